Source: an optimization exercise on an open RTL-to-GDS flow (aim: small area). Production flows keep margins and buffers that such runs may drop.
In this exercise RTL edits were held to simulation tests only and were not proved equivalent to the original.
The runs stand in the order in which they began. Some may have run side by side, so a run need not build on the results above it, and the first need not be the original design.
Not every run is shown, and edits may drop behaviour that the tests do not exercise.
The flow treats the clock pin as an ideal source. Dropping or thinning the clock tree relies on that and would not hold on a real chip.
No activity file was given, so power comes from the tool's default toggle rates.

<file path="design.v">
module pxconv(
    input clk,
    input rst,
	input [15:0] axi_to_pxconv_data,
	input axi_to_pxconv_valid,
	input pixel_ack,
	output reg pxconv_to_axi_ready_to_rd,
	output reg [11:0] pxconv_to_axi_mst_length,
	output [3:0] pxconv_to_bram_we,
	output reg [31:0] pxconv_to_bram_data,
	output reg pxconv_to_bram_wr_en,
	output reg [31:0] pxconv_to_bram_addr,
	output busy,
	output reg wnd_in_bram
    );
	wire [15:0] px_low_red, px_low_blue, px_low_green;
	wire [17:0] px_low_grey;
	reg [23:0] px_cnt;
	reg [23:0] row_cnt;
	reg [23:0] px_cnt_d;
	reg [15:0] axi_to_pxconv_data_d;
	reg axi_to_pxconv_valid_d;
	assign px_low_red = (((axi_to_pxconv_data_d & 16'hf800) >> 11) << 3);
	assign px_low_blue = (((axi_to_pxconv_data_d & 16'h07e0) >> 5) << 2);
	assign px_low_green = ((axi_to_pxconv_data_d & 16'h001f) << 3);
	assign px_low_grey = (px_low_red + px_low_blue + px_low_green) / 3;
	assign pxconv_to_bram_we = 4'hf;
	assign busy = pxconv_to_bram_wr_en; 
	always@(posedge clk) begin
		if(rst) begin
			pxconv_to_bram_data <= 'h0;
			pxconv_to_bram_addr <= 'h1400;
			pxconv_to_bram_wr_en <= 1'b0;
			px_cnt <= 24'b0;
			px_cnt_d <= 24'b0;
			row_cnt <= 24'b0;
			axi_to_pxconv_valid_d <= 1'b0;
		end
		else begin
			axi_to_pxconv_data_d <= axi_to_pxconv_data;
			axi_to_pxconv_valid_d <= axi_to_pxconv_valid;
			px_cnt_d <= px_cnt;
			pxconv_to_bram_data <= {16'b0, px_low_grey[15:0]};
			if(axi_to_pxconv_valid) begin
				if(px_cnt == 24'h4B000) begin   
					px_cnt <= 24'h0;
				end
				else begin
					px_cnt <= px_cnt + 1;
				end
			end
			if(axi_to_pxconv_valid_d) begin
				pxconv_to_bram_wr_en <= 1'b1;
				if(px_cnt_d == 32'h4B000) begin
					px_cnt_d <= 24'b0;
				end
				else begin
					px_cnt_d <= px_cnt_d + 1;
				end
				if(pxconv_to_bram_addr == 'h1400) begin
					pxconv_to_bram_addr <= 'h0;
				end 
				else begin
					pxconv_to_bram_addr <= pxconv_to_bram_addr + 1;
				end
			end
			else begin
				pxconv_to_bram_wr_en <= 1'b0;
			end
		end
	end
	always@(posedge clk) begin
		if(rst) begin
			pxconv_to_axi_mst_length <= 11'h80;  
		end
		else begin
			if(px_cnt < 24'h1400) begin
				pxconv_to_axi_mst_length <= 11'h80;  
			end
			else begin
				pxconv_to_axi_mst_length <= 11'h80;  
			end
		end
	end
	always@(posedge clk) begin
		if(rst) begin
			pxconv_to_axi_ready_to_rd <= 1'b0;
			row_cnt <= 24'h0;
		end
		else begin
			if(px_cnt < 24'h13FF) begin  
				pxconv_to_axi_ready_to_rd <= 1'b1;
			end
			else begin
				if(pixel_ack) begin
					row_cnt <= row_cnt + 1;
					pxconv_to_axi_ready_to_rd <= 1'b1;
				end
				else begin
					pxconv_to_axi_ready_to_rd <= 1'b0;
				end
			end
		end
	end
	always@(posedge clk) begin
		if(rst) begin
			wnd_in_bram <= 1'b0;
		end
		else begin
			if(px_cnt_d >= 24'h1400) wnd_in_bram <= 1'b1;
			else wnd_in_bram <= 1'b0;
		end
	end
endmodule
</file>
<file path="run.sh">
#!/bin/bash
# synth_recipe.tcl (not shown) runs the flow's synth.tcl, then flattens the netlist and writes it again
# the make line also repeats each setting of config.mk as NAME=value (left out here)
make -C /OpenROAD-flow-scripts/flow DESIGN_CONFIG=/design/flow/config.mk WORK_HOME=/design/flow/orfs CLKGATE_MAP_FILE= SYNTH_SCRIPT=/design/flow/synth_recipe.tcl finish
</file>
<file path="config.mk">
export PLATFORM = sky130hd
export DESIGN_NAME = pxconv
export DESIGN_NICKNAME = pxconv
export VERILOG_FILES = /design/flow/design.v
export SDC_FILE = /design/flow/constraint.sdc
export NUM_CORES = 4
export LEC_CHECK = 0
export CAP_MARGIN = 20
export CORE_MARGIN = 2
export CORE_UTILIZATION = 40
export SLEW_MARGIN = 20
</file>
<file path="constraint.sdc">
create_clock -name core_clock -period 10.0 [get_ports {clk}]
set_input_delay 2.0000 -clock core_clock [delete_from_list [all_inputs] [get_ports {clk}]]
set_output_delay 2.0000 -clock core_clock [all_outputs]
set_load 0.01 [all_outputs]
</file>
==> results of run 1 <==
cell usage in the layout (no fill, tap or decap), drive strengths merged, types with 6 or more instances in the layout:
master / netlist / routed
xnor2: 29 / 29
inv: 25 / 28
nor2: 118 / 118
or3: 7 / 7
nor2b: 26 / 26
and3: 13 / 13
dfxtp: 93 / 93
nand2: 51 / 51
fa: 6 / 6
o31ai: 6 / 6
ha: 13 / 13
clkdlybuf4s50: 0 / 64
clkbuf: 26 / 10
buf: 47 / 6
nor4b: 6 / 6
a21oi: 46 / 46
nand3: 35 / 35
nor3: 14 / 14
o21ai: 25 / 25
nor4: 19 / 19
conb: 2 / 39
nand4: 25 / 25
xor2: 49 / 49
edfxtp: 16 / 16
final cells by class:
class / count / share of cell area (%)
well taps: 220 / 3.62
flip-flops and latches: 109 / 30.8
inverters: 27 / 1.33
clock inverters: 6 / 1.07
repair buffers: 70 / 9.01
multi-input cells: 613 / 51.2
clock buffers: 10 / 3.01
power groups by stage:
stage,Clock (mW),Combinational (mW),Sequential (mW)
finish,0.382,0.741,0.479
global route,0.412,0.809,0.481
CTS,0.394,0.728,0.479
detailed placement,0,0.723,0.489
global placement,0,0.730,0.490
floorplan,0,0.567,0.496
worst max-delay path by stage:
stage,endpoint,slack [ps],depth (start not counted)
after floorplan,pxconv_to_bram_data[0],4430,29
final,pxconv_to_bram_data[0],3520,27
after detailed placement,pxconv_to_bram_data[0],3630,27
after global routing,pxconv_to_bram_data[0],3020,27
after global placement,pxconv_to_bram_data[0],3860,27
after CTS,pxconv_to_bram_data[0],3600,27
stage by stage:
| stage | util, % | std cells |
|---|---|---|
| floorplan | - | 822 |
| global placement | 44.5 | 1039 |
| detailed placement | 44.5 | 1039 |
| CTS | 46.4 | 1055 |
| global route | 46.4 | 1055 |
| finish | 46.4 | 1055 |
sequential cells by signal (all words and copies together), names as in the netlist:
name / flops
pxconv_to_bram_addr: 32
px_cnt: 24
px_cnt_d: 24
axi_to_pxconv_data_d: 16
pxconv_to_bram_data: 9
axi_to_pxconv_valid_d: 1
pxconv_to_axi_ready_to_rd: 1
pxconv_to_bram_wr_en: 1
wnd_in_bram: 1
cells by family (layout without fill, tap and decap cells):
group                      after synthesis  count (layout)  synth area share [%]
adders and majority gates               19              19                  4.26
xor gates and xnor gates                78              78                  10.6
buffers and inverters                  100             113                  8.35
other                                    2              39                 0.113
muxes                                    4               4                 0.603
DFF                                    109             109                  35.3
AOI/OAI and AO/OA                      141             141                  15.7
and+or+nand+nor                        332             332                  25.2
per-layer routing:
metal	GRT usage, %	part of all wire [%]	vias to the layer above
met3	3.30	4.1	31
li1	-	-	2787
met2	28.2	46	143
met1	24.0	48	2556
met5	0	0	-
met4	6.63	2.1	0
worst max-delay path: stages, from the launching register on:
cell and delay (ps):
edfxtp_1 320, inv_1 50, fa_1 530, inv_1 50
ha_1 750, clkinv_1 430, nor3_1 380, nor2_1 80
nor2_1 110, ha_1 270, nand4b_1 170, nand3_1 120
o2111a_1 250, o211ai_1 220, nand2_2 270, o311ai_0 160
o211ai_1 150, nand3_1 130, ha_1 270, nor2_1 240
o41ai_2 140, nor3_2 280, nor2_1 90, xor2_1 220
ha_1 190, inv_1 70, a2111oi_2 330, a22oi_1 100
==> results.cfg, run 1 <==
[clock_tree]
htree_levels = 3
cts_sinks = 109
insertion_delay_ps = 360
cts-buffers-inserted = 9
cts_resized = 0
cts_hold_buffers = 0
clk_pin_slew_ps = 80
cts-root-buf = clkbuf_16
cts_tree = done
cts.path.max_buffers = 2
cts_setup_buffers = 0

[floorplan]
core_area_um2 = 16400
die-area_um2 = 17600
initial_core_util_pct = 40.5
rows = 47
die_w_um = 133
die_h_um = 133
num_io_pins = 104

[grt]
grt_pass1_vias = 5199
antenna_found_initial = 0
grt_pass1_wl_um = 25600
grtUsageTotal_pct = 17.7
grt_max_degree = 39
grt-ovfl-total = 0

[sta]
fmax_ghz = 0.154
relSlewSlack_pct = 34.1
whs_ps = 529
setup_viol = 0
tns_ps = 0
slew_violations = 0
min_period_over_period_pct = 64.8
fin_crit_ps = 6480
fin_worst_skew_ps = 11.9
final_hold_viol_count = 0
rsz0062_at_grt = no
worst_pin_slew_ps = 982
setup_slack_ps = 3520

[drt]
dr.pass1.iters = 5
routedWlPerCell_um = 14.6
viasPerCell = 5.23
num_vias = 5517
postRouteAntennaNets = 0
drtIter0Drc = 586
drcViolationCount = 0
wl_um = 15400

[layout]
area_growth_pct = 14.6
layout.nets = 869
final_cell_area_um2 = 7610
nFillCells = 1595
multiInputGateArea_um2 = 3900
drive_above_1_share_pct = 6.23
diodes = 0
regArea_um2 = 2340

[setup_path]
cp-start-kind = flip-flop
reg2reg_to = pxconv_to_bram_data[0]
arrival_ps = 6720
rr_worst_depth = 27
r2r-start = axi_to_pxconv_data_d[4]
cp_max_fo = 17
r2r_slack_ps = 3520
cp-end-kind = flip-flop
cp.required_ps = 10240
cp-startpoint = axi_to_pxconv_data_d[4]
crit_type = reg2reg

[placed_design]
pre_cts_slack_ps = 3630
postPlaceCellArea_um2 = 7300
io_buffers = 64
gp_routability_congestion = 0.904
dpl.hpwl_um = 10900

[synthesis]
ys_top_cells_by_count = nor2_1 (118), dfxtp_1 (93), nand2_1 (49), xor2_1 (48), a21oi_1 (46)
yosysMostFrequentCell = nor2_1
synth_top_area_share_pct = 28.0
synthArstFlopShare_pct = 0
synthTopCellsByArea = dfxtp_1 (28%), edfxtp_1 (7.2%), nor2_1 (6.7%), xor2_1 (6.3%), buf_4 (4.6%)
synth_seq_area_share_pct = 35.3
syn_area_um2 = 6640
yosysTopAreaCell = dfxtp_1
ys_ff_latch = 109
syn_inst = 785
synth.avg_cell_area_um2 = 8.46
synthFlopType = dfxtp_1
synth_edf_count = 16
synth_warnings = 1
synth_cell_type_count = 86

[min_path]
hold_path_end = pxconv_to_bram_addr[9]
whs_path_depth = 2
hp-class = reg2reg
hp-start = pxconv_to_bram_addr[9]

[power_and_ir_drop]
intPower_mw = 0.954
combPwrFrac_pct = 46.3
switchingPower_mw = 0.647
clockPowerShare_pct = 23.9
power.total_mw = 1.60
power_density_nw_per_um2 = 210
leakage_nw = 2.81
peakVddDrop_uv = 99.7
pwr-share-seq_pct = 29.9
switching_share_pct = 40.4

[flow_run]
cap_violations = 0

[run_status]
status = complete, no violations
==> run 2: changes to the inputs <==
==> design.v (replaced) <==
module pxconv(
    input clk,
    input rst,
	input [15:0] axi_to_pxconv_data,
	input axi_to_pxconv_valid,
	input pixel_ack,
	output reg pxconv_to_axi_ready_to_rd,
	output [11:0] pxconv_to_axi_mst_length,
	output [3:0] pxconv_to_bram_we,
	output [31:0] pxconv_to_bram_data,
	output reg pxconv_to_bram_wr_en,
	output [31:0] pxconv_to_bram_addr,
	output busy,
	output reg wnd_in_bram
    );
	wire [4:0] r = axi_to_pxconv_data[15:11];
	wire [5:0] g = axi_to_pxconv_data[10:5];
	wire [4:0] b = axi_to_pxconv_data[4:0];
	wire [5:0] rb = r + b;
	wire [7:0] s = {1'b0, rb, 1'b0} + {2'b0, g};
	wire [7:0] grey = {s / 3'd3, 2'b0} | (s % 3'd3);
	reg [7:0] grey_d;    
	reg [7:0] data_q;    
	reg [18:0] px_cnt;   
	reg [12:0] addr_q;   
	reg wnd_d;           
	reg valid_d;         
	assign pxconv_to_axi_mst_length = 12'h080;
	assign pxconv_to_bram_we = 4'hf;
	assign pxconv_to_bram_data = {24'b0, data_q};
	assign pxconv_to_bram_addr = {19'b0, addr_q};
	assign busy = pxconv_to_bram_wr_en;
	wire px_last = px_cnt[18] & px_cnt[15] & px_cnt[13] & px_cnt[12];
	wire addr_last = addr_q[12] & addr_q[10];
	always @(posedge clk) begin
		grey_d <= grey;
		data_q <= grey_d;
	end
	always @(posedge clk) begin
		if (rst) begin
			px_cnt <= 19'h0;
			addr_q <= 13'h1400;
			valid_d <= 1'b0;
			pxconv_to_bram_wr_en <= 1'b0;
			pxconv_to_axi_ready_to_rd <= 1'b0;
			wnd_d <= 1'b0;
			wnd_in_bram <= 1'b0;
		end else begin
			if (axi_to_pxconv_valid)
				px_cnt <= px_last ? 19'h0 : px_cnt + 1'b1;
			if (valid_d)
				addr_q <= addr_last ? 13'h0 : addr_q + 1'b1;
			valid_d <= axi_to_pxconv_valid;
			pxconv_to_bram_wr_en <= valid_d;
			pxconv_to_axi_ready_to_rd <= (px_cnt < 19'h13FF) | pixel_ack;
			wnd_d <= px_cnt >= 19'h1400;
			wnd_in_bram <= wnd_d;
		end
	end
endmodule
==> flow/run.sh (new file) <==
#!/bin/bash
# The standard layout, with two changes to how it is built:
#  - the constant outputs share the synthesis's single tie-high and tie-low cells instead of
#    getting one tie cell each;
#  - the port buffers are the smallest buffer, buf_1.
set -euo pipefail
export SKIP_REPAIR_TIE_FANOUT=1
export BUFFER_PORTS_ARGS="-buffer_cell sky130_fd_sc_hd__buf_1"
bash standard.sh > standard.log 2>&1
==> standard.sh (new file) <==
#!/bin/bash
# synth_recipe.tcl (not shown) runs the flow's synth.tcl, then flattens the netlist and writes it again
# the make line also repeats each setting of config.mk as NAME=value (left out here)
make -C /OpenROAD-flow-scripts/flow DESIGN_CONFIG=/design/flow/config.mk WORK_HOME=/design/flow/orfs CLKGATE_MAP_FILE= SYNTH_SCRIPT=/design/flow/synth_recipe.tcl "${@:-finish}"
--- a/config.mk
+++ b/config.mk
@@ -5,6 +5,7 @@
 export SDC_FILE = /design/flow/constraint.sdc
 export NUM_CORES = 4
 export LEC_CHECK = 0
+export ABC_AREA = 1
 export CAP_MARGIN = 20
 export CORE_MARGIN = 2
 export CORE_UTILIZATION = 40
removed: run.sh
==> results.cfg, run 2 <==
[power_and_ir_drop]
power.total_mw = 0.812
pwr-share-seq_pct = 31.9
switchingPower_mw = 0.363
power_density_nw_per_um2 = 250
clockPowerShare_pct = 15.2
switching_share_pct = 44.7
peakVddDrop_uv = 105
intPower_mw = 0.449
combPwrFrac_pct = 52.9
leakage_nw = 1.39

[clock_tree]
cts_setup_buffers = 0
htree_levels = 2
cts_sinks = 53
cts_resized = 0
cts-root-buf = clkbuf_8
cts_tree = done
insertion_delay_ps = 310
cts_hold_buffers = 0
cts-buffers-inserted = 5
cts.path.max_buffers = 2
clk_pin_slew_ps = 90

[layout]
drive_above_1_share_pct = 6.82
diodes = 0
area_growth_pct = -1.93
largest_reg_flops = 19
nFillCells = 860
reg.largest.list = px_cnt: 19 flops, addr_q: 13 flops
layout_common_cells = nand2_1 (77), inv_1 (63), dfxtp_1 (53), buf_1 (44), nor2_1 (33)
layout.nets = 478
final_common_cell = nand2_1
final_cell_area_um2 = 3240
post-route-util_pct = 40.1
largest-register = px_cnt

[synthesis]
syn_inst = 449
synth_top_area_share_pct = 32.1
ys_top_cells_by_count = nand2_1 (77), inv_1 (63), buf_4 (60), dfxtp_1 (53), nor2_1 (33)
synthFlopType = dfxtp_1
ys_ff_latch = 53
synthXorXnorAreaFrac_pct = 1.85
yosysTopAreaCell = dfxtp_1
synth_cell_type_count = 40
synth.avg_cell_area_um2 = 7.36
synth_seq_area_share_pct = 32.1
syn_area_um2 = 3310
synthAdderAreaFrac_pct = 7.65
synthArstFlopShare_pct = 0
yosysMostFrequentCell = nand2_1
synthTopCellsByArea = dfxtp_1 (32%), buf_4 (14%), nand2_1 (8.7%), inv_1 (7.2%), ha_1 (6.4%)
synth-simple-area-share_pct = 26.6
synth_warnings = 1
synthMuxAreaShare_pct = 0
synth_edf_count = 0
synth_top_family_by_area = simple AND/OR/NAND/NOR gates
synth_compound_area_share_pct = 10.3

[min_path]
hp-class = reg2reg

[grt]
grtUsageTotal_pct = 12.6
grt-ovfl-total = 0
grt_pass1_wl_um = 9250
grt_pass1_vias = 2358
antenna_found_initial = 0
grt_max_degree = 55

[floorplan]
die_h_um = 94.9
core_area_um2 = 8090
rows = 33
initial_core_util_pct = 40.8
num_io_pins = 104
die_w_um = 94.9
die-area_um2 = 9010

[setup_path]
cp_max_fo = 4
crit_type = in2reg
cp.required_ps = 10210
arrival_ps = 6160
cp-end-kind = flip-flop
cp-start-kind = input port

[run_status]
status = complete, no violations

[drt]
viasPerCell = 4.60
wl_um = 5540
postRouteAntennaNets = 0
drtIter0Drc = 47
drcViolationCount = 0
num_vias = 2506
routedWlPerCell_um = 10.2
dr.pass1.iters = 6

[sta]
relSlewSlack_pct = 56.9
min_period_over_period_pct = 59.5
worst_pin_slew_ps = 647
tns_ps = 0
slew_violations = 0
rsz0062_at_grt = no
fmax_ghz = 0.168
final_hold_viol_count = 0
fin_worst_skew_ps = 8.53
fin_crit_ps = 5950
setup_viol = 0

[placed_design]
io_buffers = 44
dpl.hpwl_um = 4480
postPlaceCellArea_um2 = 3150
gp_routability_congestion = 0.788

[flow_run]
cap_violations = 0
-- run 2: metal layers --
metal / vias up / routed length, um / part of all wire (%) / global-route usage [%]
met5: - / 0 / 0 / 0
met4: 0 / 99 / 1.8 / 4.95
met3: 8 / 205 / 3.7 / 2.47
met2: 44 / 2620 / 47 / 23.1
met1: 1090 / 2610 / 47 / 14.2
li1: 1364 / - / - / -
-- run 2: final cells by class --
class	count	area [um2]	share of cell area, %
Multi-Input combinational cell	269	1540	47.6
Sequential cell	53	1060	32.7
Timing Repair Buffer	44	165	5.09
Inverter	66	248	7.64
Tap cell	105	131	4.05
Clock inverter	3	25.0	0.772
Clock buffer	5	68.8	2.12
-- run 2: per-stage QoR --
stage / instances / hold slack (ps) / worst slack (ps)
after floorplan: 449 / 310 / 4160
after global placement: 537 / 310 / 3870
after detailed placement: 537 / 312 / 3700
after CTS: 545 / 336 / 4040
after global routing: 545 / 346 / 3540
final: 545 / 334 / 4050
-- run 2: kinds of logic after synthesis --
kind of cell | after synthesis
compound gates | 57
xor+xnor | 7
fa+ha+maj | 19
buf+inv | 127
flops | 53
other cells | 2
simple gates | 184
-- run 2: power groups by stage --
| stage | sequential [mW] | clock, mW | combinational (mW) |
|---|---|---|---|
| global route | 0.263 | 0.136 | 0.496 |
| detailed placement | 0.265 | 0 | 0.431 |
| finish | 0.259 | 0.123 | 0.429 |
| floorplan | 0.272 | 0 | 0.359 |
| CTS | 0.260 | 0.129 | 0.433 |
| global placement | 0.264 | 0 | 0.422 |
-- run 2: final timing paths --
path	from	end	slack (ps)	depth (start not counted)
max	axi_to_pxconv_data[0]	grey_d[3]	4050	26
min	grey_d[2]	data_q[2]	330	0
max reg2reg	px_cnt[0]	px_cnt[17]	7670	15
min reg2reg	grey_d[2]	data_q[2]	330	0
-- run 2: critical path, cell delays in order --
cell	delay, ps
buf_1	70
ha_1	240
fa_1	530
inv_1	60
fa_1	410
nand3b_1	180
nand2_2	110
xor2_1	230
nand3_2	150
nand2_1	100
inv_2	40
o21ai_1	100
nand2_1	110
o21ai_2	170
nand2_1	100
nand3_2	130
nand2_1	70
ha_1	240
a21oi_4	200
nand3_1	120
and2_1	190
ha_1	230
inv_1	110
nand3_1	120
nand3_1	90
nand2_1	50
==> run 3: changes to the inputs <==
==> design.v (replaced) <==
module pxconv(
    input clk,
    input rst,
	input [15:0] axi_to_pxconv_data,
	input axi_to_pxconv_valid,
	input pixel_ack,
	output reg pxconv_to_axi_ready_to_rd,
	output [11:0] pxconv_to_axi_mst_length,
	output [3:0] pxconv_to_bram_we,
	output [31:0] pxconv_to_bram_data,
	output reg pxconv_to_bram_wr_en,
	output [31:0] pxconv_to_bram_addr,
	output busy,
	output reg wnd_in_bram
    );
	genvar i;
	wire [4:0] r = axi_to_pxconv_data[15:11];
	wire [5:0] g = axi_to_pxconv_data[10:5];
	wire [4:0] b = axi_to_pxconv_data[4:0];
	wire [5:0] rb;
	wire [5:0] c1;
	assign c1[0] = 1'b0;
	generate for (i = 0; i < 5; i = i + 1) begin : add_rb
		assign rb[i] = r[i] ^ b[i] ^ c1[i];
		assign c1[i+1] = (r[i] & b[i]) | (c1[i] & (r[i] ^ b[i]));
	end endgenerate
	assign rb[5] = c1[5];
	wire [7:0] s;
	wire [6:0] c2;
	assign s[0] = g[0];
	assign c2[1] = 1'b0;
	generate for (i = 1; i < 6; i = i + 1) begin : add_s
		assign s[i] = rb[i-1] ^ g[i] ^ c2[i];
		assign c2[i+1] = (rb[i-1] & g[i]) | (c2[i] & (rb[i-1] ^ g[i]));
	end endgenerate
	assign s[6] = rb[5] ^ c2[6];
	assign s[7] = rb[5] & c2[6];
	wire [1:0] rem [0:8];
	wire [7:0] quo;
	assign rem[8] = 2'd0;
	generate for (i = 7; i >= 0; i = i - 1) begin : div3
		assign quo[i] = rem[i+1][1] | (rem[i+1][0] & s[i]);
		assign rem[i][1] = rem[i+1][1] ? s[i] : (rem[i+1][0] & ~s[i]);
		assign rem[i][0] = rem[i+1][1] ? ~s[i] : (~rem[i+1][0] & s[i]);
	end endgenerate
	wire [7:0] grey = {quo[5:0], rem[0]};
	reg [7:0] grey_d;    
	reg [7:0] data_q;    
	reg [18:0] px_cnt;   
	reg [12:0] addr_q;   
	reg valid_d;         
	reg wnd_d;           
	assign pxconv_to_axi_mst_length = 12'h080;
	assign pxconv_to_bram_we = 4'hf;
	assign pxconv_to_bram_data = {24'b0, data_q};
	assign pxconv_to_bram_addr = {19'b0, addr_q};
	assign busy = pxconv_to_bram_wr_en;
	always @(posedge clk) begin
		grey_d <= grey;
		data_q <= grey_d;
	end
	wire px_last = px_cnt[18] & px_cnt[15] & px_cnt[13] & px_cnt[12];
	wire px_wrap = axi_to_pxconv_valid & px_last;
	wire [19:0] px_t;
	wire [18:0] px_inc;
	assign px_t[0] = axi_to_pxconv_valid;
	generate for (i = 0; i < 19; i = i + 1) begin : px_ha
		assign px_inc[i] = px_cnt[i] ^ px_t[i];
		assign px_t[i+1] = px_cnt[i] & px_t[i];
	end endgenerate
	localparam [18:0] PX_LAST_BITS = 19'h4B001;
	wire addr_last = addr_q[12] & addr_q[10];
	wire addr_wrap = valid_d & addr_last;
	wire [13:0] addr_t;
	wire [12:0] addr_inc;
	assign addr_t[0] = valid_d;
	generate for (i = 0; i < 13; i = i + 1) begin : addr_ha
		assign addr_inc[i] = addr_q[i] ^ addr_t[i];
		assign addr_t[i+1] = addr_q[i] & addr_t[i];
	end endgenerate
	localparam [12:0] ADDR_LAST_BITS = 13'h1401;
	generate for (i = 0; i < 19; i = i + 1) begin : px_bit
		always @(posedge clk)
			px_cnt[i] <= ~rst & px_inc[i] & ~(PX_LAST_BITS[i] & px_wrap);
	end endgenerate
	generate for (i = 0; i < 13; i = i + 1) begin : addr_bit
		always @(posedge clk)
			if (i == 12 || i == 10)
				addr_q[i] <= rst | (addr_inc[i] & ~addr_wrap);
			else
				addr_q[i] <= ~rst & addr_inc[i] & ~(ADDR_LAST_BITS[i] & addr_wrap);
	end endgenerate
	wire px_hi = |px_cnt[18:13];
	wire px_ge_1400 = px_hi | (px_cnt[12] & (px_cnt[11] | px_cnt[10]));
	wire px_ge_13ff = px_ge_1400 | (px_cnt[12] & (&px_cnt[9:0]));
	always @(posedge clk) begin
		valid_d <= ~rst & axi_to_pxconv_valid;
		pxconv_to_bram_wr_en <= ~rst & valid_d;
		pxconv_to_axi_ready_to_rd <= ~rst & (~px_ge_13ff | pixel_ack);
		wnd_d <= ~rst & px_ge_1400;
		wnd_in_bram <= ~rst & wnd_d;
	end
endmodule
==> flow/run.sh (replaced) <==
#!/bin/bash
# The standard layout, with three changes to how it is built:
#  - after the standard synthesis, the combinational logic between the registers is mapped
#    again by ABC with a stronger area script (the registers, ports, tie cells and port
#    buffers of the standard synthesis are kept as they are, with their names);
#  - the constant outputs share the synthesis's single tie-high and tie-low cells instead of
#    getting one tie cell each;
#  - the port buffers are the smallest buffer, buf_1.
# Each tool's output goes to a log of its own in this folder.
set -euo pipefail
export SKIP_REPAIR_TIE_FANOUT=1
export BUFFER_PORTS_ARGS="-buffer_cell sky130_fd_sc_hd__buf_1"
DEEPSYN_T=${DEEPSYN_T:-60}

bash standard.sh synth > standard_synth.log 2>&1

RES=orfs/results/${FLOW_PLATFORM}/pxconv/base
LIB=${FLOW_HOME}/platforms/${FLOW_PLATFORM}/lib/sky130_fd_sc_hd__tt_025C_1v80.lib
cp $RES/1_2_yosys.v standard_1_2_yosys.v

# cells kept as they are: registers, tie cells and the buffers synthesis put on the ports
keep=$(grep -oE 'sky130_fd_sc_hd__(df|conb|buf_4)[a-z0-9_]*' standard_1_2_yosys.v | sort -u)
dont_use=$(grep -oE 'cell \("sky130_fd_sc_hd__(lpflow_|probe)[a-z0-9_]*' $LIB | sed 's/cell ("//' | sort -u)
{
  echo "read_liberty -ignore_miss_func $LIB"
  echo "read_verilog standard_1_2_yosys.v"
  echo "hierarchy -top $FLOW_TOP"
  for c in $keep; do echo "setattr -mod -set blackbox 1 $c"; done
  echo "flatten"
  echo "hierarchy -top $FLOW_TOP"
  echo "opt_clean -purge"
  echo "stat -liberty $LIB"
  printf 'abc -liberty %s' "$LIB"
  for c in $dont_use; do printf ' -dont_use %s' "$c"; done
  echo " -script +strash;&get,-n;&deepsyn,-T,${DEEPSYN_T};&put;dch,-f;amap;topo"
  echo "opt_clean -purge"
  echo "rename -enumerate -pattern _r%_"
  echo "stat -liberty $LIB"
  echo "write_verilog -noattr -noexpr -nohex -nodec resynth.v"
} > resynth.ys
yosys -s resynth.ys > resynth.log 2>&1

cp resynth.v $RES/1_2_yosys.v
touch $RES/1_2_yosys.v
bash standard.sh > standard.log 2>&1
==> results.cfg, run 3 <==
[clock_tree]
cts_hold_buffers = 0
clk_pin_slew_ps = 90
cts_sinks = 53
cts_tree = done
cts-root-buf = clkbuf_8
cts-buffers-inserted = 5
cts.path.max_buffers = 2
htree_levels = 2
cts_setup_buffers = 0
cts_resized = 0
insertion_delay_ps = 300

[power_and_ir_drop]
power_density_nw_per_um2 = 189
intPower_mw = 0.322
switching_share_pct = 29.7
clockPowerShare_pct = 25.7
switchingPower_mw = 0.136
pwr-share-seq_pct = 54.2
power.total_mw = 0.458
peakVddDrop_uv = 83.1
combPwrFrac_pct = 20.1
leakage_nw = 0.848

[sta]
fmax_ghz = 0.168
tns_ps = 0
fin_crit_ps = 5960
final_hold_viol_count = 0
slew_violations = 0
fin_worst_skew_ps = 3.75
setup_slack_ps = 4040
min_period_over_period_pct = 59.6
setup_viol = 0
rsz0062_at_grt = no

[floorplan]
rows = 28
die_h_um = 83.2
die_w_um = 83.2
initial_core_util_pct = 41.9
num_io_pins = 104
core_area_um2 = 5990
die-area_um2 = 6920

[drt]
wl_um = 3690
drcViolationCount = 0
viasPerCell = 4.71
dr.pass1.iters = 4
routedWlPerCell_um = 9.62
postRouteAntennaNets = 0
drtIter0Drc = 76
num_vias = 1810

[grt]
use_met1_pct = 13.3
grtUsageTotal_pct = 11.1
grtUsageMet3_pct = 3.28
grt_max_degree = 55
grt-ovfl-total = 0
grt_pass1_vias = 1530
grt_pass1_wl_um = 6400
antenna_found_initial = 0
grt-busiest-layer = met2
grt_util_met2_pct = 18.4

[setup_path]
cp_max_fo = 4
cp-start-kind = input port
arrival_ps = 6170
crit_type = in2reg
cp-end-kind = flip-flop
cp.required_ps = 10200

[layout]
largest-register = px_cnt
layout.nets = 328
final_common_cell = nor2_1
area_growth_pct = -3.69
drive_above_1_share_pct = 2.91
layout_common_cells = nor2_1 (56), dfxtp_1 (53), buf_1 (44), clkinv_1 (27), nor3_1 (17)
nFillCells = 611
reg.largest.list = px_cnt: 19 flops, addr_q: 13 flops
largest_reg_flops = 19
diodes = 0

[placed_design]
dpl.hpwl_um = 2840
io_buffers = 44
gp_routability_congestion = 0.736
pre_cts_slack_ps = 3690

[synthesis]
synth_warnings = 1
syn_area_um2 = 2510
syn_inst = 316
synth.avg_cell_area_um2 = 7.93

[min_path]
hp-class = reg2reg

[run_status]
status = complete, no violations

[flow_run]
cap_violations = 0
run 3: worst max-delay path, cell delays in order:
cell and delay [ps]:
buf_1 110, nor2_1 50, a21oi_1 140, nand2_1 80, o21ai_0 120, a21oi_1 130
nand2_1 80, o21ai_0 120, o21ai_0 230, nand2_1 90, o21ai_0 140, nor3_1 100
a31oi_1 210, clkinv_1 110, a22oi_1 220, o21ai_0 140, o21ai_0 130, nor2b_1 90
or2_0 230, nand2_1 90, o21ai_0 110, o21ai_0 220, o22ai_1 150, nor2b_1 170
or2_0 240, o32ai_1 350, nor2_1 100, a22o_1 200
run 3: cell type report:
type | instances | area [um2] | share of cell area (%)
inverter | 27 | 101 | 4.20
clock buffer | 5 | 68.8 | 2.85
multi-input combinational | 176 | 895 | 37.0
sequential | 53 | 1060 | 43.9
clock inverter | 3 | 22.5 | 0.933
tap | 75 | 93.8 | 3.89
timing repair buffer | 45 | 173 | 7.15
run 3: worst paths after layout:
kind	from	endpoint	slack, ps	cells past startpoint
max	axi_to_pxconv_data[6]	grey_d[0]	4040	28
max reg2reg	px_cnt[0]	px_cnt[17]	6880	18
min reg2reg	grey_d[7]	data_q[7]	330	0
min	grey_d[7]	data_q[7]	330	0
run 3: stage by stage:
stage                     utilization (%)  hold slack [ps]  instances  cell area [um2]
after CTS                            40.3              335        384             2410
final                                40.3              333        384             2410
after global routing                 40.3              338        384             2410
after global placement               38.8              312        376             2320
after detailed placement             38.8              312        376             2320
after floorplan                         -              310        316             2510
run 3: power by group through the flow:
stage | sequential [mW] | combinational, mW | clock, mW
after global placement | 0.254 | 0.0905 | 0
after floorplan | 0.260 | 0.0762 | 0
final | 0.248 | 0.0918 | 0.118
after CTS | 0.249 | 0.0928 | 0.125
after detailed placement | 0.254 | 0.0926 | 0
after global routing | 0.251 | 0.105 | 0.132
run 3: per-layer routing:
metal	part of all wire, %	up-vias
met5	0	-
met4	1.9	0
met3	5.3	6
met2	46	33
met1	47	792
li1	-	979
==> run 4: changes to the inputs <==
--- a/flow/run.sh
+++ b/flow/run.sh
@@ -10,6 +10,7 @@
 set -euo pipefail
 export SKIP_REPAIR_TIE_FANOUT=1
 export BUFFER_PORTS_ARGS="-buffer_cell sky130_fd_sc_hd__buf_1"
+export CTS_ARGS="-sink_clustering_enable -repair_clock_nets -dont_use_dummy_load -buf_list sky130_fd_sc_hd__clkbuf_8 -root_buf sky130_fd_sc_hd__clkbuf_8 -sink_clustering_size 60 -sink_clustering_max_diameter 500"
 DEEPSYN_T=${DEEPSYN_T:-60}
 
 bash standard.sh synth > standard_synth.log 2>&1
==> results.cfg, run 4 <==
[run_status]
status = complete, no violations

[min_path]
hp-class = reg2reg

[floorplan]
rows = 28
die-area_um2 = 6920
die_h_um = 83.2
num_io_pins = 104
initial_core_util_pct = 41.9
core_area_um2 = 5990
die_w_um = 83.2

[drt]
dr.pass1.iters = 4
drtIter0Drc = 62
drcViolationCount = 0
wl_um = 3680
num_vias = 1796
viasPerCell = 4.71
routedWlPerCell_um = 9.67
postRouteAntennaNets = 0

[setup_path]
arrival_ps = 6170
r2r_slack_ps = 6880
cp_max_fo = 4
cp-start-kind = input port
cp.required_ps = 10200
crit_type = in2reg
cp-end-kind = flip-flop

[synthesis]
synth.avg_cell_area_um2 = 7.93
synth_warnings = 1
syn_inst = 316
syn_area_um2 = 2510

[grt]
grt_max_degree = 55
grt-ovfl-total = 0
grt_pass1_wl_um = 6380
grtUsageTotal_pct = 11.1
antenna_found_initial = 0
grt_pass1_vias = 1527

[clock_tree]
cts_tree = done
htree_levels = 2
insertion_delay_ps = 300
cts_hold_buffers = 0
cts.path.max_buffers = 2
cts_sinks = 53
cts-buffers-inserted = 5
cts_setup_buffers = 0
cts_resized = 0
cts-root-buf = clkbuf_8
clk_pin_slew_ps = 90

[layout]
largest-register = px_cnt
reg.largest.list = px_cnt: 19 flops, addr_q: 13 flops
layout.nets = 328
post-route-util_pct = 39.9
drive_above_1_share_pct = 1.96
final_common_cell = nor2_1
finalNonFillerCells = 381
area_growth_pct = -4.59
layout_common_cells = nor2_1 (56), dfxtp_1 (53), buf_1 (44), clkinv_1 (27), nor3_1 (17)
diodes = 0
largest_reg_flops = 19

[sta]
rsz0062_at_grt = no
final_hold_viol_count = 0
setup_viol = 0
fin_worst_skew_ps = 16.2
fin_crit_ps = 5970
min_period_over_period_pct = 59.7
fmax_ghz = 0.168
tns_ps = 0
slew_violations = 0
whs_ps = 329

[placed_design]
dp_cells = 376
io_buffers = 44
gp_routability_congestion = 0.736
dpl.hpwl_um = 2840

[power_and_ir_drop]
power.total_mw = 0.444
power_density_nw_per_um2 = 186
leakage_nw = 0.836
peakVddDrop_uv = 75.5

[flow_run]
cap_violations = 0
==> run 4: worst paths after layout <==
path	startpoint	end	depth (start not counted)
worst max register to register	px_cnt[0]	px_cnt[17]	18
worst max-delay path	axi_to_pxconv_data[6]	grey_d[0]	28
worst min-delay path	grey_d[7]	data_q[7]	0
worst min register to register	grey_d[7]	data_q[7]	0
==> run 4: power by group <==
| part | internal, mW | total, mW | switching, mW | leakage [nW] |
|---|---|---|---|---|
| combinational | 0.0309 | 0.0918 | 0.0609 | 0.365 |
| sequential | 0.241 | 0.248 | 0.00717 | 0.435 |
| clock | 0.0452 | 0.104 | 0.0591 | 0.0359 |
| total | 0.317 | 0.444 | 0.127 | 0.836 |
==> run 4: final cells by class <==
| class | count | area, um2 |
|---|---|---|
| fill | 612 | 3600 |
| sequential | 53 | 1060 |
| multi-input combinational | 176 | 895 |
| timing repair buffer | 45 | 173 |
| inverter | 27 | 101 |
| tap | 75 | 93.8 |
| clock buffer | 5 | 68.8 |
==> run 4: worst max-delay path, stage by stage <==
cell	delay, ps
buf_1	110
nor2_1	50
a21oi_1	140
nand2_1	80
o21ai_0	120
a21oi_1	130
nand2_1	80
o21ai_0	120
o21ai_0	230
nand2_1	90
o21ai_0	140
nor3_1	100
a31oi_1	210
clkinv_1	110
a22oi_1	220
o21ai_0	140
o21ai_0	130
nor2b_1	90
or2_0	230
nand2_1	90
o21ai_0	110
o21ai_0	220
o22ai_1	150
nor2b_1	170
or2_0	240
o32ai_1	350
nor2_1	100
a22o_1	200
==> run 4: metal layers <==
layer	GRT usage (%)	share of wire (%)
met1	13.2	47
met2	18.5	46
met3	2.68	5.3
met4	5.37	1.8
met5	0	0
==> run 4: stage by stage <==
step           setup WS (ps)  area (um2)
2_1_floorplan           4340        2510
3_3_place_gp            3890        2320
3_5_place_dp            3690        2320
4_1_cts                 4010        2390
5_1_grt                 3290        2390
6_report                4030        2390
==> run 5: changes to the inputs <==
--- a/flow/run.sh
+++ b/flow/run.sh
@@ -10,7 +10,7 @@
 set -euo pipefail
 export SKIP_REPAIR_TIE_FANOUT=1
 export BUFFER_PORTS_ARGS="-buffer_cell sky130_fd_sc_hd__buf_1"
-export CTS_ARGS="-sink_clustering_enable -repair_clock_nets -dont_use_dummy_load -buf_list sky130_fd_sc_hd__clkbuf_8 -root_buf sky130_fd_sc_hd__clkbuf_8 -sink_clustering_size 60 -sink_clustering_max_diameter 500"
+export CTS_ARGS="-sink_clustering_enable -repair_clock_nets -dont_use_dummy_load -buf_list sky130_fd_sc_hd__clkbuf_8 -root_buf sky130_fd_sc_hd__clkbuf_8 -sink_clustering_size 60 -sink_clustering_max_diameter 500 -sink_buffer_max_cap_derate 1.0"
 DEEPSYN_T=${DEEPSYN_T:-60}
 
 bash standard.sh synth > standard_synth.log 2>&1
==> results.cfg, run 5 <==
[layout]
regArea_um2 = 1060
area_growth_pct = -4.59
layout_common_cells = nor2_1 (56), dfxtp_1 (53), buf_1 (44), clkinv_1 (27), nor3_1 (17)
final_common_cell = nor2_1
post-route-util_pct = 39.9
largest-register = px_cnt
drive_above_1_share_pct = 1.96
final_cell_area_um2 = 2390
layout.nets = 328
nFillCells = 612
multiInputGateArea_um2 = 895
largest_reg_flops = 19
reg.largest.list = px_cnt: 19 flops, addr_q: 13 flops
diodes = 0

[sta]
min_period_over_period_pct = 59.7
slew_violations = 0
fin_crit_ps = 5970
rsz0062_at_grt = no
setup_viol = 0
tns_ps = 0
fin_worst_skew_ps = 16.2
setup_slack_ps = 4030
fmax_ghz = 0.168
final_hold_viol_count = 0

[drt]
drcViolationCount = 0
dr.pass1.iters = 4
drtIter0Drc = 62
wl_um = 3680
routedWlPerCell_um = 9.67
viasPerCell = 4.71
postRouteAntennaNets = 0
num_vias = 1796

[synthesis]
synth_warnings = 1
synth.avg_cell_area_um2 = 7.93
syn_area_um2 = 2510
syn_inst = 316

[floorplan]
die_h_um = 83.2
initial_core_util_pct = 41.9
die_w_um = 83.2
num_io_pins = 104
rows = 28
core_area_um2 = 5990
die-area_um2 = 6920

[setup_path]
arrival_ps = 6170
cp-end-kind = flip-flop
cp-start-kind = input port
cp_max_fo = 4
crit_type = in2reg
cp.required_ps = 10200

[run_status]
status = complete, no violations

[placed_design]
io_buffers = 44
gp_routability_congestion = 0.736
dpl.hpwl_um = 2840
pre_cts_slack_ps = 3690
postPlaceCellArea_um2 = 2320

[grt]
grt_pass1_wl_um = 6380
grt_max_degree = 55
grt_pass1_vias = 1527
grtUsageTotal_pct = 11.1
antenna_found_initial = 0
grt-ovfl-total = 0

[min_path]
hp-class = reg2reg

[clock_tree]
clk_pin_slew_ps = 90
cts-buffers-inserted = 5
cts_sinks = 53
cts_resized = 0
cts_tree = done
cts-root-buf = clkbuf_8
cts.path.max_buffers = 2
cts_hold_buffers = 0
htree_levels = 2
insertion_delay_ps = 300
cts_setup_buffers = 0

[power_and_ir_drop]
power.total_mw = 0.444
peakVddDrop_uv = 75.5
power_density_nw_per_um2 = 186
leakage_nw = 0.836

[flow_run]
cap_violations = 0
run 5: cell counts in the layout (fill, tap and decap cells not counted):
No cell type changed its count.
run 5: layout make-up:
class | count | share of cell area, %
Sequential cell | 53 | 44.4
Multi-Input combinational cell | 176 | 37.4
Timing Repair Buffer | 45 | 7.22
Inverter | 27 | 4.24
Tap cell | 75 | 3.92
Clock buffer | 5 | 2.88
run 5: path summary, 6_finish.rpt:
path | endpoint | startpoint | slack (ps) | cells past startpoint
worst min-delay path | data_q[7] | grey_d[7] | 330 | 0
worst max-delay path | grey_d[0] | axi_to_pxconv_data[6] | 4030 | 28
worst max register to register | px_cnt[17] | px_cnt[0] | 6880 | 18
worst min register to register | data_q[7] | grey_d[7] | 330 | 0
run 5: worst max-delay path, stage by stage:
cell and delay (ps):
buf_1 110, nor2_1 50, a21oi_1 140, nand2_1 80
o21ai_0 120, a21oi_1 130, nand2_1 80, o21ai_0 120
o21ai_0 230, nand2_1 90, o21ai_0 140, nor3_1 100
a31oi_1 210, clkinv_1 110, a22oi_1 220, o21ai_0 140
o21ai_0 130, nor2b_1 90, or2_0 230, nand2_1 90
o21ai_0 110, o21ai_0 220, o22ai_1 150, nor2b_1 170
or2_0 240, o32ai_1 350, nor2_1 100, a22o_1 200
run 5: stage by stage:
| stage | std cells | hold WS, ps |
|---|---|---|
| final | 381 | 329 |
| after global routing | 381 | 334 |
| after CTS | 381 | 332 |
| after detailed placement | 376 | 312 |
| after global placement | 376 | 312 |
| after floorplan | 316 | 310 |
run 5: report_power, final:
group | total [mW] | switching [mW] | internal, mW
clock | 0.104 | 0.0591 | 0.0452
sequential | 0.248 | 0.00717 | 0.241
combinational | 0.0918 | 0.0609 | 0.0309
run 5: layer usage:
metal  vias up  wire, um  global-route usage (%)
met2        34      1690                    18.5
met5         -         0                       0
met4         0        65                    5.37
met3         5       195                    2.68
li1        974         -                       -
met1       783      1730                    13.2
==> run 6: changes to the inputs <==
--- a/flow/run.sh
+++ b/flow/run.sh
@@ -10,7 +10,7 @@
 set -euo pipefail
 export SKIP_REPAIR_TIE_FANOUT=1
 export BUFFER_PORTS_ARGS="-buffer_cell sky130_fd_sc_hd__buf_1"
-export CTS_ARGS="-sink_clustering_enable -repair_clock_nets -dont_use_dummy_load -buf_list sky130_fd_sc_hd__clkbuf_8 -root_buf sky130_fd_sc_hd__clkbuf_8 -sink_clustering_size 60 -sink_clustering_max_diameter 500 -sink_buffer_max_cap_derate 1.0"
+export CTS_ARGS="-sink_clustering_enable -repair_clock_nets -dont_use_dummy_load -buf_list sky130_fd_sc_hd__clkbuf_16 -root_buf sky130_fd_sc_hd__clkbuf_16 -sink_clustering_size 60 -sink_clustering_max_diameter 500 -sink_buffer_max_cap_derate 1.0"
 DEEPSYN_T=${DEEPSYN_T:-60}
 
 bash standard.sh synth > standard_synth.log 2>&1
==> results.cfg, run 6 <==
[run_status]
status = complete, no violations

[synthesis]
syn_area_um2 = 2510
synth_warnings = 1
syn_inst = 316
synth.avg_cell_area_um2 = 7.93

[power_and_ir_drop]
peakVddDrop_uv = 91.6
power_density_nw_per_um2 = 201
leakage_nw = 0.861

[clock_tree]
htree_levels = 2
cts_tree = done
cts_setup_buffers = 0
cts-root-buf = clkbuf_16
insertion_delay_ps = 290
cts_hold_buffers = 0
cts-buffers-inserted = 5
cts_sinks = 53
cts.path.max_buffers = 2
clk_pin_slew_ps = 60
cts_resized = 0

[placed_design]
io_buffers = 44
dp_cells = 376
dpl.hpwl_um = 2840
gp_routability_congestion = 0.736

[setup_path]
cp.required_ps = 10180
r2r_slack_ps = 6880
reg2reg_to = px_cnt[17]
cp_slowest_cell = o32ai_1
crit_top_cell = o21ai_0
crit_type = in2reg
cp-end-kind = flip-flop
arrival_ps = 6170
cp_max_fo = 4
crit_buf_inv = 2
r2r-start = px_cnt[0]
worst-path-stages = 28
rr_worst_depth = 18
cp-startpoint = axi_to_pxconv_data[6]
cp-start-kind = input port
critical_path.top_delay_family = compound AO/OA/AOI/OAI gates
critPathMaxStageDelay_ps = 350

[drt]
drcViolationCount = 0
drtIter0Drc = 70
dr.pass1.iters = 4
postRouteAntennaNets = 0
routedWlPerCell_um = 9.74
viasPerCell = 4.74
num_vias = 1807
wl_um = 3710

[sta]
setup_viol = 0
fin_crit_ps = 5990
whs_ps = 324
rsz0062_at_grt = no
slew_violations = 0
tns_ps = 0
fmax_ghz = 0.167
final_hold_viol_count = 0
fin_worst_skew_ps = 12.1
min_period_over_period_pct = 59.9

[layout]
final_common_cell = nor2_1
drive_above_1_share_pct = 1.96
multiInputGateArea_um2 = 895
largest-register = px_cnt
post-route-util_pct = 40.9
layout_common_cells = nor2_1 (56), dfxtp_1 (53), buf_1 (44), clkinv_1 (27), nor3_1 (17)
reg.largest.list = px_cnt: 19 flops, addr_q: 13 flops
largest_reg_flops = 19
layout.nets = 328
nFillCells = 606
diodes = 0
finalNonFillerCells = 381
regArea_um2 = 1060
area_growth_pct = -2.35

[floorplan]
num_io_pins = 104
die_h_um = 83.2
initial_core_util_pct = 41.9
die-area_um2 = 6920
rows = 28
die_w_um = 83.2
core_area_um2 = 5990

[grt]
grt-ovfl-total = 0
grt_pass1_vias = 1534
grt_max_degree = 55
grt_pass1_wl_um = 6400
grtUsageTotal_pct = 11.1
antenna_found_initial = 0

[min_path]
whs_path_depth = 0
hold_path_end = data_q[7]
hp-class = reg2reg
hp-start = grey_d[7]

[flow_run]
cap_violations = 0
## run 6: where the power goes
group	internal, mW	switching [mW]
registers	0.241	0.00716
logic	0.0309	0.0610
clock network	0.0884	0.0635
total	0.361	0.132
## run 6: routing by layer
metal | vias to the layer above | track usage, % | wire (um)
met5 | - | 0 | 0
met4 | 0 | 4.47 | 38
met3 | 4 | 3.28 | 202
met2 | 34 | 18.7 | 1730
met1 | 795 | 13.3 | 1740
li1 | 974 | - | -
## run 6: cell type report
class	instances	area share (%)
multi-input cells	176	36.5
clock buffers	5	5.11
inverters	27	4.14
flip-flops and latches	53	43.3
well taps	75	3.83
repair buffers	45	7.05
## run 6: worst max path at each step
stage	end	slack [ps]
4_1_cts	grey_d[0]	3990
3_3_place_gp	grey_d[0]	3890
5_1_grt	grey_d[0]	3260
3_5_place_dp	grey_d[0]	3690
2_1_floorplan	grey_d[0]	4340
6_report	grey_d[0]	4010
## run 6: metrics by stage
step                      cell area (um2)  worst slack, ps  power [mW]
after floorplan                      2510             4340       0.337
after global placement               2320             3890       0.344
after detailed placement             2320             3690       0.347
after CTS                            2450             3990       0.502
after global routing                 2450             3260       0.524
final                                2450             4010       0.492
==> run 7: changes to the inputs <==
--- a/flow/run.sh
+++ b/flow/run.sh
@@ -5,13 +5,17 @@
 #    buffers of the standard synthesis are kept as they are, with their names);
 #  - the constant outputs share the synthesis's single tie-high and tie-low cells instead of
 #    getting one tie cell each;
-#  - the port buffers are the smallest buffer, buf_1.
+#  - the port buffers are the smallest buffer, buf_1;
+#  - the clock tree is a few leaf buffers driven from the clock port (flow/post_cts.tcl).
 # Each tool's output goes to a log of its own in this folder.
 set -euo pipefail
 export SKIP_REPAIR_TIE_FANOUT=1
 export BUFFER_PORTS_ARGS="-buffer_cell sky130_fd_sc_hd__buf_1"
-export CTS_ARGS="-sink_clustering_enable -repair_clock_nets -dont_use_dummy_load -buf_list sky130_fd_sc_hd__clkbuf_16 -root_buf sky130_fd_sc_hd__clkbuf_16 -sink_clustering_size 60 -sink_clustering_max_diameter 500 -sink_buffer_max_cap_derate 1.0"
 DEEPSYN_T=${DEEPSYN_T:-60}
+# CTS without dummy loads; its tree is then replaced by flow/post_cts.tcl
+export CTS_ARGS="-sink_clustering_enable -repair_clock_nets -dont_use_dummy_load"
+export FLOW_FLOW_DIR=$PWD/flow
+export POST_CTS_TCL=$PWD/flow/post_cts.tcl
 
 bash standard.sh synth > standard_synth.log 2>&1
 
==> flow/clock_tree.tcl (new file) <==
# Replaces the clock tree CTS built with K leaf buffers driven straight from the clock port,
# each driving the registers of one cluster (k-means on the register positions).
proc my_clock_tree { k cell } {
  set block [ord::get_db_block]
  set clknet [$block findNet clk]
  set cbs {}
  foreach inst [$block getInsts] {
    if {[string match *clkbuf* [[$inst getMaster] getName]] || [string match *clkinv* [[$inst getMaster] getName]] && [string match clkload* [$inst getName]]} { lappend cbs $inst }
  }
  foreach inst $cbs {
    foreach it [$inst getITerms] {
      if {[$it isOutputSignal]} {
        set on [$it getNet]
        if {$on eq "NULL"} { continue }
        foreach s [$on getITerms] { if {[$s getInst] != $inst} { $s disconnect; $s connect $clknet } }
        $it disconnect
        odb::dbNet_destroy $on
      }
    }
  }
  foreach inst $cbs { foreach it [$inst getITerms] { $it disconnect }; odb::dbInst_destroy $inst }
  # sinks and their positions
  set pts {}
  foreach it [$clknet getITerms] {
    set b [[$it getInst] getBBox]
    lappend pts [list $it [expr {([$b xMin] + [$b xMax]) / 2.0}] [expr {([$b yMin] + [$b yMax]) / 2.0}]]
  }
  set pts [lsort -real -index 1 $pts]
  set n [llength $pts]
  # seed centres spread along x, then k-means
  set cs {}
  for {set i 0} {$i < $k} {incr i} { set p [lindex $pts [expr {int(($i + 0.5) * $n / $k)}]]; lappend cs [list [lindex $p 1] [lindex $p 2]] }
  for {set iter 0} {$iter < 50} {incr iter} {
    set groups {}
    for {set i 0} {$i < $k} {incr i} { lappend groups {} }
    foreach p $pts {
      set best 0; set bd 1e30
      for {set i 0} {$i < $k} {incr i} {
        set c [lindex $cs $i]
        set d [expr {abs([lindex $p 1] - [lindex $c 0]) + abs([lindex $p 2] - [lindex $c 1])}]
        if {$d < $bd} { set bd $d; set best $i }
      }
      lset groups $best [concat [lindex $groups $best] [list $p]]
    }
    set ncs {}
    for {set i 0} {$i < $k} {incr i} {
      set g [lindex $groups $i]
      if {[llength $g] == 0} { lappend ncs [lindex $cs $i]; continue }
      set sx 0; set sy 0
      foreach p $g { set sx [expr {$sx + [lindex $p 1]}]; set sy [expr {$sy + [lindex $p 2]}] }
      lappend ncs [list [expr {$sx / [llength $g]}] [expr {$sy / [llength $g]}]]
    }
    set cs $ncs
  }
  set dbu [$block getDbUnitsPerMicron]
  for {set i 0} {$i < $k} {incr i} {
    set g [lindex $groups $i]
    if {[llength $g] == 0} { continue }
    set pins {}
    foreach p $g { set it [lindex $p 0]; lappend pins [get_pins "[[$it getInst] getName]/[[$it getMTerm] getName]"] }
    set c [lindex $cs $i]
    puts "clock leaf $i: [llength $g] sinks at [expr {[lindex $c 0] / $dbu}] [expr {[lindex $c 1] / $dbu}]"
    insert_buffer -buffer_cell $cell -net clk -load_pins $pins -buffer_name clkleaf_$i -net_name clk_leaf_$i \
      -location [list [expr {[lindex $c 0] / $dbu}] [expr {[lindex $c 1] / $dbu}]]
  }
}
==> flow/post_cts.tcl (new file) <==
# Runs at the end of ORFS's CTS step: swaps CTS's tree (a root buffer and four leaf buffers)
# for 2 leaf buffers that the clock port drives directly.
source $::env(FLOW_FLOW_DIR)/clock_tree.tcl
my_clock_tree 2 sky130_fd_sc_hd__clkbuf_16
set_placement_padding -global -left $::env(CELL_PAD_IN_SITES_DETAIL_PLACEMENT) -right $::env(CELL_PAD_IN_SITES_DETAIL_PLACEMENT)
detailed_placement
check_placement -verbose
estimate_parasitics -placement
report_worst_slack -max
report_worst_slack -min
==> results.cfg, run 7 <==
[run_status]
status = complete, no violations

[layout]
regArea_um2 = 1060
diodes = 0
reg.largest.list = px_cnt: 19 flops, addr_q: 13 flops
nFillCells = 612
largest-register = px_cnt
final_common_cell = nor2_1
layout_common_cells = nor2_1 (56), dfxtp_1 (53), buf_1 (44), clkinv_1 (27), nor3_1 (17)
area_growth_pct = -5.34
drive_above_1_share_pct = 0.990
largest_reg_flops = 19
layout.nets = 325
multiInputGateArea_um2 = 895

[flow_run]
cap_violations = 0

[setup_path]
cp.required_ps = 10060
r2r_slack_ps = 6890
crit_type = in2reg
reg2reg_to = px_cnt[17]
rr_worst_depth = 18
cp_max_fo = 4
arrival_ps = 6160
cp-end-kind = flip-flop
cp-start-kind = input port
r2r-start = px_cnt[0]

[grt]
grt_max_degree = 55
grt_pass1_vias = 1494
grtUsageTotal_pct = 12.5
antenna_found_initial = 0
grt_pass1_wl_um = 6230
grt-ovfl-total = 0

[placed_design]
pre_cts_slack_ps = 3690
dpl.hpwl_um = 2840
io_buffers = 44
gp_routability_congestion = 0.736

[drt]
dr.pass1.iters = 6
wl_um = 3710
viasPerCell = 4.82
num_vias = 1822
drcViolationCount = 0
drtIter0Drc = 140
postRouteAntennaNets = 0
routedWlPerCell_um = 9.81

[sta]
setup_slack_ps = 3900
final_hold_viol_count = 0
rsz0062_at_grt = no
fin_crit_ps = 6100
slew_violations = 0
setup_viol = 0
fin_worst_skew_ps = 8.22
fmax_ghz = 0.164
min_period_over_period_pct = 61.0
tns_ps = 0

[floorplan]
core_area_um2 = 5990
rows = 28
initial_core_util_pct = 41.9
die-area_um2 = 6920
num_io_pins = 104
die_w_um = 83.2
die_h_um = 83.2

[min_path]
hold_path_end = data_q[7]
hp-start = grey_d[7]
whs_path_depth = 0
hp-class = reg2reg

[power_and_ir_drop]
clockPowerShare_pct = 20.1
pwr-share-seq_pct = 58.3
leakage_nw = 0.824
power_density_nw_per_um2 = 179
intPower_mw = 0.309
switchingPower_mw = 0.117
combPwrFrac_pct = 21.6
switching_share_pct = 27.5
peakVddDrop_uv = 132

[synthesis]
synth.avg_cell_area_um2 = 7.93
syn_area_um2 = 2510
syn_inst = 316
synth_warnings = 1

[clock_tree]
clk_pin_slew_ps = 100
insertion_delay_ps = 160
cts_sinks = 53
run 7: power by group through the flow:
stage	registers, mW	clock network [mW]	logic [mW]
after floorplan	0.260	0	0.0762
after global placement	0.254	0	0.0905
after detailed placement	0.254	0	0.0926
after global routing	0.251	0.0968	0.105
final	0.248	0.0857	0.0918
run 7: how the worst max path moves through the flow:
stage	startpoint	end	slack, ps	cells after the start
2_1_floorplan	axi_to_pxconv_data[0]	grey_d[0]	4340	28
3_3_place_gp	axi_to_pxconv_data[0]	grey_d[0]	3890	28
3_5_place_dp	axi_to_pxconv_data[0]	grey_d[0]	3690	28
5_1_grt	axi_to_pxconv_data[0]	grey_d[0]	3130	28
6_report	axi_to_pxconv_data[6]	grey_d[0]	3900	28
run 7: per-layer routing:
metal | wire, um | up-vias | GRT usage (%)
met5 | 0 | - | 0
met4 | 28 | 0 | 2.68
met3 | 260 | 3 | 2.19
met2 | 1780 | 48 | 21.3
met1 | 1640 | 802 | 16.6
li1 | - | 969 | -
run 7: cell type report, without the clock buffers:
class	count	area share (%)
multi-input cells	176	37.7
repair buffers	45	7.27
well taps	75	3.95
flip-flops and latches	53	44.7
inverters	27	4.27
run 7: critical path, cell delays in order:
cell,delay [ps]
buf_1,110
nor2_1,50
a21oi_1,140
nand2_1,80
o21ai_0,120
a21oi_1,130
nand2_1,80
o21ai_0,120
o21ai_0,220
nand2_1,90
o21ai_0,140
nor3_1,100
a31oi_1,210
clkinv_1,110
a22oi_1,220
o21ai_0,140
o21ai_0,130
nor2b_1,90
or2_0,240
nand2_1,90
o21ai_0,110
o21ai_0,230
o22ai_1,160
nor2b_1,170
or2_0,240
o32ai_1,350
nor2_1,90
a22o_1,200
run 7: through the flow:
stage          area [um2]  utilization (%)  hold WS, ps  std cells  total power, mW
5_1_grt              2370             39.6          341        378            0.453
2_1_floorplan        2510                -          310        316            0.337
3_5_place_dp         2320             38.8          312        376            0.347
6_report             2370             39.6          336        378            0.426
3_3_place_gp         2320             38.8          312        376            0.344
==> run 8: changes to the inputs <==
==> flow/post_cts.tcl (replaced) <==
# Runs at the end of ORFS's CTS step: swaps CTS's tree (a root buffer and four leaf buffers)
# for 3 leaf buffers that the clock port drives directly.
source $::env(FLOW_FLOW_DIR)/clock_tree.tcl
my_clock_tree 3 sky130_fd_sc_hd__clkbuf_8
set_placement_padding -global -left $::env(CELL_PAD_IN_SITES_DETAIL_PLACEMENT) -right $::env(CELL_PAD_IN_SITES_DETAIL_PLACEMENT)
detailed_placement
check_placement -verbose
estimate_parasitics -placement
report_worst_slack -max
report_worst_slack -min
==> results.cfg, run 8 <==
[sta]
setup_slack_ps = 3900
final_hold_viol_count = 0
min_period_over_period_pct = 61.0
fin_worst_skew_ps = 7.79
rsz0062_at_grt = no
slew_violations = 0
fin_crit_ps = 6100
setup_viol = 0
whs_ps = 337
fmax_ghz = 0.164
tns_ps = 0

[drt]
routedWlPerCell_um = 9.80
drtIter0Drc = 209
postRouteAntennaNets = 0
dr.pass1.iters = 4
wl_um = 3720
viasPerCell = 4.81
num_vias = 1824
drcViolationCount = 0

[layout]
drive_above_1_share_pct = 1.32
area_growth_pct = -5.69
layout_common_cells = nor2_1 (56), dfxtp_1 (53), buf_1 (44), clkinv_1 (27), nor3_1 (17)
final_common_cell = nor2_1
layout.nets = 326
reg.largest.list = px_cnt: 19 flops, addr_q: 13 flops
largest-register = px_cnt
largest_reg_flops = 19
post-route-util_pct = 39.5
diodes = 0

[synthesis]
syn_area_um2 = 2510
synth.avg_cell_area_um2 = 7.93
syn_inst = 316
synth_warnings = 1

[clock_tree]
clk_pin_slew_ps = 100
insertion_delay_ps = 160
cts_sinks = 53

[grt]
grt_pass1_wl_um = 6310
grt_max_degree = 55
grtUsageTotal_pct = 13.0
grt_pass1_vias = 1496
antenna_found_initial = 0
grt-ovfl-total = 0

[power_and_ir_drop]
power_density_nw_per_um2 = 177
leakage_nw = 0.821
power.total_mw = 0.418
peakVddDrop_uv = 113

[floorplan]
die_h_um = 83.2
die_w_um = 83.2
num_io_pins = 104
rows = 28
initial_core_util_pct = 41.9
die-area_um2 = 6920
core_area_um2 = 5990

[placed_design]
pre_cts_slack_ps = 3690
io_buffers = 44
dpl.hpwl_um = 2840
gp_routability_congestion = 0.736

[setup_path]
crit_type = in2reg
cp_slowest_cell = o32ai_1
cp.required_ps = 10070
crit_top_cell = o21ai_0
cp-start-kind = input port
cp_max_fo = 4
critPathMaxStageDelay_ps = 350
arrival_ps = 6170
cp-end-kind = flip-flop

[run_status]
status = complete, no violations

[min_path]
hp-class = reg2reg

[flow_run]
cap_violations = 0
run 8: through the flow:
step | area [um2] | instances
finish | 2360 | 379
global route | 2360 | 379
detailed placement | 2320 | 376
global placement | 2320 | 376
floorplan | 2510 | 316
run 8: path summary, 6_finish.rpt:
path | startpoint | to | slack [ps] | cells after the start
min | grey_d[1] | data_q[1] | 340 | 0
max reg2reg | px_cnt[0] | px_cnt[17] | 6890 | 18
max | axi_to_pxconv_data[6] | grey_d[0] | 3900 | 28
min reg2reg | grey_d[1] | data_q[1] | 340 | 0
run 8: area by class of cell, without the clock buffers:
type,instances,area (um2)
fillers,614,3630
inverters,27,101
multi-input cells,176,895
flip-flops and latches,53,1060
well taps,75,93.8
repair buffers,45,173
run 8: per-layer routing:
metal / up-vias / share of wire (%) / track usage (%)
met3: 5 / 5.7 / 2.98
li1: 972 / - / -
met4: 0 / 1.3 / 2.68
met5: - / 0 / 0
met2: 43 / 48 / 22.2
met1: 804 / 45 / 16.7
run 8: critical path: cells and delay by family:
kind,cells,cell delay (ps)
compound gates,15,2630
simple gates,11,1320
buf+inv,2,220
run 8: power by group:
part	leakage, nW	internal [mW]	total [mW]	switching (mW)
Clock	0.0216	0.0279	0.0774	0.0496
Sequential	0.435	0.241	0.249	0.00749
Combinational	0.365	0.0309	0.0919	0.0610
Total	0.821	0.300	0.418	0.118
==> run 9: changes to the inputs <==
--- a/flow/run.sh
+++ b/flow/run.sh
@@ -1,5 +1,5 @@
 #!/bin/bash
-# The standard layout, with three changes to how it is built:
+# The standard layout, with these changes to how it is built:
 #  - after the standard synthesis, the combinational logic between the registers is mapped
 #    again by ABC with a stronger area script (the registers, ports, tie cells and port
 #    buffers of the standard synthesis are kept as they are, with their names);
==> results.cfg, run 9 <==
[run_status]
status = complete, no violations

[drt]
drcViolationCount = 0
routedWlPerCell_um = 9.80
postRouteAntennaNets = 0
dr.pass1.iters = 4
num_vias = 1824
wl_um = 3720
viasPerCell = 4.81
drtIter0Drc = 209

[layout]
drive_above_1_share_pct = 1.32
nFillCells = 614
final_common_cell = nor2_1
largest-register = px_cnt
layout_common_cells = nor2_1 (56), dfxtp_1 (53), buf_1 (44), clkinv_1 (27), nor3_1 (17)
finalNonFillerCells = 379
diodes = 0
layout.nets = 326
area_growth_pct = -5.69
largest_reg_flops = 19
reg.largest.list = px_cnt: 19 flops, addr_q: 13 flops

[placed_design]
io_buffers = 44
gp_routability_congestion = 0.736
dpl.hpwl_um = 2840
dp_cells = 376

[power_and_ir_drop]
power.total_mw = 0.418
pwr-share-seq_pct = 59.5
clockPowerShare_pct = 18.5
switching_share_pct = 28.3
peakVddDrop_uv = 113
power_density_nw_per_um2 = 177
leakage_nw = 0.821
intPower_mw = 0.300
combPwrFrac_pct = 22.0
switchingPower_mw = 0.118

[sta]
fin_crit_ps = 6100
rsz0062_at_grt = no
tns_ps = 0
min_period_over_period_pct = 61.0
slew_violations = 0
whs_ps = 337
fin_worst_skew_ps = 7.79
final_hold_viol_count = 0
fmax_ghz = 0.164
setup_viol = 0

[synthesis]
syn_inst = 316
syn_area_um2 = 2510
synth_warnings = 1
synth.avg_cell_area_um2 = 7.93

[clock_tree]
insertion_delay_ps = 160
cts_sinks = 53
clk_pin_slew_ps = 100

[floorplan]
rows = 28
die-area_um2 = 6920
num_io_pins = 104
die_h_um = 83.2
core_area_um2 = 5990
die_w_um = 83.2
initial_core_util_pct = 41.9

[flow_run]
cap_violations = 0

[setup_path]
cp-start-kind = input port
r2r-start = px_cnt[0]
cp-end-kind = flip-flop
arrival_ps = 6170
crit_type = in2reg
cp_max_fo = 4
critPathMaxStageDelay_ps = 350
cp_slowest_cell = o32ai_1
cp-startpoint = axi_to_pxconv_data[6]
cp.required_ps = 10070
crit_top_cell = o21ai_0

[grt]
grt-ovfl-total = 0
grt_pass1_vias = 1496
grt_max_degree = 55
grt_pass1_wl_um = 6310
grtUsageTotal_pct = 13.0
antenna_found_initial = 0

[min_path]
hp-start = grey_d[1]
hp-class = reg2reg
[run 9: cell type report, without the clock buffers]
type,instances,area [um2],area share [%]
inverter,27,101,4.29
tap,75,93.8,3.97
sequential,53,1060,44.9
timing repair buffer,45,173,7.30
multi-input combinational,176,895,37.8
[run 9: path summary, 6_finish.rpt]
check                           cells after the start  slack, ps         end
worst max-delay path                               28       3900   grey_d[0]
worst max register to register                     18       6890  px_cnt[17]
worst min-delay path                                0        340   data_q[1]
worst min register to register                      0        340   data_q[1]
[run 9: stage by stage]
| step | setup WS (ps) | util (%) | cell area [um2] |
|---|---|---|---|
| 3_3_place_gp | 3890 | 38.8 | 2320 |
| 6_report | 3900 | 39.5 | 2360 |
| 5_1_grt | 3140 | 39.5 | 2360 |
| 3_5_place_dp | 3690 | 38.8 | 2320 |
| 2_1_floorplan | 4340 | - | 2510 |
[run 9: power groups by stage]
stage / logic, mW / clock network (mW) / registers, mW
after floorplan: 0.0762 / 0 / 0.260
after global placement: 0.0905 / 0 / 0.254
after detailed placement: 0.0926 / 0 / 0.254
after global routing: 0.105 / 0.0886 / 0.251
final: 0.0919 / 0.0774 / 0.249
[run 9: routing by layer]
metal	global-route usage, %	wire [um]	share of wire [%]	up-vias
met5	0	0	0	-
met4	2.68	47	1.3	0
met3	2.98	211	5.7	5
met2	22.2	1790	48	43
met1	16.7	1670	45	804
li1	-	-	-	972
[run 9: critical path: cells and delay by family]
kind | cells | cell delay, ps
AOI/OAI and AO/OA | 15 | 2630
buffers and inverters | 2 | 220
and+or+nand+nor | 11 | 1320
==> run 10: changes to the inputs <==
==> flow/run.sh (replaced) <==
#!/bin/bash
# The standard layout, with these changes to how it is built:
#  - after the standard synthesis, the combinational logic between the registers is mapped
#    again by ABC with a stronger area script, the best of several seeds (the registers, ports, tie cells and port
#    buffers of the standard synthesis are kept as they are, with their names);
#  - the constant outputs share the synthesis's single tie-high and tie-low cells instead of
#    getting one tie cell each;
#  - the port buffers are the smallest buffer, buf_1;
#  - the clock tree is a few leaf buffers driven from the clock port (flow/post_cts.tcl).
# Each tool's output goes to a log of its own in this folder.
set -euo pipefail
export SKIP_REPAIR_TIE_FANOUT=1
export BUFFER_PORTS_ARGS="-buffer_cell sky130_fd_sc_hd__buf_1"
DEEPSYN_T=${DEEPSYN_T:-30}
SEEDS="0 1 2 3 4 5 6 7 8 9 10 11"
# CTS without dummy loads; its tree is then replaced by flow/post_cts.tcl
export CTS_ARGS="-sink_clustering_enable -repair_clock_nets -dont_use_dummy_load"
export FLOW_FLOW_DIR=$PWD/flow
export POST_CTS_TCL=$PWD/flow/post_cts.tcl

bash standard.sh synth > standard_synth.log 2>&1

RES=orfs/results/${FLOW_PLATFORM}/pxconv/base
LIB=${FLOW_HOME}/platforms/${FLOW_PLATFORM}/lib/sky130_fd_sc_hd__tt_025C_1v80.lib
cp $RES/1_2_yosys.v standard_1_2_yosys.v

# cells kept as they are: registers, tie cells and the buffers synthesis put on the ports
keep=$(grep -oE 'sky130_fd_sc_hd__(df|conb|buf_4)[a-z0-9_]*' standard_1_2_yosys.v | sort -u)
dont_use=$(grep -oE 'cell \("sky130_fd_sc_hd__(lpflow_|probe)[a-z0-9_]*' $LIB | sed 's/cell ("//' | sort -u)
# ABC's deep synthesis is a randomised search: run it with several seeds and keep the
# smallest result.
mkdir -p resynth
for seed in $SEEDS; do
  {
    echo "read_liberty -ignore_miss_func $LIB"
    echo "read_verilog standard_1_2_yosys.v"
    echo "hierarchy -top $FLOW_TOP"
    for c in $keep; do echo "setattr -mod -set blackbox 1 $c"; done
    echo "flatten"
    echo "hierarchy -top $FLOW_TOP"
    echo "opt_clean -purge"
    echo "stat -liberty $LIB"
    printf 'abc -liberty %s' "$LIB"
    for c in $dont_use; do printf ' -dont_use %s' "$c"; done
    echo " -script +strash;dc2;&get,-n;&deepsyn,-T,${DEEPSYN_T},-S,${seed};&put;dc2;dch,-f;amap;topo"
    echo "opt_clean -purge"
    echo "rename -enumerate -pattern _r%_"
    echo "tee -o resynth/area_${seed}.txt stat -liberty $LIB"
    echo "write_verilog -noattr -noexpr -nohex -nodec resynth/resynth_${seed}.v"
  } > resynth/resynth_${seed}.ys
done
printf '%s\n' $SEEDS | xargs -P ${NUM_CORES:-4} -I{} sh -c 'yosys -s resynth/resynth_{}.ys > resynth/resynth_{}.log 2>&1'
best=""
for seed in $SEEDS; do
  a=$(grep -E 'Chip area' resynth/area_${seed}.txt | awk '{print $NF}')
  echo "seed $seed area $a" >> resynth/areas.log
  if [[ -z "$best" ]] || awk -v a="$a" -v b="$besta" 'BEGIN{exit !(a < b)}'; then best=$seed; besta=$a; fi
done
echo "best seed $best area $besta" >> resynth/areas.log
cp resynth/resynth_${best}.v resynth.v

cp resynth.v $RES/1_2_yosys.v
touch $RES/1_2_yosys.v
bash standard.sh > standard.log 2>&1
--- a/config.mk
+++ b/config.mk
@@ -6,7 +6,7 @@
 export NUM_CORES = 4
 export LEC_CHECK = 0
 export ABC_AREA = 1
-export CAP_MARGIN = 20
+export CAP_MARGIN = 0
 export CORE_MARGIN = 2
 export CORE_UTILIZATION = 40
-export SLEW_MARGIN = 20
+export SLEW_MARGIN = 0
==> results.cfg, run 10 <==
[min_path]
hp-class = reg2reg

[setup_path]
cp-startpoint = axi_to_pxconv_data[0]
r2r_slack_ps = 7000
r2r-start = px_cnt[0]
crit_top_cell = o21ai_0
reg2reg_to = px_cnt[18]
cp_slowest_cell = o22ai_1
crit_path_end = grey_d[0]
worst-path-stages = 26
arrival_ps = 5490
critical_path.top_delay_family = compound AO/OA/AOI/OAI gates
cp-end-kind = flip-flop
crit_buf_inv = 2
critPathMaxStageDelay_ps = 250
cp_max_fo = 4
cp.required_ps = 10070
rr_worst_depth = 18
crit_type = in2reg
cp-start-kind = input port

[layout]
drive_above_1_share_pct = 1.38
multiInputGateArea_um2 = 873
final_cell_area_um2 = 2310
diodes = 0
layout.nets = 312
largest-register = px_cnt
regArea_um2 = 1060
post-route-util_pct = 38.9
reg.largest.list = px_cnt: 19 flops, addr_q: 13 flops
layout_common_cells = dfxtp_1 (53), nor2_1 (48), buf_1 (44), o21ai_0 (23)
nFillCells = 649
largest_reg_flops = 19
area_growth_pct = -5.83
final_common_cell = dfxtp_1
finalNonFillerCells = 365

[grt]
grt-ovfl-total = 0
grtUsageTotal_pct = 12.8
antenna_found_initial = 0
grt_pass1_vias = 1371
grt_max_degree = 55
grt_pass1_wl_um = 5670

[drt]
postRouteAntennaNets = 0
viasPerCell = 4.91
drtIter0Drc = 168
drcViolationCount = 0
wl_um = 3700
dr.pass1.iters = 9
routedWlPerCell_um = 10.1
num_vias = 1792

[power_and_ir_drop]
peakVddDrop_uv = 84.1
power_density_nw_per_um2 = 182
power.total_mw = 0.419
leakage_nw = 0.833

[floorplan]
initial_core_util_pct = 41.4
die_w_um = 82.2
rows = 28
die-area_um2 = 6760
core_area_um2 = 5920
num_io_pins = 104
die_h_um = 82.2

[sta]
fin_worst_skew_ps = 17.3
fmax_ghz = 0.185
fin_crit_ps = 5420
whs_ps = 338
worst_pin_slew_ps = 653
tns_ps = 0
setup_slack_ps = 4580
min_period_over_period_pct = 54.2
relSlewSlack_pct = 56.0
setup_viol = 0
rsz0062_at_grt = no
final_hold_viol_count = 0
slew_violations = 0

[flow_run]
cap_violations = 0

[placed_design]
postPlaceCellArea_um2 = 2260
io_buffers = 44
dp_cells = 362
gp_routability_congestion = 0.745
pre_cts_slack_ps = 4380
dpl.hpwl_um = 2690

[clock_tree]
clk_pin_slew_ps = 110
insertion_delay_ps = 170
cts_sinks = 53

[synthesis]
syn_inst = 302
synth.avg_cell_area_um2 = 8.11
synth_warnings = 1
syn_area_um2 = 2450

[run_status]
status = complete, no violations
run 10: worst min path at each step:
stage | start | to | slack, ps | depth (start not counted)
after detailed placement | grey_d[3] | data_q[3] | 310 | 0
after global placement | grey_d[6] | data_q[6] | 310 | 0
after floorplan | grey_d[0] | data_q[0] | 310 | 0
after global routing | grey_d[7] | data_q[7] | 340 | 0
final | grey_d[7] | data_q[7] | 340 | 0
run 10: layout make-up, without the clock buffers:
class / instances / share of cell area, %
Tap cell: 75 / 4.07
Sequential cell: 53 / 46.0
Timing Repair Buffer: 45 / 7.49
Inverter: 17 / 2.77
Multi-Input combinational cell: 172 / 37.9
run 10: power breakdown:
part	internal, mW	total [mW]	leakage (nW)	switching [mW]
logic	0.0304	0.0906	0.377	0.0602
registers	0.242	0.250	0.435	0.00788
clock network	0.0279	0.0788	0.0216	0.0509
total	0.300	0.419	0.833	0.119
run 10: layer usage:
metal	track usage [%]	wire length, um	up-vias
li1	-	-	935
met1	17.9	1670	767
met2	19.2	1530	85
met3	3.70	441	5
met4	3.67	49	0
met5	0	0	-
==> run 11: changes to the inputs <==
--- a/flow/run.sh
+++ b/flow/run.sh
@@ -11,8 +11,8 @@
 set -euo pipefail
 export SKIP_REPAIR_TIE_FANOUT=1
 export BUFFER_PORTS_ARGS="-buffer_cell sky130_fd_sc_hd__buf_1"
-DEEPSYN_T=${DEEPSYN_T:-30}
-SEEDS="0 1 2 3 4 5 6 7 8 9 10 11"
+DEEPSYN_T=${DEEPSYN_T:-3}
+SEEDS=$(seq 0 100)
 # CTS without dummy loads; its tree is then replaced by flow/post_cts.tcl
 export CTS_ARGS="-sink_clustering_enable -repair_clock_nets -dont_use_dummy_load"
 export FLOW_FLOW_DIR=$PWD/flow
@@ -30,7 +30,14 @@
 # ABC's deep synthesis is a randomised search: run it with several seeds and keep the
 # smallest result.
 mkdir -p resynth
-for seed in $SEEDS; do
+# two scripts, differing in the clean-up after the deep synthesis, each with every seed
+SCRIPT_a="strash;dc2;&get,-n;&deepsyn,-T,${DEEPSYN_T},-S,SEED;&put;dc2;dch,-f;amap;topo"
+SCRIPT_b="strash;dc2;&get,-n;&deepsyn,-T,${DEEPSYN_T},-S,SEED;&put;dc2;dc2;dch,-f;amap;topo"
+RUNS=""
+for v in a b; do for seed in $SEEDS; do RUNS="$RUNS $v$seed"; done; done
+for run in $RUNS; do
+  v=${run:0:1}; seed=${run:1}
+  scr=SCRIPT_$v; scr=${!scr}; scr=${scr//SEED/$seed}
   {
     echo "read_liberty -ignore_miss_func $LIB"
     echo "read_verilog standard_1_2_yosys.v"
@@ -42,21 +49,21 @@
     echo "stat -liberty $LIB"
     printf 'abc -liberty %s' "$LIB"
     for c in $dont_use; do printf ' -dont_use %s' "$c"; done
-    echo " -script +strash;dc2;&get,-n;&deepsyn,-T,${DEEPSYN_T},-S,${seed};&put;dc2;dch,-f;amap;topo"
+    echo " -script +$scr"
     echo "opt_clean -purge"
     echo "rename -enumerate -pattern _r%_"
-    echo "tee -o resynth/area_${seed}.txt stat -liberty $LIB"
-    echo "write_verilog -noattr -noexpr -nohex -nodec resynth/resynth_${seed}.v"
-  } > resynth/resynth_${seed}.ys
+    echo "tee -o resynth/area_${run}.txt stat -liberty $LIB"
+    echo "write_verilog -noattr -noexpr -nohex -nodec resynth/resynth_${run}.v"
+  } > resynth/resynth_${run}.ys
 done
-printf '%s\n' $SEEDS | xargs -P ${NUM_CORES:-4} -I{} sh -c 'yosys -s resynth/resynth_{}.ys > resynth/resynth_{}.log 2>&1'
+printf '%s\n' $RUNS | xargs -P ${NUM_CORES:-4} -I{} sh -c 'yosys -s resynth/resynth_{}.ys > resynth/resynth_{}.log 2>&1'
 best=""
-for seed in $SEEDS; do
-  a=$(grep -E 'Chip area' resynth/area_${seed}.txt | awk '{print $NF}')
-  echo "seed $seed area $a" >> resynth/areas.log
-  if [[ -z "$best" ]] || awk -v a="$a" -v b="$besta" 'BEGIN{exit !(a < b)}'; then best=$seed; besta=$a; fi
+for run in $RUNS; do
+  a=$(grep -E 'Chip area' resynth/area_${run}.txt | awk '{print $NF}')
+  echo "run $run area $a" >> resynth/areas.log
+  if [[ -z "$best" ]] || awk -v a="$a" -v b="$besta" 'BEGIN{exit !(a < b)}'; then best=$run; besta=$a; fi
 done
-echo "best seed $best area $besta" >> resynth/areas.log
+echo "best run $best area $besta" >> resynth/areas.log
 cp resynth/resynth_${best}.v resynth.v
 
 cp resynth.v $RES/1_2_yosys.v
==> results.cfg, run 11 <==
[run_status]
status = complete, no violations

[drt]
postRouteAntennaNets = 0
wl_um = 3720
drcViolationCount = 0
routedWlPerCell_um = 10.2
num_vias = 1728
dr.pass1.iters = 6
drtIter0Drc = 120
viasPerCell = 4.76

[placed_design]
io_buffers = 44
postPlaceCellArea_um2 = 2250
dpl.hpwl_um = 2740
gp_routability_congestion = 0.734

[power_and_ir_drop]
power_density_nw_per_um2 = 183
peakVddDrop_uv = 81.2
leakage_nw = 0.817

[setup_path]
cp_max_fo = 4
crit_type = in2reg
cp-start-kind = input port
critical_path.top_delay_family = compound AO/OA/AOI/OAI gates
cp.required_ps = 10080
arrival_ps = 5730
r2r-start = px_cnt[0]
critPathMaxStageDelay_ps = 250
r2r_slack_ps = 6680
crit_buf_inv = 3
cp_slowest_cell = o22ai_1
cp-startpoint = axi_to_pxconv_data[12]
crit_top_cell = o21ai_0
cp-end-kind = flip-flop

[sta]
whs_ps = 328
relSlewSlack_pct = 61.0
fin_crit_ps = 5650
slew_violations = 0
fmax_ghz = 0.177
tns_ps = 0
setup_viol = 0
fin_worst_skew_ps = 23.0
min_period_over_period_pct = 56.5
rsz0062_at_grt = no
worst_pin_slew_ps = 579
final_hold_viol_count = 0

[clock_tree]
cts_sinks = 53
clk_pin_slew_ps = 120
insertion_delay_ps = 170

[layout]
reg.largest.list = px_cnt: 19 flops, addr_q: 13 flops
diodes = 0
largest-register = px_cnt
nFillCells = 610
area_growth_pct = -5.85
post-route-util_pct = 38.8
largest_reg_flops = 19
final_cell_area_um2 = 2300
drive_above_1_share_pct = 1.39
layout_common_cells = dfxtp_1 (53), nor2_1 (44), buf_1 (44), o21ai_0 (26), clkinv_1 (18)
layout.nets = 310
final_common_cell = dfxtp_1

[floorplan]
die_h_um = 82.1
num_io_pins = 104
die-area_um2 = 6740
core_area_um2 = 5920
initial_core_util_pct = 41.2
die_w_um = 82.1
rows = 28

[synthesis]
synth.avg_cell_area_um2 = 8.13
synth_warnings = 1
syn_area_um2 = 2440
syn_inst = 300

[grt]
antenna_found_initial = 0
grtUsageTotal_pct = 14.3
grt-ovfl-total = 0
grt_pass1_vias = 1501
grt_pass1_wl_um = 6320
grt_max_degree = 55

[flow_run]
cap_violations = 0

[min_path]
hp-start = grey_d[3]
hp-class = reg2reg
-- run 11: power by group --
| part | total, mW | switching, mW | internal, mW |
|---|---|---|---|
| clock network | 0.0786 | 0.0507 | 0.0279 |
| logic | 0.0904 | 0.0604 | 0.0300 |
| registers | 0.250 | 0.00842 | 0.242 |
| total | 0.419 | 0.120 | 0.300 |
-- run 11: layout make-up, without the clock buffers --
| class | count | area, um2 | share of cell area (%) |
|---|---|---|---|
| Sequential cell | 53 | 1060 | 46.2 |
| Multi-Input combinational cell | 169 | 860 | 37.4 |
| Timing Repair Buffer | 45 | 173 | 7.52 |
| Tap cell | 75 | 93.8 | 4.09 |
| Inverter | 18 | 67.6 | 2.94 |
-- run 11: final timing paths --
| check | cells after the start | end |
|---|---|---|
| min | 0 | data_q[3] |
| min reg2reg | 0 | data_q[3] |
| max | 28 | grey_d[0] |
| max reg2reg | 20 | px_cnt[17] |
-- run 11: per-layer routing --
| layer | global-route usage (%) | vias up | share of wire, % |
|---|---|---|---|
| met2 | 22.6 | 64 | 45 |
| li1 | - | 929 | - |
| met4 | 4.00 | 0 | 1.5 |
| met1 | 19.8 | 729 | 45 |
| met3 | 2.86 | 6 | 8.5 |
| met5 | 0 | - | 0 |
-- run 11: through the flow --
step / power [mW] / cells / setup WS, ps
after floorplan: 0.336 / 300 / 4760
after global placement: 0.343 / 360 / 4410
after detailed placement: 0.346 / 360 / 4150
after global routing: 0.449 / 363 / 3540
final: 0.419 / 363 / 4350
==> run 12: changes to the inputs <==
--- a/flow/run.sh
+++ b/flow/run.sh
@@ -3,8 +3,8 @@
 #  - after the standard synthesis, the combinational logic between the registers is mapped
 #    again by ABC with a stronger area script, the best of several seeds (the registers, ports, tie cells and port
 #    buffers of the standard synthesis are kept as they are, with their names);
-#  - the constant outputs share the synthesis's single tie-high and tie-low cells instead of
-#    getting one tie cell each;
+#  - the constant outputs share one tie cell (its HI and LO outputs) instead of getting one
+#    tie cell each;
 #  - the port buffers are the smallest buffer, buf_1;
 #  - the clock tree is a few leaf buffers driven from the clock port (flow/post_cts.tcl).
 # Each tool's output goes to a log of its own in this folder.
@@ -64,7 +64,7 @@
   if [[ -z "$best" ]] || awk -v a="$a" -v b="$besta" 'BEGIN{exit !(a < b)}'; then best=$run; besta=$a; fi
 done
 echo "best run $best area $besta" >> resynth/areas.log
-cp resynth/resynth_${best}.v resynth.v
+python3 flow/merge_ties.py resynth/resynth_${best}.v resynth.v
 
 cp resynth.v $RES/1_2_yosys.v
 touch $RES/1_2_yosys.v
==> flow/merge_ties.py (new file) <==
"""Merges the tie-high and the tie-low cell of a netlist into one conb cell, which has both a
HI and a LO output: python3 merge_ties.py in.v out.v"""
import re
import sys

text = open(sys.argv[1]).read()
cell = re.compile(r"\n\s*sky130_fd_sc_hd__conb_1\s+(\S+)\s*\((.*?)\);", re.S)
ties = cell.findall(text)
pins = {}
for name, body in ties:
    for pin, net in re.findall(r"\.(HI|LO)\(([^)]*)\)", body):
        pins.setdefault(pin, net.strip())
if len(ties) == 2 and len(pins) == 2:
    first = True

    def repl(m):
        global first
        if first:
            first = False
            return "\n  sky130_fd_sc_hd__conb_1 %s (\n    .HI(%s),\n    .LO(%s)\n  );" % (
                m.group(1), pins["HI"], pins["LO"])
        return ""

    text = cell.sub(repl, text)
open(sys.argv[2], "w").write(text)
==> results.cfg, run 12 <==
[sta]
setup_viol = 0
fin_crit_ps = 5580
worst_pin_slew_ps = 542
final_hold_viol_count = 0
rsz0062_at_grt = no
setup_slack_ps = 4420
fin_worst_skew_ps = 7.58
min_period_over_period_pct = 55.8
whs_ps = 335
slew_violations = 0
relSlewSlack_pct = 63.5
fmax_ghz = 0.179
tns_ps = 0

[placed_design]
pre_cts_slack_ps = 4220
io_buffers = 44
gp_routability_congestion = 0.697
dpl.hpwl_um = 2630
postPlaceCellArea_um2 = 2250
dp_cells = 359

[grt]
use_met1_pct = 18.5
grtUsageTotal_pct = 13.0
grt_max_degree = 55
antenna_found_initial = 0
grt-busiest-layer = met2
grt_pass1_vias = 1421
grt-ovfl-total = 0
grt_util_met2_pct = 20.1
grt_pass1_wl_um = 5840
grtUsageMet3_pct = 2.64

[power_and_ir_drop]
clockPowerShare_pct = 18.5
leakage_nw = 0.814
power.total_mw = 0.415
pwr-share-seq_pct = 60.0
switching_share_pct = 27.8
intPower_mw = 0.300
peakVddDrop_uv = 94.4
switchingPower_mw = 0.116
power_density_nw_per_um2 = 181
combPwrFrac_pct = 21.5

[layout]
post-route-util_pct = 38.9
largest-register = px_cnt
nFillCells = 642
area_growth_pct = -5.86
layout.nets = 310
regArea_um2 = 1060
finalNonFillerCells = 362
largest_reg_flops = 19
multiInputGateArea_um2 = 856
diodes = 0
reg.largest.list = px_cnt: 19 flops, addr_q: 13 flops
layout_common_cells = dfxtp_1 (53), nor2_1 (44), buf_1 (44), o21ai_0 (26), clkinv_1 (18)
final_common_cell = dfxtp_1
drive_above_1_share_pct = 1.39
final_cell_area_um2 = 2290

[synthesis]
syn_area_um2 = 2430
syn_inst = 299
synth_warnings = 1
synth.avg_cell_area_um2 = 8.14

[run_status]
status = complete, no violations

[setup_path]
cp-start-kind = input port
cp.required_ps = 10060
crit_top_cell = o21ai_0
arrival_ps = 5640
critPathMaxStageDelay_ps = 250
cp_slowest_cell = o22ai_1
crit_type = in2reg
cp-end-kind = flip-flop
cp_max_fo = 4
crit_buf_inv = 3
critical_path.top_delay_family = compound AO/OA/AOI/OAI gates

[floorplan]
die_h_um = 82.0
core_area_um2 = 5890
initial_core_util_pct = 41.4
num_io_pins = 104
die_w_um = 82.0
rows = 28
die-area_um2 = 6730

[clock_tree]
clk_pin_slew_ps = 100
insertion_delay_ps = 160
cts_sinks = 53

[drt]
wl_um = 3490
num_vias = 1743
routedWlPerCell_um = 9.65
drcViolationCount = 0
postRouteAntennaNets = 0
dr.pass1.iters = 5
viasPerCell = 4.81
drtIter0Drc = 145

[min_path]
hp-class = reg2reg

[flow_run]
cap_violations = 0
[run 12: cell count changes in the layout (fill, tap and decap cells not counted), sizes merged]
cell and delta:
conb -1
[run 12: final cells by class, without the clock buffers]
class                   instances  share of cell area [%]
multi-input cells             168                    37.3
repair buffers                 45                    7.53
flip-flops and latches         53                    46.3
inverters                      18                    2.95
well taps                      75                    4.09
[run 12: worst paths after layout]
check	cells after the start	start	endpoint	slack, ps
setup / recovery	28	axi_to_pxconv_data[12]	grey_d[0]	4420
hold reg to reg	0	grey_d[5]	data_q[5]	340
hold / removal	0	grey_d[5]	data_q[5]	340
setup reg to reg	20	px_cnt[0]	px_cnt[17]	6680
[run 12: worst reg2reg max path, stage by stage, from the launching register on]
cell,delay [ps]
dfxtp_1,330
clkinv_1,90
nor2_1,210
nand2_1,100
nor2_1,200
nand2_1,100
nor2_1,160
and2_0,240
nand2_1,90
nor2_1,160
and2_0,230
nand2_1,90
nor2_1,160
nand2_1,120
clkinv_1,70
and3_1,220
nand2_1,90
nor2_1,210
and2_0,190
nor2_1,50
nor3_1,150
[run 12: layer usage]
layer  part of all wire, %  vias up
met5                     0        -
met4                  0.89        0
met3                   8.2        2
met2                    45       62
met1                    46      748
li1                      -      931
[run 12: power by group through the flow]
stage / logic, mW / clock network (mW) / registers, mW
2_1_floorplan: 0.0740 / 0 / 0.262
3_3_place_gp: 0.0884 / 0 / 0.254
3_5_place_dp: 0.0902 / 0 / 0.255
5_1_grt: 0.104 / 0.0895 / 0.252
6_report: 0.0894 / 0.0770 / 0.249
==> run 13: changes to the inputs <==
--- a/flow/run.sh
+++ b/flow/run.sh
@@ -6,7 +6,8 @@
 #  - the constant outputs share one tie cell (its HI and LO outputs) instead of getting one
 #    tie cell each;
 #  - the port buffers are the smallest buffer, buf_1;
-#  - the clock tree is a few leaf buffers driven from the clock port (flow/post_cts.tcl).
+#  - the clock tree is a few leaf buffers driven from the clock port, and signal buffers
+#    that placement added are dropped again (flow/post_cts.tcl).
 # Each tool's output goes to a log of its own in this folder.
 set -euo pipefail
 export SKIP_REPAIR_TIE_FANOUT=1
==> flow/post_cts.tcl (replaced) <==
# Runs at the end of ORFS's CTS step: swaps CTS's tree (a root buffer and four leaf buffers)
# for 3 leaf buffers that the clock port drives directly, and drops signal buffers that
# placement added.
source $::env(FLOW_FLOW_DIR)/clock_tree.tcl
my_clock_tree 3 sky130_fd_sc_hd__clkbuf_8
# Drop buffers the timing-driven global placement added on signal nets (not the port
# buffers): with the final placement they are not needed for slew or capacitance, and
# the later repair steps put back any that are.
set extra {}
foreach inst [[ord::get_db_block] getInsts] {
  set name [$inst getName]
  if {[string match sky130_fd_sc_hd__buf_* [[$inst getMaster] getName]] &&
      ![string match input* $name] && ![string match output* $name]} {
    lappend extra $name
  }
}
puts "extra buffers: $extra"
if {[llength $extra] > 0} {
  set cells [get_cells $extra]
  if {[llength $cells] == [llength $extra]} { remove_buffers $cells }
}
set_placement_padding -global -left $::env(CELL_PAD_IN_SITES_DETAIL_PLACEMENT) -right $::env(CELL_PAD_IN_SITES_DETAIL_PLACEMENT)
detailed_placement
check_placement -verbose
estimate_parasitics -placement
report_worst_slack -max
report_worst_slack -min
report_check_types -max_slew -max_capacitance -max_fanout -violators
==> results.cfg, run 13 <==
[grt]
grtUsageMet3_pct = 2.64
grtUsageTotal_pct = 13.0
grt-ovfl-total = 0
antenna_found_initial = 0
grt_util_met2_pct = 20.2
use_met1_pct = 18.4
grt-busiest-layer = met2
grt_pass1_vias = 1429
grt_pass1_wl_um = 5840
grt_max_degree = 55

[floorplan]
rows = 28
num_io_pins = 104
die_h_um = 82.0
die-area_um2 = 6730
core_area_um2 = 5890
initial_core_util_pct = 41.4
die_w_um = 82.0

[power_and_ir_drop]
intPower_mw = 0.299
pwr-share-seq_pct = 60.0
combPwrFrac_pct = 21.5
switching_share_pct = 27.8
leakage_nw = 0.809
clockPowerShare_pct = 18.5
power_density_nw_per_um2 = 182
peakVddDrop_uv = 93.8
switchingPower_mw = 0.115

[sta]
relSlewSlack_pct = 25.0
fin_worst_skew_ps = 9.11
fmax_ghz = 0.179
slew_violations = 0
whs_ps = 335
fin_crit_ps = 5590
rsz0062_at_grt = no
tns_ps = 0
final_hold_viol_count = 0
setup_viol = 0
worst_pin_slew_ps = 1130
min_period_over_period_pct = 55.9

[drt]
viasPerCell = 4.83
routedWlPerCell_um = 9.67
drtIter0Drc = 167
dr.pass1.iters = 6
drcViolationCount = 0
wl_um = 3490
num_vias = 1742
postRouteAntennaNets = 0

[layout]
finalNonFillerCells = 361
largest_reg_flops = 19
area_growth_pct = -6.17
layout.nets = 309
nFillCells = 644
final_common_cell = dfxtp_1
reg.largest.list = px_cnt: 19 flops, addr_q: 13 flops
diodes = 0
drive_above_1_share_pct = 1.05
largest-register = px_cnt
layout_common_cells = dfxtp_1 (53), nor2_1 (44), buf_1 (44), o21ai_0 (26), clkinv_1 (18)

[setup_path]
r2r-start = px_cnt[0]
cp_max_fo = 4
reg2reg_to = px_cnt[17]
r2r_slack_ps = 6660
cp.required_ps = 10060
crit_top_cell = o21ai_0
cp-start-kind = input port
critPathMaxStageDelay_ps = 250
cp_slowest_cell = o22ai_1
rr_worst_depth = 20
arrival_ps = 5650
crit_type = in2reg
cp-end-kind = flip-flop
cp-startpoint = axi_to_pxconv_data[12]

[synthesis]
synth.avg_cell_area_um2 = 8.14
synth_warnings = 1
syn_inst = 299
syn_area_um2 = 2430

[min_path]
hold_path_end = data_q[5]
hp-start = grey_d[5]
whs_path_depth = 0
hp-class = reg2reg

[flow_run]
cap_violations = 0

[placed_design]
dpl.hpwl_um = 2630
gp_routability_congestion = 0.697
dp_cells = 359
io_buffers = 44

[clock_tree]
clk_pin_slew_ps = 100
cts_sinks = 53
insertion_delay_ps = 160

[run_status]
status = complete, no violations
==> run 13: changes by cell type in the layout (fill, tap and decap cells not counted), sizes merged <==
cell / delta
buf: -1
==> run 13: per-layer routing <==
| layer | routed length (um) | vias up |
|---|---|---|
| li1 | - | 927 |
| met1 | 1590 | 754 |
| met2 | 1580 | 59 |
| met3 | 290 | 2 |
| met4 | 34 | 0 |
| met5 | 0 | - |
==> run 13: through the flow <==
stage / setup slack, ps / util [%] / cell area [um2] / total power, mW
floorplan: 4760 / - / 2430 / 0.336
global placement: 4410 / 38.2 / 2250 / 0.343
detailed placement: 4220 / 38.2 / 2250 / 0.345
global route: 3610 / 38.8 / 2280 / 0.446
finish: 4410 / 38.8 / 2280 / 0.415
==> run 13: final cells by class, without the clock buffers <==
class / instances / area (um2) / area share [%]
Sequential cell: 53 / 1060 / 46.4
Inverter: 18 / 67.6 / 2.96
Tap cell: 75 / 93.8 / 4.11
Multi-Input combinational cell: 168 / 856 / 37.5
Timing Repair Buffer: 44 / 165 / 7.23
==> run 13: worst max path at each step <==
stage	to	cells after the start
2_1_floorplan	grey_d[0]	27
3_3_place_gp	grey_d[0]	28
3_5_place_dp	grey_d[0]	28
5_1_grt	grey_d[0]	28
6_report	grey_d[0]	28
==> run 13: power groups by stage <==
stage          Combinational (mW)  Clock [mW]  Sequential, mW
5_1_grt                     0.104      0.0895           0.252
3_3_place_gp               0.0884           0           0.254
6_report                   0.0892      0.0768           0.249
3_5_place_dp               0.0902           0           0.255
2_1_floorplan              0.0740           0           0.262
==> run 13: worst max-delay path, delay by kind of cell <==
family                 cells  cell delay, ps
and+or+nand+nor           10             990
buffers and inverters      3             300
AOI/OAI and AO/OA         15            2350
==> run 14: changes to the inputs <==
==> flow/run.sh (replaced) <==
#!/bin/bash
# The standard layout, with these changes to how it is built:
#  - after the standard synthesis, the combinational logic between the registers is mapped
#    again by ABC with a stronger area script, the best of several seeds, in two rounds (the registers, ports, tie cells and port
#    buffers of the standard synthesis are kept as they are, with their names);
#  - the constant outputs share one tie cell (its HI and LO outputs) instead of getting one
#    tie cell each;
#  - the port buffers are the smallest buffer, buf_1;
#  - the clock tree is a few leaf buffers driven from the clock port, and signal buffers
#    that placement added are dropped again (flow/post_cts.tcl).
# Each tool's output goes to a log of its own in this folder.
set -euo pipefail
export SKIP_REPAIR_TIE_FANOUT=1
export BUFFER_PORTS_ARGS="-buffer_cell sky130_fd_sc_hd__buf_1"
DEEPSYN_T=${DEEPSYN_T:-3}
SEEDS=$(seq 0 100)
# CTS without dummy loads; its tree is then replaced by flow/post_cts.tcl
export CTS_ARGS="-sink_clustering_enable -repair_clock_nets -dont_use_dummy_load"
export FLOW_FLOW_DIR=$PWD/flow
export POST_CTS_TCL=$PWD/flow/post_cts.tcl

bash standard.sh synth > standard_synth.log 2>&1

RES=orfs/results/${FLOW_PLATFORM}/pxconv/base
LIB=${FLOW_HOME}/platforms/${FLOW_PLATFORM}/lib/sky130_fd_sc_hd__tt_025C_1v80.lib
cp $RES/1_2_yosys.v standard_1_2_yosys.v

# cells kept as they are: registers, tie cells and the buffers synthesis put on the ports
keep=$(grep -oE 'sky130_fd_sc_hd__(df|conb|buf_4)[a-z0-9_]*' standard_1_2_yosys.v | sort -u)
dont_use=$(grep -oE 'cell \("sky130_fd_sc_hd__(lpflow_|probe)[a-z0-9_]*' $LIB | sed 's/cell ("//' | sort -u)
# ABC's deep synthesis is a randomised search: run it with several seeds and keep the
# smallest result.
mkdir -p resynth
# search input round: maps input's logic with every script and seed; leaves the smallest
# result in resynth/best_<round>.v and its area in besta
search() {
  local input=$1 round=$2
  # two scripts, differing in the clean-up after the deep synthesis, each with every seed
  SCRIPT_a="strash;dc2;&get,-n;&deepsyn,-T,${DEEPSYN_T},-S,SEED;&put;dc2;dch,-f;amap;topo"
  SCRIPT_b="strash;dc2;&get,-n;&deepsyn,-T,${DEEPSYN_T},-S,SEED;&put;dc2;dc2;dch,-f;amap;topo"
  RUNS=""
  for v in a b; do for seed in $SEEDS; do RUNS="$RUNS $v$seed"; done; done
  for run in $RUNS; do
    v=${run:0:1}; seed=${run:1}
    scr=SCRIPT_$v; scr=${!scr}; scr=${scr//SEED/$seed}
    {
      echo "read_liberty -ignore_miss_func $LIB"
      echo "read_verilog $input"
      echo "hierarchy -top $FLOW_TOP"
      for c in $keep; do echo "setattr -mod -set blackbox 1 $c"; done
      echo "flatten"
      echo "hierarchy -top $FLOW_TOP"
      echo "opt_clean -purge"
      echo "stat -liberty $LIB"
      printf 'abc -liberty %s' "$LIB"
      for c in $dont_use; do printf ' -dont_use %s' "$c"; done
      echo " -script +$scr"
      echo "opt_clean -purge"
      echo "rename -enumerate -pattern _r${round}_%_"
      echo "tee -o resynth/area_${round}_${run}.txt stat -liberty $LIB"
      echo "write_verilog -noattr -noexpr -nohex -nodec resynth/resynth_${round}_${run}.v"
    } > resynth/resynth_${round}_${run}.ys
  done
  printf '%s\n' $RUNS | xargs -P ${NUM_CORES:-4} -I{} sh -c "yosys -s resynth/resynth_${round}_{}.ys > resynth/resynth_${round}_{}.log 2>&1"
  best=""
  for run in $RUNS; do
    a=$(grep -E 'Chip area' resynth/area_${round}_${run}.txt | awk '{print $NF}')
    echo "round $round run $run area $a" >> resynth/areas.log
    if [[ -z "$best" ]] || awk -v a="$a" -v b="$besta" 'BEGIN{exit !(a < b)}'; then best=$run; besta=$a; fi
  done
  echo "round $round best run $best area $besta" >> resynth/areas.log
  cp resynth/resynth_${round}_${best}.v resynth/best_${round}.v
}
# a first round from the standard synthesis, then a second from the first's best netlist;
# the smaller of the two is kept
search standard_1_2_yosys.v 1
area1=$besta
search resynth/best_1.v 2
area2=$besta
if awk -v a="$area2" -v b="$area1" 'BEGIN{exit !(a < b)}'; then final=resynth/best_2.v; else final=resynth/best_1.v; fi
echo "kept $final" >> resynth/areas.log
python3 flow/merge_ties.py $final resynth.v

cp resynth.v $RES/1_2_yosys.v
touch $RES/1_2_yosys.v
bash standard.sh > standard.log 2>&1
==> results.cfg, run 14 <==
[sta]
setup_viol = 0
relSlewSlack_pct = 26.1
fin_worst_skew_ps = 14.7
final_hold_viol_count = 0
rsz0062_at_grt = no
tns_ps = 0
fin_crit_ps = 5430
min_period_over_period_pct = 54.3
worst_pin_slew_ps = 1110
slew_violations = 0
fmax_ghz = 0.184

[synthesis]
synth_warnings = 1
syn_area_um2 = 2430
syn_inst = 301
synth.avg_cell_area_um2 = 8.08

[layout]
area_growth_pct = -6.17
final_common_cell = dfxtp_1
multiInputGateArea_um2 = 853
largest_reg_flops = 19
diodes = 0
nFillCells = 615
largest-register = px_cnt
layout_common_cells = dfxtp_1 (53), buf_1 (44), nor2_1 (40), o21ai_0 (26)
final_cell_area_um2 = 2280
drive_above_1_share_pct = 1.04
layout.nets = 311
reg.largest.list = px_cnt: 19 flops, addr_q: 13 flops
regArea_um2 = 1060

[setup_path]
r2r-start = px_cnt[0]
reg2reg_to = px_cnt[17]
r2r_slack_ps = 6680
cp-end-kind = flip-flop
cp.required_ps = 10110
crit_type = in2reg
cp_max_fo = 4
rr_worst_depth = 19
cp-start-kind = input port
arrival_ps = 5540

[placed_design]
io_buffers = 44
gp_routability_congestion = 0.749
dpl.hpwl_um = 2670
postPlaceCellArea_um2 = 2240

[min_path]
hold_path_end = data_q[5]
whs_path_depth = 0
hp-start = grey_d[5]
hp-class = reg2reg

[drt]
drtIter0Drc = 159
routedWlPerCell_um = 9.71
num_vias = 1699
dr.pass1.iters = 5
viasPerCell = 4.68
wl_um = 3530
drcViolationCount = 0
postRouteAntennaNets = 0

[run_status]
status = complete, no violations

[floorplan]
die_w_um = 82.0
core_area_um2 = 5890
initial_core_util_pct = 41.3
die-area_um2 = 6720
rows = 28
die_h_um = 82.0
num_io_pins = 104

[grt]
antenna_found_initial = 0
grtUsageTotal_pct = 13.0
grt_max_degree = 55
grt_pass1_vias = 1413
grt_pass1_wl_um = 5800
grt-ovfl-total = 0

[clock_tree]
clk_pin_slew_ps = 110
cts_sinks = 53
insertion_delay_ps = 160

[power_and_ir_drop]
peakVddDrop_uv = 124
leakage_nw = 0.801
power_density_nw_per_um2 = 181

[flow_run]
cap_violations = 0
-- run 14: area by class of cell, without the clock buffers --
cell class,count,share of cell area (%)
timing repair buffer,44,7.24
tap,75,4.11
sequential,53,46.5
inverter,18,2.96
multi-input combinational,170,37.4
-- run 14: how the worst max path moves through the flow --
stage                           start        end  slack (ps)  depth (start not counted)
5_1_grt        axi_to_pxconv_data[13]  grey_d[0]        3860                         26
3_3_place_gp   axi_to_pxconv_data[12]  grey_d[2]        4580                         23
6_report       axi_to_pxconv_data[12]  grey_d[0]        4570                         25
2_1_floorplan  axi_to_pxconv_data[12]  grey_d[2]        4920                         22
3_5_place_dp   axi_to_pxconv_data[12]  grey_d[2]        4400                         23
-- run 14: power breakdown --
group          total (mW)  internal (mW)  switching [mW]
clock network      0.0770         0.0279          0.0491
logic              0.0860         0.0277          0.0583
registers           0.249          0.242         0.00777
total               0.412          0.297           0.115
-- run 14: critical path, cell delays in order --
cell and delay (ps):
buf_1 80, o21ai_0 270, nor2_1 70, a21oi_1 150, nand2_1 80, o21ai_0 100, nand2_1 90, and2_0 180
nand2_1 80, o21ai_0 130, a21oi_1 240, clkinv_1 110, a21oi_1 210, o21ai_0 120, o21ai_0 140, o22ai_1 150
o21ai_0 290, clkinv_1 90, o21ai_0 230, clkinv_1 110, o21ai_0 210, o22ai_1 150, nand2_1 110, o21ai_0 80
nor2_1 90
-- run 14: metal layers --
metal | vias up | track usage [%] | part of all wire, %
met2 | 57 | 19.1 | 44
met3 | 6 | 2.20 | 7.5
li1 | 932 | - | -
met1 | 704 | 19.2 | 47
met4 | 0 | 4.17 | 1.6
met5 | - | 0 | 0
-- run 14: stage by stage --
step | std cells | util [%] | setup WS (ps) | hold WS (ps) | power, mW
after floorplan | 301 | - | 4920 | 310 | 0.333
after global placement | 360 | 38.1 | 4580 | 311 | 0.339
after detailed placement | 360 | 38.1 | 4400 | 312 | 0.341
final | 363 | 38.8 | 4570 | 338 | 0.412
after global routing | 363 | 38.8 | 3860 | 346 | 0.440

## static timing again, ports no longer ideal
Ports are ideal in the flow. The routed layouts listed here were re-timed in OpenROAD.
Step 1, drivers: a clkbuf_16 drives clk and a buf_2 each remaining input, both assumed.
Step 2, shift: input delay + t, output delay - t, t = (earliest + latest rising clock arrival at the registers) / 2. This alone moves slack from input paths to output paths.
a / b / c = ideal / step 1 / step 2; a / b = the first two.
| run | shift t [ns] | slack for setup (ns) | worst setup path after step 2 | worst register clock-pin slew, ns |
|---|---|---|---|---|
| run 1 | 0.400 | 3.519 / 3.519 / 3.519 | register to register | 0.08 / 0.08 |
| run 2 | 0.333 | 4.047 / 4.055 / 3.722 | input to register | 0.10 / 0.10 |
| run 3 | 0.328 | 4.035 / 4.041 / 3.713 | input to register | 0.09 / 0.09 |
| run 4 | 0.321 | 4.034 / 4.040 / 3.720 | input to register | 0.09 / 0.09 |
| run 5 | 0.321 | 4.034 / 4.040 / 3.720 | input to register | 0.09 / 0.09 |
| run 6 | 0.309 | 4.012 / 4.021 / 3.712 | input to register | 0.06 / 0.06 |
| run 7 | 0.202 | 3.904 / 3.929 / 3.728 | input to register | 0.10 / 0.10 |
| run 8 | 0.200 | 3.896 / 3.918 / 3.718 | input to register | 0.10 / 0.10 |
| run 9 | 0.200 | 3.896 / 3.918 / 3.718 | input to register | 0.10 / 0.10 |
| run 10 | 0.203 | 4.580 / 4.606 / 4.403 | input to register | 0.11 / 0.11 |
| run 11 | 0.206 | 4.348 / 4.374 / 4.169 | input to register | 0.12 / 0.12 |
| run 12 | 0.198 | 4.421 / 4.442 / 4.245 | input to register | 0.10 / 0.10 |
| run 13 | 0.199 | 4.414 / 4.437 / 4.238 | input to register | 0.10 / 0.10 |
| run 14 | 0.197 | 4.565 / 4.589 / 4.392 | input to register | 0.11 / 0.11 |
After both steps every run listed still meets setup and hold. For run 2, which loses most, drivers alone change the setup slack by +0.008 ns; drivers and shift together by -0.325 ns.
